Background: an optimization exercise with open tools, aiming at a short achievable clock period and few clock cycles. Do not read the settings as production practice. At most, simulation tests tie the RTL to the original design; equivalence was not proved. The runs stand in the order in which they began. Some may have run side by side, so a run need not build on the results above it, and the first need not be the original design. Some runs may be left out. An edit can pass the tests and still lose a function that they never use. Only the layout flow was run in run 3; the RTL was not checked for function there. No activity file was given, so power comes from the tool's default toggle rates.

[flow/run.sh]
#!/bin/bash
# synth_recipe.tcl (not shown) runs the flow's synth.tcl, then flattens the netlist and writes it again
# the make line also repeats each setting of config.mk as NAME=value (left out here)
make -C /OpenROAD-flow-scripts/flow DESIGN_CONFIG=/design/flow/config.mk WORK_HOME=/design/flow/orfs CLKGATE_MAP_FILE= SYNTH_SCRIPT=/design/flow/synth_recipe.tcl finish
[flow/config.mk]
export PLATFORM = sky130hd
export DESIGN_NAME = RISC_V_Processor
export DESIGN_NICKNAME = RISC_V_Processor
export VERILOG_FILES = /design/flow/design.v
export SDC_FILE = /design/flow/constraint.sdc
export NUM_CORES = 4
export LEC_CHECK = 0
export CAP_MARGIN = 20
export CORE_MARGIN = 2
export CORE_UTILIZATION = 45
export PLACE_DENSITY = 0.6
export SETUP_SLACK_MARGIN = 1.5
export SLEW_MARGIN = 20
[flow/constraint.sdc]
create_clock -name core_clock -period 13.0 [get_ports {clk}]
set_input_delay 2.6000 -clock core_clock [delete_from_list [all_inputs] [get_ports {clk}]]
set_output_delay 2.6000 -clock core_clock [all_outputs]
set_load 0.01 [all_outputs]
[flow/design.v]
module adder(
	input [63:0] a,
	input [63:0] b,
	output reg [63:0] out
);
always @(*)
begin
  out = a + b;
end
endmodule
module mux1(
	input [63:0] a,
	input [63:0] b,
	input sel,
	output [63:0] data_out
);
assign data_out = sel ? b : a;
endmodule
module instruction_parser(
	input [31:0] ins,
	output [6:0] opcode,
	output [4:0] rd,
	output [2:0] func3,
	output [4:0] rs1,
	output [4:0] rs2,
	output [6:0] func7
);
assign opcode = ins[6:0];
assign rd = ins[11:7];
assign func3 = ins[14:12];
assign rs1 = ins[19:15];
assign rs2 = ins[24:20];
assign func7 = ins[31:25];
endmodule
module Control_Unit
(
    input [6:0] Opcode,
    output reg [1:0] ALUOp,
    output reg Branch,MemRead,MemtoReg,MemWrite,ALUSrc,Regwrite
);
always @(*)
begin
    case (Opcode)
    7'b0110011:
        begin
        ALUSrc = 1'b0;
        MemtoReg = 1'b0;
        Regwrite = 1'b1;
        MemRead = 1'b0;
        MemWrite = 1'b0;
        Branch = 1'b0;
        ALUOp = 2'b10;
        end
    7'b0000011:
        begin
        ALUSrc = 1'b1;
        MemtoReg = 1'b1;
        Regwrite = 1'b1;
        MemRead = 1'b1;
        MemWrite = 1'b0;
        Branch = 1'b0;
        ALUOp = 2'b00;
        end
    7'b0100011:
        begin
        ALUSrc = 1'b1;
        MemtoReg = 1'b0;
        Regwrite = 1'b0;
        MemRead = 1'b0;
        MemWrite = 1'b1;
        Branch = 1'b0;
        ALUOp = 2'b00;
        end
    7'b1100011:
        begin
        ALUSrc = 1'b0;
        MemtoReg = 1'b0;
        Regwrite = 1'b0;
        MemRead = 1'b0;
        MemWrite = 1'b0;
        Branch = 1'b1;
        ALUOp = 2'b01;
        end
	7'b0_01_00_11 : 
		begin
		ALUSrc = 1;
		MemtoReg = 0;
		Regwrite = 1;
		MemRead = 0;
		MemWrite = 0;
		Branch = 0;
		ALUOp = 2'b00;
		end
	default :
		begin
		ALUSrc = 1'b0;
		MemtoReg = 1'b0;
		Regwrite = 1'b0;
		MemRead = 1'b0;
		MemWrite = 1'b0;
		Branch = 1'b0;
		ALUOp = 2'b00;
		end
    endcase
end
endmodule
module ALU_Control
(
    input [1:0] ALUOp,
    input [3:0] Funct,
    output reg [3:0] Operation
);
always@(*)
begin
    Operation = 4'b0010;
    case(ALUOp)
        2'b00:
            begin
		Operation = 4'b0010;  
            end
        2'b01:
            begin
            Operation = 4'b0110;
            end
        2'b10:
            begin
            case(Funct)
            4'b0000:  
                begin
                Operation = 4'b0010;
                end
            4'b1000:  
                begin
                Operation = 4'b0110;
                end
            4'b0111:  
                begin
                Operation = 4'b0000;
                end
            4'b0110:  
                begin
                Operation = 4'b0001;
                end
            default: Operation = 4'b0010;
            endcase
            end
        default: Operation = 4'b0010;
    endcase
end
endmodule
module ImmGen(
	input [31:0] ins,
	output reg [63:0] data
);
always @(*)
begin
case (ins[6:5])
	2'b00 : data = {{52{ins[31]}},ins[31:20]};
	2'b01 : data = {{52{ins[31]}},{ins[31:25],ins[11:7]}};
	default : data = {{52{ins[31]}},{ins[31],ins[7],ins[30:25],ins[11:8]}};
endcase	
end
endmodule
module alu_64(
	input [63:0] a, 
    input [63:0] b,
    input [3:0] ALUOp,
	output reg [63:0] Result,
	output reg ZERO
);
always @ (*)
begin
    case(ALUOp)
    4'b0000 :
        begin
        Result = a&b;
        end
    4'b0001 :
        begin
        Result = a|b;
        end
    4'b0010 :
        begin
        Result = a+b;
        end
    4'b0110:
        begin
        Result = a-b;
        end
    4'b1100:
        begin
        Result = ~(a|b);
        end
    default : Result = 0;
endcase
  	if (Result == 64'd0)
		ZERO = 1'b1;
	else
		ZERO = 1'b0;
	end
endmodule
module registerFile(
	input [63:0] WriteData,
	input [4:0] RS1,
	input [4:0] RS2,
	input [4:0] RD,
	input RegWrite, clk, reset,
	output reg [63:0] ReadData1,
	output reg [63:0] ReadData2
);
reg [63:0] Registers [31:1];
always @(posedge clk)
    if(RegWrite && !reset && RD != 5'd0)
        begin
        Registers[RD] <= WriteData;
        end
always @(*)
    if(reset)
        begin
        ReadData1 = 64'b0;
        ReadData2 = 64'b0;
        end
    else
        begin
        ReadData1 = (RS1 == 5'd0) ? 64'b0 : Registers[RS1];
        ReadData2 = (RS2 == 5'd0) ? 64'b0 : Registers[RS2];
        end
endmodule
module pc_counter(
	input [63:0] PC_In,
	input reset,clk,
	output reg [63:0] PC_Out
);
always @(posedge reset or posedge clk)
begin
  if (reset)
      PC_Out <= 0;
 else
      PC_Out <= PC_In;
end
endmodule
module RISC_V_Processor(
	input clk,
	input reset,
	output [63:0] imem_addr,
	input  [31:0] imem_data,
	output [63:0] dmem_addr,
	output [63:0] dmem_wdata,
	output        dmem_we,
	output        dmem_re,
	input  [63:0] dmem_rdata
);
wire [63:0] out;   
wire [63:0] b1;   
wire [63:0] out1;   
wire [3:0] Operation;
wire [3:0] functx;
wire [1:0] ALUOp;   
wire Branch,MemRead,MemtoReg,MemWrite,ALUSrc,Regwrite;
wire [63:0] Read_Data;
wire [63:0] data;   
assign b1 = data << 1;
wire [31:0] Instruction;   
wire [6:0] opcode;    
wire [4:0] rd;
wire [2:0] func3;
wire [4:0] rs1;
wire [4:0] rs2;
wire [6:0] func7;
wire sel;
wire [63:0] data_out;   
wire [63:0] data_out1;   
wire [63:0] Result;
wire ZERO;
wire [4:0] RS1;
wire [4:0] RS2;
wire [4:0] RD;
wire [63:0] ReadData1;
wire [63:0] ReadData2;
wire [63:0] data_out2;   
wire [63:0] PC_Out;    
wire [63:0] b;               
assign b = 64'd4;
wire GE = ($signed(ReadData1) >= $signed(ReadData2));
assign sel = Branch & (func3[2] ? GE : ZERO);
assign functx = {Instruction[30] ,Instruction[14:12]};
	adder adder1(
	.a(PC_Out),.b(b),
	.out(out)
	);
	mux1 muxAdder(
	.a(out),
	.b(out1),
	.sel(sel),
	.data_out(data_out)
	);
	adder adder2(
	.a(PC_Out),
	.b(b1),
	.out(out1)
	);
	assign imem_addr = PC_Out;
	assign Instruction = imem_data;
	instruction_parser ins_par(
	.ins(Instruction),
	.opcode(opcode),
	.rd(rd),
	.func3(func3),
	.rs1(rs1),
	.rs2(rs2),
	.func7(func7)
	);
	Control_Unit ctrl_unit(
	.Opcode(opcode),
	.ALUOp(ALUOp),
	.Branch(Branch),
	.MemRead(MemRead),
	.MemtoReg(MemtoReg),
	.MemWrite(MemWrite),
	.ALUSrc(ALUSrc),
	.Regwrite(Regwrite)
	);
	registerFile reg_file(
	.WriteData(data_out2),
	.RS1(rs1),.RS2(rs2),
	.RD(rd),
	.RegWrite(Regwrite),
	.clk(clk),
	.reset(reset),
	.ReadData1(ReadData1),
	.ReadData2(ReadData2)
	);
	mux1 muxRegister(
	.a(ReadData2),
	.b(data),
	.sel(ALUSrc),
	.data_out(data_out1)
	);
	ALU_Control  alu_ctrl(
	.ALUOp(ALUOp),
	.Funct(functx),
	.Operation(Operation)
	);
	assign dmem_addr = Result;
	assign dmem_wdata = ReadData2;
	assign dmem_we = MemWrite & ~reset;
	assign dmem_re = MemRead;
	assign Read_Data = dmem_rdata;
	ImmGen Imm(
	.ins(Instruction),
	.data(data)
	);  
	alu_64 alu64(
	.a(ReadData1),
	.b(data_out1),
	.ALUOp(Operation),
	.Result(Result),
	.ZERO(ZERO)
	);
	mux1 mux3(
	.a(Result),
	.b(Read_Data),
	.sel(MemtoReg),
	.data_out(data_out2)
	);
	pc_counter pc(
	.PC_In(
	data_out),
	.reset(reset),
	.clk(clk),
	.PC_Out(PC_Out)
	);
endmodule
==> results.txt, run 1 <==
- Status: no timing/DRC/antenna violations
- Pwr dens: 142 mW/mm²
- Die ar.: 0.250 mm²
- GPL Wtd Cong: 1.01
- Layout cell share with drive strength beyond 1: 25.2%
- DP Worst Slack: -0.283 ns
- WP data required: 10.40 ns
- CP max-delay cell: a22oi_2
- Fmax: 84.7 MHz
- Clock buffer depth: 3
- Final worst slack: 1.19 ns
- Post-Layout Inst Area: 0.131 mm²
- Slew HR: 15.9%
- Hold WS: 0.542 ns
- Synth warn: 7
- Worst Path Max Fanout: 6
- Fillers: 20.1k
- Initial Utilization: 45.1%
- Post-synth cell types: 112
- Avg WL per Cell: 39.4 µm
- Synth async-reset ratio: 3.08%
- Die X: 500 µm
- Final setup viols: 0
- Period utilisation layout: 90.8%
- Fin util: 53.2%
- WS Path Type: in -> out
- CP Launch Type: input port
- DRC viols: 0
- Worst Tran Pin Value: 1.26 ns
- First-pass GRT wire length: 643 mm
- FF-to-FF setup slack: 3.60 ns
- Area Growth Syn to Fin: 18.0%
- Final Skew: 0.0971 ns
- Routed Antenna Nets: 0
- Clk root buf: clkbuf_16
- GR Layer Usage met2: 53.6%
- Num CTS Buffers: 210
- Top delay family on crit path: compound AO/OA/AOI/OAI gates
- Iteration count of the initial detailed-routing pass: 7
- GR met3 Demand/Resource: 13.4%
- Static Leak: 0.0461 µW
- Clk sinks: 2047
- Site row count: 182
- Post-Synthesis Cells: 7884
- Final Hold Viols: 0
- Reg area: 0.0612 mm²
- Min Tclk post-route: 11.81 ns
- Die Height: 500 µm
- Initial antenna violation count: 37
- Primary FF master, synth: edfxtp_1
- DR vias/cell: 7.04
- Post-Route Setup TNS: 0 ns
- Initial DRC Count: 14.2k
- CTS clock-pin slew for the worst setup and hold paths: 0.06 ns
- Arr. time, crit path: 9.21 ns
- Global-route layer with the greatest usage: met2
- Largest net degree at the start of global routing: 96
- DP Area: 0.121 mm²
- Area of the core: 0.245 mm²
- CTS H-tree depth: 4
- CTS tree: built
- Class of the worst hold path: reg -> reg
- Vias in the first global route: 79.8k
- I/O pins: 292
- Final net count: 8907
- Gr ovfl total: 0
- CP bufs+invs: 4
- Clock latency on the worst-skew pair: 0.92 ns
- I/O Buffers: 290
- Slew Limit Fails: 0
- Seq/Total Area, Yosys: 55.3%
- RSZ-0062 raised after global routing: true
- Post-DP HPWL: 310 mm
- Critical path endpoint category: output port
- Routing usage on met1: 49.2%
- Critical Path Max Stage Delay: 0.60 ns
- All-Layer GR Usage: 37.0%
- Multi-input gate area: 0.0478 mm²
- Average size of a mapped cell: 14.0 µm²
- Via Count: 84.7k
- EDFF count, synth: 1984
- Area of the mapped netlist: 0.111 mm²
- WL final: 474 mm
- Max-Cap Viols: 0
- Flops & latches, synth: 2047
- Peak supply drop: 0.000149 V
power by group:
part	internal, µW	leakage [µW]	total (µW)	switching, µW
clock	3570	0.00346	6300	2740
sequential	7820	0.0187	7940	117
combinational	1520	0.0239	4270	2750
total	12900	0.0461	18500	5600
worst reg2reg max path: cells and delay by family (launching register included):
kind	cells	cell delay (ns)
and+or+nand+nor	14	3.82
AOI/OAI and AO/OA	10	2.43
buffers and inverters	9	1.30
muxes	2	0.74
adders and majority gates	2	0.55
DFF	1	0.39
xor gates and xnor gates	1	0.09
Yosys cell counts, drive strengths merged, types with 58 or more instances:
cell	count	area (µm²)
xor2	98	858
nor2b	58	363
mux2i	700	7010
ha	195	2440
inv	163	612
edfxtp	1984	59600
a21o	94	706
nor3	99	495
a221oi	75	657
mux2	78	878
nand4	62	388
a211oi	118	906
nand2	478	1790
a22oi	97	728
nor2	515	1940
mux4	642	14500
dfrtp	63	1580
o221ai	67	587
a21oi	371	1870
o22ai	150	938
buf	302	2110
o21ai	232	1180
clkbuf	239	900
nand3	116	586
xnor2	115	1010
path summary, 6_finish.rpt:
check,cells past startpoint,start,to
worst min-delay path,1,pc.PC_Out[1],pc.PC_Out[1]
worst max-delay path,31,imem_data[20],dmem_addr[63]
worst min register to register,1,pc.PC_Out[1],pc.PC_Out[1]
max in group asynchronous,7,reset,pc.PC_Out[8]
min in group asynchronous,6,reset,pc.PC_Out[53]
worst max register to register,38,reg_file.Registers[26][0],pc.PC_Out[52]
cells by family after synthesis:
family / count (synthesis) / synth area share, %
fa+ha+maj: 235 / 2.59
compound gates: 1626 / 9.98
flops: 2047 / 55.3
buf+inv: 707 / 3.29
simple gates: 1635 / 6.95
mux: 1420 / 20.2
other cells: 1 / 0.00339
xor+xnor: 213 / 1.69
through the flow:
stage | total power [µW] | cells
after floorplan | 10200 | 7884
after global placement | 12000 | 11512
after detailed placement | 12000 | 11513
after CTS | 18300 | 11972
after global routing | 19000 | 12013
final | 18500 | 12035
state kept, by name, summed over array words and instances, names as in the netlist:
name,cells
reg_file.Registers,1984
pc.PC_Out,63
layout by cell type (no fill, tap or decap), drive strengths merged, types with 172 or more instances in the layout:
master	n
o21ai	232
mux4	642
clkbuf	253
nor2	515
inv	172
buf	779
nand2	478
ha	195
clkdlybuf4s50	253
edfxtp	1984
mux2i	700
a21oi	371
what timing repair did:
item,in CTS,in global routing
pin swaps,79,68
setup buffers,56,39
gates cloned,11,1
resized for setup,223,168
endpoints found under the setup margin,103,40
hold buffers,0,0
per-layer routing:
metal	share of wire, %	routed length, µm	vias to the layer above
li1	-	-	33243
met4	5.6	26700	24
met3	16	73800	1254
met1	36	171000	43200
met2	43	202000	7016
met5	0.050	235	-
final cells by class:
class	instances	share of cell area, %
Clock buffer	252	4.17
Inverter	166	0.478
Multi-Input combinational cell	5131	36.6
Antenna cell	23	0.0441
Tap cell	3220	3.09
Clock inverter	140	1.29
Timing Repair Buffer	1056	7.48
Sequential cell	2047	46.8
Testbench counts, summed over its fixed seeds: cycles 61,358.
==> run 2: changes to the inputs <==
--- a/flow/design.v
+++ b/flow/design.v
@@ -250,124 +250,145 @@
 	output        dmem_re,
 	input  [63:0] dmem_rdata
 );
-wire [63:0] out;   
-wire [63:0] b1;   
-wire [63:0] out1;   
-wire [3:0] Operation;
-wire [3:0] functx;
-wire [1:0] ALUOp;   
-wire Branch,MemRead,MemtoReg,MemWrite,ALUSrc,Regwrite;
-wire [63:0] Read_Data;
-wire [63:0] data;   
-assign b1 = data << 1;
-wire [31:0] Instruction;   
-wire [6:0] opcode;    
-wire [4:0] rd;
-wire [2:0] func3;
-wire [4:0] rs1;
-wire [4:0] rs2;
-wire [6:0] func7;
-wire sel;
-wire [63:0] data_out;   
-wire [63:0] data_out1;   
-wire [63:0] Result;
-wire ZERO;
-wire [4:0] RS1;
-wire [4:0] RS2;
-wire [4:0] RD;
-wire [63:0] ReadData1;
-wire [63:0] ReadData2;
-wire [63:0] data_out2;   
-wire [63:0] PC_Out;    
-wire [63:0] b;               
-assign b = 64'd4;
-wire GE = ($signed(ReadData1) >= $signed(ReadData2));
-assign sel = Branch & (func3[2] ? GE : ZERO);
-assign functx = {Instruction[30] ,Instruction[14:12]};
-	adder adder1(
-	.a(PC_Out),.b(b),
-	.out(out)
-	);
-	mux1 muxAdder(
-	.a(out),
-	.b(out1),
-	.sel(sel),
-	.data_out(data_out)
-	);
-	adder adder2(
-	.a(PC_Out),
-	.b(b1),
-	.out(out1)
-	);
-	assign imem_addr = PC_Out;
-	assign Instruction = imem_data;
-	instruction_parser ins_par(
-	.ins(Instruction),
-	.opcode(opcode),
-	.rd(rd),
-	.func3(func3),
-	.rs1(rs1),
-	.rs2(rs2),
-	.func7(func7)
-	);
-	Control_Unit ctrl_unit(
-	.Opcode(opcode),
-	.ALUOp(ALUOp),
-	.Branch(Branch),
-	.MemRead(MemRead),
-	.MemtoReg(MemtoReg),
-	.MemWrite(MemWrite),
-	.ALUSrc(ALUSrc),
-	.Regwrite(Regwrite)
-	);
-	registerFile reg_file(
-	.WriteData(data_out2),
-	.RS1(rs1),.RS2(rs2),
-	.RD(rd),
-	.RegWrite(Regwrite),
-	.clk(clk),
-	.reset(reset),
-	.ReadData1(ReadData1),
-	.ReadData2(ReadData2)
-	);
-	mux1 muxRegister(
-	.a(ReadData2),
-	.b(data),
-	.sel(ALUSrc),
-	.data_out(data_out1)
-	);
-	ALU_Control  alu_ctrl(
-	.ALUOp(ALUOp),
-	.Funct(functx),
-	.Operation(Operation)
-	);
-	assign dmem_addr = Result;
-	assign dmem_wdata = ReadData2;
-	assign dmem_we = MemWrite & ~reset;
-	assign dmem_re = MemRead;
-	assign Read_Data = dmem_rdata;
-	ImmGen Imm(
-	.ins(Instruction),
-	.data(data)
-	);  
-	alu_64 alu64(
-	.a(ReadData1),
-	.b(data_out1),
-	.ALUOp(Operation),
-	.Result(Result),
-	.ZERO(ZERO)
-	);
-	mux1 mux3(
-	.a(Result),
-	.b(Read_Data),
-	.sel(MemtoReg),
-	.data_out(data_out2)
-	);
-	pc_counter pc(
-	.PC_In(
-	data_out),
-	.reset(reset),
-	.clk(clk),
-	.PC_Out(PC_Out)
-	);
+reg  [63:0] pc_f;
+reg  [31:0] ir_d;
+reg  [63:0] pc_d;
+reg         v_d, pred_d;
+reg  [63:0] a_e, b_e, imm_e, alt_e;
+reg  [4:0]  rd_e;
+reg         wr_e, ld_e, st_e, br_e, pred_e, ge_e;
+reg         useimm_e, sub_e, and_e, or_e;
+reg         f1m_e, f1w_e, f2m_e, f2w_e;
+reg  [63:0] res_m, wd_m;
+reg  [4:0]  rd_m;
+reg         wr_m, we_m, re_m;
+reg  [63:0] wb_w;
+reg  [4:0]  rd_w;
+reg         wr_w;
+reg  [63:0] rf [31:1];
+wire redirect;
+wire loaduse;
+assign imem_addr = pc_f;
+wire [31:0] ins_f = imem_data;
+wire br_f   = ins_f[6:0] == 7'b1100011;
+wire pred_f = br_f & (ins_f[31] | (ins_f[19:15] == ins_f[24:20]));
+wire [12:0] off_f = {ins_f[31], ins_f[7], ins_f[30:25], ins_f[11:8], 1'b0};
+wire [13:0] lo_f  = {1'b0, pc_f[12:0]} + {1'b0, off_f};
+wire [50:0] hi_f  = pc_f[63:13];
+wire [50:0] hip_f = hi_f + 51'd1;
+wire [50:0] him_f = hi_f - 51'd1;
+wire [50:0] hit_f = ins_f[31] ? (lo_f[13] ? hi_f : him_f) : (lo_f[13] ? hip_f : hi_f);
+wire [63:0] tgt_f = {hit_f, lo_f[12:0]};
+wire [63:0] seq_f = pc_f + 64'd4;
+always @(posedge clk or posedge reset)
+	if (reset)
+		pc_f <= 64'd0;
+	else if (redirect)
+		pc_f <= alt_e;
+	else if (!loaduse)
+		pc_f <= pred_f ? tgt_f : seq_f;
+always @(posedge clk or posedge reset)
+	if (reset) begin
+		v_d <= 1'b0;
+		pred_d <= 1'b0;
+	end else if (redirect) begin
+		v_d <= 1'b0;
+		pred_d <= 1'b0;
+	end else if (!loaduse) begin
+		v_d <= 1'b1;
+		pred_d <= pred_f;
+	end
+always @(posedge clk)
+	if (!loaduse) begin
+		ir_d <= ins_f;
+		pc_d <= pc_f;
+	end
+wire [6:0] op_d  = ir_d[6:0];
+wire [4:0] rd_d  = ir_d[11:7];
+wire [2:0] f3_d  = ir_d[14:12];
+wire [4:0] rs1_d = ir_d[19:15];
+wire [4:0] rs2_d = ir_d[24:20];
+wire r_d  = op_d == 7'b0110011;
+wire i_d  = op_d == 7'b0010011;
+wire ld_d = op_d == 7'b0000011;
+wire st_d = op_d == 7'b0100011;
+wire br_d = op_d == 7'b1100011;
+wire wr_d = (r_d | i_d | ld_d) & (rd_d != 5'd0);
+wire u1_d = r_d | i_d | ld_d | st_d | br_d;
+wire u2_d = r_d | st_d | br_d;
+wire [63:0] immi_d = {{52{ir_d[31]}}, ir_d[31:20]};
+wire [63:0] imms_d = {{52{ir_d[31]}}, ir_d[31:25], ir_d[11:7]};
+wire [63:0] immb_d = {{51{ir_d[31]}}, ir_d[31], ir_d[7], ir_d[30:25], ir_d[11:8], 1'b0};
+wire [63:0] tgt_d = pc_d + immb_d;
+wire [63:0] seq_d = pc_d + 64'd4;
+wire byp1_d = wr_w & (rd_w == rs1_d);
+wire byp2_d = wr_w & (rd_w == rs2_d);
+wire [63:0] rf1_d = (rs1_d == 5'd0) ? 64'd0 : byp1_d ? wb_w : rf[rs1_d];
+wire [63:0] rf2_d = (rs2_d == 5'd0) ? 64'd0 : byp2_d ? wb_w : rf[rs2_d];
+assign loaduse = v_d & ld_e & ((u1_d & (rs1_d == rd_e)) | (u2_d & (rs2_d == rd_e)));
+wire go_d = v_d & ~redirect & ~loaduse;
+always @(posedge clk or posedge reset)
+	if (reset) begin
+		wr_e <= 1'b0; ld_e <= 1'b0; st_e <= 1'b0; br_e <= 1'b0;
+	end else begin
+		wr_e <= go_d & wr_d;
+		ld_e <= go_d & ld_d & wr_d;
+		st_e <= go_d & st_d;
+		br_e <= go_d & br_d;
+	end
+always @(posedge clk) begin
+	a_e      <= rf1_d;
+	b_e      <= rf2_d;
+	imm_e    <= st_d ? imms_d : immi_d;
+	alt_e    <= pred_d ? seq_d : tgt_d;
+	rd_e     <= rd_d;
+	pred_e   <= pred_d;
+	ge_e     <= f3_d[2];
+	useimm_e <= i_d | ld_d | st_d;
+	sub_e    <= r_d & ( ir_d[30] & (f3_d == 3'b000));
+	and_e    <= r_d & (~ir_d[30] & (f3_d == 3'b111));
+	or_e     <= r_d & (~ir_d[30] & (f3_d == 3'b110));
+	f1m_e    <= wr_e & (rd_e == rs1_d);
+	f1w_e    <= wr_m & (rd_m == rs1_d);
+	f2m_e    <= wr_e & (rd_e == rs2_d);
+	f2w_e    <= wr_m & (rd_m == rs2_d);
+end
+wire [63:0] a_x  = f1m_e ? res_m : f1w_e ? wb_w : a_e;
+wire [63:0] b_x  = f2m_e ? res_m : f2w_e ? wb_w : b_e;
+wire [63:0] o2_x = useimm_e ? imm_e : b_x;
+wire [64:0] as_x = {a_x, 1'b1} + {o2_x ^ {64{sub_e}}, sub_e};
+wire [63:0] res_x = and_e ? (a_x & o2_x) : or_e ? (a_x | o2_x) : as_x[64:1];
+wire eq_x    = a_x == b_x;
+wire ge_x    = $signed(a_x) >= $signed(b_x);
+wire taken_x = ge_e ? ge_x : eq_x;
+assign redirect = br_e & (taken_x ^ pred_e);
+always @(posedge clk or posedge reset)
+	if (reset) begin
+		wr_m <= 1'b0; we_m <= 1'b0; re_m <= 1'b0;
+	end else begin
+		wr_m <= wr_e;
+		we_m <= st_e;
+		re_m <= ld_e;
+	end
+always @(posedge clk) begin
+	res_m <= res_x;
+	wd_m  <= b_x;
+	rd_m  <= rd_e;
+end
+assign dmem_addr  = res_m;
+assign dmem_wdata = wd_m;
+assign dmem_we    = we_m;
+assign dmem_re    = re_m;
+always @(posedge clk or posedge reset)
+	if (reset)
+		wr_w <= 1'b0;
+	else
+		wr_w <= wr_m;
+always @(posedge clk) begin
+	wb_w <= re_m ? dmem_rdata : res_m;
+	rd_w <= rd_m;
+end
+always @(posedge clk)
+	if (wr_w)
+		rf[rd_w] <= wb_w;
 endmodule
==> results.txt, run 2 <==
- WP data required: 13.79 ns
- Fin util: 51.1%
- CTS H-tree depth: 5
- DR vias/cell: 6.62
- Layout cell share with drive strength beyond 1: 21.2%
- Fmax: 149 MHz
- Gr ovfl total: 0
- CTS tree: built
- Clock Power Share: 32.7%
- CP Launch Type: register
- Largest area contributor in the netlist: edfxtp_1
- Worst reg2reg path endpoint: pc_f[56]
- Slew HR: 17.4%
- Clock buffer depth: 4
- Worst r2r path cells: 17
- Initial DRC Count: 9864
- Initial antenna violation count: 9
- Postcts setup bufs: 0
- Total internal power: 17000 µW
- Top delay family on crit path: compound AO/OA/AOI/OAI gates
- Die ar.: 0.290 mm²
- GPL Wtd Cong: 0.933
- Final Hold Viols: 0
- RSZ-0062 raised after global routing: false
- Synth async-reset ratio: 2.87%
- Static Leak: 0.0494 µW
- Average size of a mapped cell: 14.6 µm²
- Worst hold start: pc_d[0]
- Max FFs per register: 1984
- Commonest non-fill, non-tap cell in the layout: edfxtp_1
- CTS clock-pin slew for the worst setup and hold paths: 0.06 ns
- Largest net degree at the start of global routing: 125
- Final Skew: 0.0556 ns
- WL final: 444 mm
- Combinational power share: 21.4%
- Routed Antenna Nets: 0
- I/O Buffers: 291
- First-pass GRT wire length: 629 mm
- Peak supply drop: 0.000113 V
- Class of the worst hold path: reg -> reg
- Vias in the first global route: 86.4k
- Pwr dens: 169 mW/mm²
- Worst Tran Pin Value: 1.24 ns
- I/O pins: 292
- Clock latency on the worst-skew pair: 0.95 ns
- Post-Synthesis Cells: 8775
- Crit path cell chain: buf_4, buf_4, nor2_1, a21oi_1, inv_1, ha_1, a21oi_1, a21oi_1, a2111oi_0, o21ai_1, a21o_1, a311oi_2, mux2i_4, buf_4, inv_2, and3_1, a221o_1
- EDFF count, synth: 2080
- Critical Path Max Stage Delay: 0.65 ns
- Arr. time, crit path: 7.48 ns
- Via Count: 85.9k
- Fillers: 23.5k
- Top reg by flops: rf
- Min Tclk post-route: 6.69 ns
- Commonest non-fill, non-tap cells in the layout: 2080 x edfxtp_1, 998 x mux4_2, 620 x a21oi_1, 501 x nor2_1, 424 x mux2i_1
- Sw frac: 30.8%
- Clk root buf: clkbuf_16
- CP bufs+invs: 5
- Iteration count of the initial detailed-routing pass: 6
- Final setup viols: 0
- Top post-synthesis cells by area: edfxtp_1 49%, mux4_2 17%, dfxtp_1 6.6%
- FF-to-FF setup slack: 6.31 ns
- CP max-delay cell: buf_4
- Critical path endpoint category: register
- DRC viols: 0
- Period utilisation layout: 51.5%
- Worst hold stages: 0
- Worst hold path endpoint: alt_e[0]
- Area of the core: 0.285 mm²
- Site row count: 196
- Flops & latches, synth: 2575
- Hold WS: 0.342 ns
- Post-Route Setup TNS: 0 ns
- Synth warn: 1
- Area Growth Syn to Fin: 13.2%
- Post-synth cell types: 92
- Post-cts repair resize count: 0
- Die X: 538 µm
- Primary FF master, synth: edfxtp_1
- Seq/Total Area, Yosys: 56.6%
- Cts hold-fix bufs: 0
- R2r startpoint: f1m_e
- Count leader, synth: edfxtp_1
- Worst Path Max Fanout: 68
- Max-Cap Viols: 0
- Die Height: 538 µm
- Area of the mapped netlist: 0.129 mm²
- Overall Power: 24600 µW
- Sequential power share: 45.9%
- Status: no timing/DRC/antenna violations
- All-Layer GR Usage: 30.1%
- Slew Limit Fails: 0
- Post-DP HPWL: 273 mm
- Num CTS Buffers: 298
- WS Path Type: reg -> reg
- Clk sinks: 2575
- Final net count: 9360
- Most common library cells after synthesis: 2080 x edfxtp_1, 998 x mux4_2, 622 x a21oi_1
- P_sw: 7580 µW
- Initial Utilization: 45.1%
- Yosys top cell area share: 48.6%
- Avg WL per Cell: 34.2 µm
## run 2: logic make-up after synthesis
logic type | after synthesis | share of synthesized area, %
AO/OA/AOI/OAI | 1733 | 8.49
XOR/XNOR | 322 | 2.19
adder cells (fa/ha/maj) | 255 | 2.50
buffers and inverters | 783 | 2.33
flip-flops | 2575 | 56.6
multiplexers | 1617 | 22.5
AND/OR/NAND/NOR | 1490 | 5.36
## run 2: worst max-delay path by stage
stage,start,endpoint,cells after the start
floorplan,imem_data[31],pc_f[61],14
global placement,imem_data[31],pc_f[61],15
detailed placement,imem_data[31],pc_f[61],15
CTS,f1m_e,pc_f[56],17
global route,f1m_e,pc_f[56],17
finish,f1m_e,pc_f[56],17
## run 2: metrics by stage
| stage | instances | setup slack (ns) | instance area (µm²) |
|---|---|---|---|
| global route | 12986 | 5.71 | 145000 |
| floorplan | 8775 | 7.19 | 129000 |
| CTS | 12982 | 6.19 | 145000 |
| finish | 12989 | 6.31 | 145000 |
| detailed placement | 12467 | 5.66 | 136000 |
| global placement | 12461 | 5.64 | 136000 |
## run 2: final cells by class
type                    instances  area [µm²]  share of cell area (%)
well taps                    3762        4710                    3.24
repair buffers                524        4990                    3.43
flip-flops and latches       2575       72800                    50.0
clock inverters               141        1150                   0.789
multi-input cells            5417       53100                    36.5
diodes                          5        12.5                 0.00860
inverters                     191         721                   0.495
clock buffers                 374        8000                    5.50
## run 2: power groups by stage
stage          sequential (µW)  clock, µW  combinational [µW]
4_1_cts                  11300       8120                5200
3_3_place_gp             11500          0                5110
3_5_place_dp             11500          0                5170
2_1_floorplan            11500          0                2660
5_1_grt                  11400       8430                5620
6_report                 11300       8050                5260
## run 2: per-layer routing
layer  up-vias  global-route usage, %  wire length [µm]
met1     44703                   38.3            166000
met5         -                      0                27
li1      35661                      -                 -
met4         4                   17.6             29800
met3      1045                   4.14             34100
met2      4525                   49.3            214000
## run 2: worst reg2reg max path, cell delays in order, from the launching register on
cell and delay (ns):
dfxtp_4 0.48, buf_4 0.65, buf_4 0.57, nor2_1 0.12, a21oi_1 0.28, inv_1 0.13
ha_1 0.33, a21oi_1 0.18, a21oi_1 0.09, a2111oi_0 0.59, o21ai_1 0.38, a21o_1 0.25
a311oi_2 0.59, mux2i_4 0.32, buf_4 0.55, inv_2 0.49, and3_1 0.31, a221o_1 0.25
Testbench counts for the RTL of run 2, summed over its fixed seeds: cycles 69,827.
==> run 3: changes to the inputs <==
--- a/flow/design.v
+++ b/flow/design.v
@@ -251,144 +251,108 @@
 	input  [63:0] dmem_rdata
 );
 reg  [63:0] pc_f;
-reg  [31:0] ir_d;
-reg  [63:0] pc_d;
-reg         v_d, pred_d;
-reg  [63:0] a_e, b_e, imm_e, alt_e;
-reg  [4:0]  rd_e;
-reg         wr_e, ld_e, st_e, br_e, pred_e, ge_e;
-reg         useimm_e, sub_e, and_e, or_e;
-reg         f1m_e, f1w_e, f2m_e, f2w_e;
+reg  [63:0] a_x, b_x, imm_x, alt_x;
+reg  [4:0]  rd_x;
+reg         wr_x, ld_x, st_x, br_x, pred_x, ge_x;
+reg         useimm_x, sub_x, and_x, or_x;
+reg         f1m_x, f2m_x;
 reg  [63:0] res_m, wd_m;
 reg  [4:0]  rd_m;
 reg         wr_m, we_m, re_m;
-reg  [63:0] wb_w;
-reg  [4:0]  rd_w;
-reg         wr_w;
 reg  [63:0] rf [31:1];
 wire redirect;
 wire loaduse;
 assign imem_addr = pc_f;
-wire [31:0] ins_f = imem_data;
-wire br_f   = ins_f[6:0] == 7'b1100011;
-wire pred_f = br_f & (ins_f[31] | (ins_f[19:15] == ins_f[24:20]));
-wire [12:0] off_f = {ins_f[31], ins_f[7], ins_f[30:25], ins_f[11:8], 1'b0};
+wire [31:0] ir = imem_data;
+wire [6:0] op  = ir[6:0];
+wire [4:0] rd  = ir[11:7];
+wire [2:0] f3  = ir[14:12];
+wire [4:0] rs1 = ir[19:15];
+wire [4:0] rs2 = ir[24:20];
+wire is_r  = op == 7'b0110011;
+wire is_i  = op == 7'b0010011;
+wire is_ld = op == 7'b0000011;
+wire is_st = op == 7'b0100011;
+wire is_br = op == 7'b1100011;
+wire wr_f  = (is_r | is_i | is_ld) & (rd != 5'd0);
+wire u1_f  = is_r | is_i | is_ld | is_st | is_br;
+wire u2_f  = is_r | is_st | is_br;
+wire pred_f = is_br & (ir[31] | (rs1 == rs2));
+wire [12:0] off_f = {ir[31], ir[7], ir[30:25], ir[11:8], 1'b0};
 wire [13:0] lo_f  = {1'b0, pc_f[12:0]} + {1'b0, off_f};
 wire [50:0] hi_f  = pc_f[63:13];
 wire [50:0] hip_f = hi_f + 51'd1;
 wire [50:0] him_f = hi_f - 51'd1;
-wire [50:0] hit_f = ins_f[31] ? (lo_f[13] ? hi_f : him_f) : (lo_f[13] ? hip_f : hi_f);
+wire [50:0] hit_f = ir[31] ? (lo_f[13] ? hi_f : him_f) : (lo_f[13] ? hip_f : hi_f);
 wire [63:0] tgt_f = {hit_f, lo_f[12:0]};
 wire [63:0] seq_f = pc_f + 64'd4;
+wire [63:0] val_m = re_m ? dmem_rdata : res_m;
+wire byp1 = wr_m & (rd_m == rs1);
+wire byp2 = wr_m & (rd_m == rs2);
+wire [63:0] rf1 = (rs1 == 5'd0) ? 64'd0 : byp1 ? val_m : rf[rs1];
+wire [63:0] rf2 = (rs2 == 5'd0) ? 64'd0 : byp2 ? val_m : rf[rs2];
+wire [63:0] imm_i = {{52{ir[31]}}, ir[31:20]};
+wire [63:0] imm_s = {{52{ir[31]}}, ir[31:25], ir[11:7]};
+assign loaduse = ld_x & ((u1_f & (rs1 == rd_x)) | (u2_f & (rs2 == rd_x)));
+wire go = ~redirect & ~loaduse;
 always @(posedge clk or posedge reset)
 	if (reset)
 		pc_f <= 64'd0;
 	else if (redirect)
-		pc_f <= alt_e;
+		pc_f <= alt_x;
 	else if (!loaduse)
 		pc_f <= pred_f ? tgt_f : seq_f;
 always @(posedge clk or posedge reset)
 	if (reset) begin
-		v_d <= 1'b0;
-		pred_d <= 1'b0;
-	end else if (redirect) begin
-		v_d <= 1'b0;
-		pred_d <= 1'b0;
-	end else if (!loaduse) begin
-		v_d <= 1'b1;
-		pred_d <= pred_f;
-	end
-always @(posedge clk)
-	if (!loaduse) begin
-		ir_d <= ins_f;
-		pc_d <= pc_f;
-	end
-wire [6:0] op_d  = ir_d[6:0];
-wire [4:0] rd_d  = ir_d[11:7];
-wire [2:0] f3_d  = ir_d[14:12];
-wire [4:0] rs1_d = ir_d[19:15];
-wire [4:0] rs2_d = ir_d[24:20];
-wire r_d  = op_d == 7'b0110011;
-wire i_d  = op_d == 7'b0010011;
-wire ld_d = op_d == 7'b0000011;
-wire st_d = op_d == 7'b0100011;
-wire br_d = op_d == 7'b1100011;
-wire wr_d = (r_d | i_d | ld_d) & (rd_d != 5'd0);
-wire u1_d = r_d | i_d | ld_d | st_d | br_d;
-wire u2_d = r_d | st_d | br_d;
-wire [63:0] immi_d = {{52{ir_d[31]}}, ir_d[31:20]};
-wire [63:0] imms_d = {{52{ir_d[31]}}, ir_d[31:25], ir_d[11:7]};
-wire [63:0] immb_d = {{51{ir_d[31]}}, ir_d[31], ir_d[7], ir_d[30:25], ir_d[11:8], 1'b0};
-wire [63:0] tgt_d = pc_d + immb_d;
-wire [63:0] seq_d = pc_d + 64'd4;
-wire byp1_d = wr_w & (rd_w == rs1_d);
-wire byp2_d = wr_w & (rd_w == rs2_d);
-wire [63:0] rf1_d = (rs1_d == 5'd0) ? 64'd0 : byp1_d ? wb_w : rf[rs1_d];
-wire [63:0] rf2_d = (rs2_d == 5'd0) ? 64'd0 : byp2_d ? wb_w : rf[rs2_d];
-assign loaduse = v_d & ld_e & ((u1_d & (rs1_d == rd_e)) | (u2_d & (rs2_d == rd_e)));
-wire go_d = v_d & ~redirect & ~loaduse;
-always @(posedge clk or posedge reset)
-	if (reset) begin
-		wr_e <= 1'b0; ld_e <= 1'b0; st_e <= 1'b0; br_e <= 1'b0;
+		wr_x <= 1'b0; ld_x <= 1'b0; st_x <= 1'b0; br_x <= 1'b0;
 	end else begin
-		wr_e <= go_d & wr_d;
-		ld_e <= go_d & ld_d & wr_d;
-		st_e <= go_d & st_d;
-		br_e <= go_d & br_d;
+		wr_x <= go & wr_f;
+		ld_x <= go & is_ld & wr_f;
+		st_x <= go & is_st;
+		br_x <= go & is_br;
 	end
 always @(posedge clk) begin
-	a_e      <= rf1_d;
-	b_e      <= rf2_d;
-	imm_e    <= st_d ? imms_d : immi_d;
-	alt_e    <= pred_d ? seq_d : tgt_d;
-	rd_e     <= rd_d;
-	pred_e   <= pred_d;
-	ge_e     <= f3_d[2];
-	useimm_e <= i_d | ld_d | st_d;
-	sub_e    <= r_d & ( ir_d[30] & (f3_d == 3'b000));
-	and_e    <= r_d & (~ir_d[30] & (f3_d == 3'b111));
-	or_e     <= r_d & (~ir_d[30] & (f3_d == 3'b110));
-	f1m_e    <= wr_e & (rd_e == rs1_d);
-	f1w_e    <= wr_m & (rd_m == rs1_d);
-	f2m_e    <= wr_e & (rd_e == rs2_d);
-	f2w_e    <= wr_m & (rd_m == rs2_d);
+	a_x      <= rf1;
+	b_x      <= rf2;
+	imm_x    <= is_st ? imm_s : imm_i;
+	alt_x    <= pred_f ? seq_f : tgt_f;
+	rd_x     <= rd;
+	pred_x   <= pred_f;
+	ge_x     <= f3[2];
+	useimm_x <= is_i | is_ld | is_st;
+	sub_x    <= is_r & ( ir[30] & (f3 == 3'b000));
+	and_x    <= is_r & (~ir[30] & (f3 == 3'b111));
+	or_x     <= is_r & (~ir[30] & (f3 == 3'b110));
+	f1m_x    <= wr_x & (rd_x == rs1);
+	f2m_x    <= wr_x & (rd_x == rs2);
 end
-wire [63:0] a_x  = f1m_e ? res_m : f1w_e ? wb_w : a_e;
-wire [63:0] b_x  = f2m_e ? res_m : f2w_e ? wb_w : b_e;
-wire [63:0] o2_x = useimm_e ? imm_e : b_x;
-wire [64:0] as_x = {a_x, 1'b1} + {o2_x ^ {64{sub_e}}, sub_e};
-wire [63:0] res_x = and_e ? (a_x & o2_x) : or_e ? (a_x | o2_x) : as_x[64:1];
-wire eq_x    = a_x == b_x;
-wire ge_x    = $signed(a_x) >= $signed(b_x);
-wire taken_x = ge_e ? ge_x : eq_x;
-assign redirect = br_e & (taken_x ^ pred_e);
+wire [63:0] a   = f1m_x ? res_m : a_x;
+wire [63:0] b   = f2m_x ? res_m : b_x;
+wire [63:0] o2  = useimm_x ? imm_x : b;
+wire [64:0] as  = {a, 1'b1} + {o2 ^ {64{sub_x}}, sub_x};
+wire [63:0] res = and_x ? (a & o2) : or_x ? (a | o2) : as[64:1];
+wire eq    = a == b;
+wire ge    = $signed(a) >= $signed(b);
+wire taken = ge_x ? ge : eq;
+assign redirect = br_x & (taken ^ pred_x);
 always @(posedge clk or posedge reset)
 	if (reset) begin
 		wr_m <= 1'b0; we_m <= 1'b0; re_m <= 1'b0;
 	end else begin
-		wr_m <= wr_e;
-		we_m <= st_e;
-		re_m <= ld_e;
+		wr_m <= wr_x;
+		we_m <= st_x;
+		re_m <= ld_x;
 	end
 always @(posedge clk) begin
-	res_m <= res_x;
-	wd_m  <= b_x;
-	rd_m  <= rd_e;
+	res_m <= res;
+	wd_m  <= b;
+	rd_m  <= rd_x;
 end
 assign dmem_addr  = res_m;
 assign dmem_wdata = wd_m;
 assign dmem_we    = we_m;
 assign dmem_re    = re_m;
-always @(posedge clk or posedge reset)
-	if (reset)
-		wr_w <= 1'b0;
-	else
-		wr_w <= wr_m;
-always @(posedge clk) begin
-	wb_w <= re_m ? dmem_rdata : res_m;
-	rd_w <= rd_m;
-end
 always @(posedge clk)
-	if (wr_w)
-		rf[rd_w] <= wb_w;
+	if (wr_m)
+		rf[rd_m] <= val_m;
 endmodule
==> flow/flow/run.sh (new file) <==
#!/bin/bash
# Standard layout, with repair_timing asked to aim well below the clock period
# (a larger setup margin); the clock, SDC and everything else are the standard flow's.
set -euo pipefail
bash standard.sh SETUP_SLACK_MARGIN=9 finish > standard_flow.log 2>&1
==> flow/standard.sh (new file) <==
#!/bin/bash
# synth_recipe.tcl (not shown) runs the flow's synth.tcl, then flattens the netlist and writes it again
# the make line also repeats each setting of config.mk as NAME=value (left out here)
make -C /OpenROAD-flow-scripts/flow DESIGN_CONFIG=/design/flow/config.mk WORK_HOME=/design/flow/orfs CLKGATE_MAP_FILE= SYNTH_SCRIPT=/design/flow/synth_recipe.tcl "${@:-finish}"
removed: flow/run.sh
==> results.txt, run 3 <==
- Commonest non-fill, non-tap cell in the layout: edfxtp_1
- DP Area: 0.126 mm²
- CTS tree: built
- Count leader, synth: edfxtp_1
- Avg WL per Cell: 39.7 µm
- CTS H-tree depth: 4
- GPL Wtd Cong: 0.944
- WP data required: 13.79 ns
- Clk sinks: 2405
- Die ar.: 0.264 mm²
- I/O pins: 292
- DRC viols: 0
- Class of the worst hold path: reg -> reg
- Clk root buf: clkbuf_16
- Clock buffer depth: 4
- Primary FF master, synth: edfxtp_1
- Post-Synthesis Cells: 7684
- Post-Synth XOR/XNOR Area: 2.01%
- Synth Area in Adders: 1.54%
- Max-Cap Viols: 0
- Most common library cells after synthesis: 1984 x edfxtp_1, 878 x mux4_2, 476 x a21oi_1
- Cts hold-fix bufs: 0
- Fmax: 209 MHz
- Gr ovfl total: 0
- Period utilisation layout: 36.9%
- Commonest non-fill, non-tap cells in the layout: 1984 x edfxtp_1, 878 x mux4_2, 519 x buf_4, 379 x a21oi_1, 332 x mux2i_1
- Post-Route Setup TNS: 0 ns
- Min Tclk post-route: 4.79 ns
- Area Growth Syn to Fin: 28.7%
- Site row count: 187
- Initial Utilization: 45.2%
- Top post-synthesis cells by area: edfxtp_1 51%, mux4_2 17%, dfxtp_1 6.0%
- CP Launch Type: input port
- Pwr dens: 150 mW/mm²
- Num CTS Buffers: 249
- Seq/Total Area, Yosys: 58.4%
- GR Layer Usage met2: 52.4%
- Max FFs per register: 1984
- Slew Limit Fails: 0
- Largest area contributor in the netlist: edfxtp_1
- Final Hold Viols: 0
- Static Leak: 0.0525 µW
- Routed Antenna Nets: 0
- Die X: 514 µm
- Post-DP HPWL: 246 mm
- Flops & latches, synth: 2405
- Final net count: 8873
- Status: no timing/DRC/antenna violations
- Initial DRC Count: 14.8k
- I/O Buffers: 291
- All-Layer GR Usage: 34.6%
- Post-Layout Inst Area: 0.151 mm²
- Compound-Gate Fraction of Synth Area: 7.12%
- Iteration count of the initial detailed-routing pass: 8
- Die Height: 514 µm
- EDFF count, synth: 1984
- Synth warn: 1
- Top reg by flops: rf
- WS Path Type: in -> reg
- Worst Tran Pin Value: 1.16 ns
- Post-synth cell types: 82
- Slew HR: 22.3%
- Initial antenna violation count: 31
- Vias in the first global route: 81.0k
- GR met3 Demand/Resource: 9.83%
- Worst Path Max Fanout: 6
- Layout cell share with drive strength beyond 1: 43.0%
- Peak supply drop: 0.000148 V
- Fillers: 19.4k
- Average size of a mapped cell: 15.2 µm²
- Post-synthesis mux area share: 23.7%
- Final setup viols: 0
- Post-synthesis simple-gate area fraction: 4.74%
- Area of the core: 0.259 mm²
- Synth async-reset ratio: 2.95%
- Via Count: 85.5k
- Final Skew: 0.0716 ns
- Clock latency on the worst-skew pair: 0.95 ns
- First-pass GRT wire length: 639 mm
- Area of the mapped netlist: 0.117 mm²
- Global-route layer with the greatest usage: met2
- Routing usage on met1: 45.8%
- Critical path endpoint category: register
- Yosys top cell area share: 50.9%
- DR vias/cell: 6.97
- Arr. time, crit path: 5.58 ns
- Main combinational cell family by area after synthesis: multiplexers
- CTS clock-pin slew for the worst setup and hold paths: 0.06 ns
- WL final: 486 mm
- Largest net degree at the start of global routing: 64
- RSZ-0062 raised after global routing: true
[run 3: cell type report]
type                       instances  area [µm²]  area share, %
sequential                      2405       68700           45.6
antenna                           21        52.6         0.0349
inverter                         182         711          0.472
clock inverter                   123        1210          0.802
multi-input combinational       4523       52200           34.7
timing repair buffer            1268       16500           10.9
clock buffer                     335        6930           4.61
tap                             3402        4260           2.83
timing repair inverter             3        15.0        0.00997
[run 3: critical path, cell delays in order]
cell	delay, ns
buf_4	0.14
inv_1	0.07
fa_2	0.37
nor2b_1	0.13
o21a_1	0.18
o21ai_4	0.10
a211o_4	0.41
buf_6	0.14
a211oi_4	0.40
nand2_4	0.19
o22ai_4	0.23
nand2_2	0.08
a21oi_2	0.16
xor2_1	0.10
mux2_2	0.26
[run 3: routing by layer]
layer	wire length [µm]	vias to the layer above
li1	-	33017
met1	173000	43980
met2	215000	6996
met3	68400	1505
met4	30000	12
met5	79	-
[run 3: repair_timing]
action                      CTS  global route
hold endpoints to repair      0             0
setup endpoints to repair   699           478
pin swaps                   174           292
gates resized for setup    1944           635
gates cloned                106            73
buffers inserted            377           255
[run 3: metrics by stage]
| step | total power [µW] | std cells | worst slack, ns | hold slack (ns) | utilization [%] |
|---|---|---|---|---|---|
| 2_1_floorplan | 12200 | 7684 | 7.72 | 0.331 | - |
| 3_3_place_gp | 13900 | 10972 | 5.93 | 0.334 | 48.6 |
| 3_5_place_dp | 14000 | 10972 | 5.96 | 0.339 | 48.6 |
| 4_1_cts | 21900 | 11913 | 8.41 | 0.354 | 55.5 |
| 5_1_grt | 23100 | 12248 | 8.16 | 0.357 | 58.1 |
| 6_report | 22600 | 12262 | 8.21 | 0.351 | 58.1 |
[run 3: cells by family (layout without fill, tap and decap cells)]
kind of cell / after synthesis / after routing
flops: 2405 / 2405
mux: 1625 / 1625
compound gates: 1337 / 1338
simple gates: 1142 / 1148
buf+inv: 763 / 1911
xor+xnor: 269 / 269
fa+ha+maj: 143 / 143
other cells: 0 / 21
[run 3: where the power goes]
group	internal [µW]	leakage [µW]	switching (µW)
clock network	4140	0.00401	3150
registers	9620	0.0215	341
logic	2050	0.0270	3290
[run 3: worst paths after layout]
path | from | to | slack [ns] | cells past startpoint
worst max-delay path | imem_data[9] | pc_f[48] | 8.21 | 15
worst min-delay path | st_x | we_m | 0.35 | 0
worst min register to register | st_x | we_m | 0.35 | 0
max in group asynchronous | reset | pc_f[48] | 9.66 | 3
worst max register to register | f2m_x | pc_f[56] | 8.36 | 18
min in group asynchronous | reset | wr_m | 1.98 | 2
==> run 4: changes to the inputs <==
--- a/flow/design.v
+++ b/flow/design.v
@@ -331,8 +331,14 @@
 wire [63:0] o2  = useimm_x ? imm_x : b;
 wire [64:0] as  = {a, 1'b1} + {o2 ^ {64{sub_x}}, sub_x};
 wire [63:0] res = and_x ? (a & o2) : or_x ? (a | o2) : as[64:1];
-wire eq    = a == b;
-wire ge    = $signed(a) >= $signed(b);
+wire eq_nn = a_x == b_x;
+wire eq_mn = res_m == b_x;
+wire eq_nm = a_x == res_m;
+wire ge_nn = $signed(a_x) >= $signed(b_x);
+wire ge_mn = $signed(res_m) >= $signed(b_x);
+wire ge_nm = $signed(a_x) >= $signed(res_m);
+wire eq    = f1m_x ? (f2m_x ? 1'b1 : eq_mn) : (f2m_x ? eq_nm : eq_nn);
+wire ge    = f1m_x ? (f2m_x ? 1'b1 : ge_mn) : (f2m_x ? ge_nm : ge_nn);
 wire taken = ge_x ? ge : eq;
 assign redirect = br_x & (taken ^ pred_x);
 always @(posedge clk or posedge reset)
==> results.txt, run 4 <==
- Initial antenna violation count: 17
- Area of the mapped netlist: 0.120 mm²
- All-Layer GR Usage: 35.3%
- Post-DP HPWL: 252 mm
- Largest area contributor in the netlist: edfxtp_1
- Yosys top cell area share: 49.6%
- Initial Utilization: 45.2%
- I/O pins: 292
- Routed Antenna Nets: 0
- CTS H-tree depth: 5
- Primary FF master, synth: edfxtp_1
- Commonest non-fill, non-tap cells in the layout: 1984 x edfxtp_1, 1008 x mux4_2, 524 x buf_4, 382 x a21oi_1, 330 x nand2_1
- DRC viols: 0
- Synth async-reset ratio: 2.95%
- Status: no timing/DRC/antenna violations
- Top delay family on crit path: compound AO/OA/AOI/OAI gates
- Initial DRC Count: 14.2k
- Gr ovfl total: 0
- Clk root buf: clkbuf_16
- Post-Route Setup TNS: 0 ns
- Static Leak: 0.0550 µW
- Final Hold Viols: 0
- Placed cell count: 11.4k
- DP Area: 0.129 mm²
- Average size of a mapped cell: 15.0 µm²
- Final setup viols: 0
- Clock latency on the worst-skew pair: 0.87 ns
- Arr. time, crit path: 5.55 ns
- RSZ-0062 raised after global routing: true
- Top reg by flops: rf
- Layout cell share with drive strength beyond 1: 41.3%
- Clock buffer depth: 4
- WS Path Type: in -> reg
- EDFF count, synth: 1984
- Clk sinks: 2405
- First-pass GRT wire length: 669 mm
- Worst Path Max Fanout: 7
- Avg WL per Cell: 39.5 µm
- I/O Buffers: 291
- WP data required: 13.74 ns
- Fmax: 208 MHz
- Iteration count of the initial detailed-routing pass: 8
- Vias in the first global route: 83.6k
- Via Count: 88.7k
- Flops & latches, synth: 2405
- Largest net degree at the start of global routing: 86
- CP bufs+invs: 2
- Site row count: 189
- Seq/Total Area, Yosys: 57.0%
- Critical path endpoint category: register
- Cts hold-fix bufs: 0
- CP max-delay cell: o32a_1
- WL final: 504 mm
- Setup crit start: imem_data[28]
- Most common library cells after synthesis: 1984 x edfxtp_1, 1008 x mux4_2, 459 x o21ai_0
- Fin cells: 12.8k
- CP Launch Type: input port
- Pwr dens: 156 mW/mm²
- Final net count: 9385
- DR vias/cell: 6.95
- Fillers: 19.8k
- Post-synth cell types: 82
- Final Skew: 0.0508 ns
- Min Tclk post-route: 4.81 ns
- Slew HR: 16.2%
- Slew Limit Fails: 0
- Max-Cap Viols: 0
- Count leader, synth: edfxtp_1
- Max FFs per register: 1984
- Crit path cell chain: clkdlybuf4s15_2, ha_2, a21oi_4, nor3b_2, nand3_2, a311oi_2, buf_6, and2_4, nand3_4, or2_4, o32a_1, o22ai_1, a21oi_1, mux2_4
- CTS clock-pin slew for the worst setup and hold paths: 0.06 ns
- GPL Wtd Cong: 0.976
- Num CTS Buffers: 272
- Worst hold start: st_x
- Worst Tran Pin Value: 1.26 ns
- Die Height: 520 µm
- Commonest non-fill, non-tap cell in the layout: edfxtp_1
- R2r startpoint: f2m_x
- CTS tree: built
- Critical Path Max Stage Delay: 0.39 ns
- Period utilisation layout: 37.0%
- Top post-synthesis cells by area: edfxtp_1 50%, mux4_2 19%, dfxtp_1 5.8%
- Area of the core: 0.265 mm²
- Die ar.: 0.271 mm²
- Post-Layout Inst Area: 0.155 mm²
- Post-Synthesis Cells: 8004
- Class of the worst hold path: reg -> reg
- Synth warn: 1
- Peak supply drop: 0.000104 V
- Die X: 520 µm
- Area Growth Syn to Fin: 29.0%
==> run 4: cell count changes in the layout (fill, tap and decap cells not counted), sizes merged, moves of 24 or more <==
cell / before / now
a21o: 56 / 110
o21ai: 364 / 462
nand2: 225 / 375
buf: 1076 / 1140
mux4: 878 / 1008
a221oi: 206 / 109
o221ai: 74 / 45
nor2b: 71 / 47
inv: 183 / 231
nor3: 194 / 117
nor2: 313 / 387
ha: 142 / 270
a211oi: 23 / 84
mux2: 375 / 179
==> run 4: kinds of logic after synthesis <==
kind of cell	after synthesis	synth area share, %
AO/OA/AOI/OAI	1417	7.17
adder cells (fa/ha/maj)	271	2.83
flip-flops	2405	57.0
XOR/XNOR	265	1.93
multiplexers	1539	23.5
buffers and inverters	810	2.55
AND/OR/NAND/NOR	1297	5.04
==> run 4: path summary, 6_finish.rpt <==
check	slack, ns	endpoint	cells after the start
max reg2reg	8.39	res_m[61]	21
max in group asynchronous	10.09	pc_f[55]	4
min	0.36	we_m	0
max	8.19	pc_f[60]	14
min in group asynchronous	2.23	we_m	3
min reg2reg	0.36	we_m	0
==> run 4: stage by stage <==
step | util [%] | setup WS, ns | hold slack, ns | power [µW]
final | 58.4 | 8.19 | 0.363 | 24100
after global routing | 58.4 | 8.15 | 0.369 | 24700
after CTS | 56.2 | 8.28 | 0.361 | 23400
after detailed placement | 48.5 | 5.79 | 0.346 | 14900
after global placement | 48.5 | 5.77 | 0.334 | 14800
after floorplan | - | 7.53 | 0.331 | 12900
==> run 4: layout make-up <==
type / instances / area (µm²) / share of cell area (%)
Inverter: 228 / 936 / 0.604
Clock buffer: 360 / 7480 / 4.83
Timing Repair Buffer: 1303 / 17200 / 11.1
Clock inverter: 120 / 1220 / 0.785
Sequential cell: 2405 / 68700 / 44.4
Antenna cell: 9 / 22.5 / 0.0145
Tap cell: 3533 / 4420 / 2.85
Timing Repair inverter: 2 / 22.5 / 0.0145
Multi-Input combinational cell: 4804 / 54800 / 35.4
==> run 4: repair_timing <==
action / 4_1_cts / 5_1_grt
resized for setup: 2043 / 598
endpoints found under the setup margin: 534 / 759
gates cloned: 150 / 51
buffers inserted: 410 / 218
pin swaps: 171 / 289
==> run 4: metal layers <==
layer | GRT usage, % | share of wire (%) | vias to the layer above
met2 | 52.8 | 44 | 7120
met4 | 17.7 | 6.5 | 14
li1 | - | - | 34268
met1 | 46.9 | 36 | 45827
met5 | 0 | 0.063 | -
met3 | 10.7 | 14 | 1500
==> run 4: report_power, final <==
group | internal, µW | total (µW) | switching [µW]
combinational | 2510 | 6330 | 3820
clock | 4460 | 7740 | 3280
sequential | 9650 | 10100 | 402
Testbench counts for the RTL of run 4, summed over its fixed seeds: cycles 65,665.
==> run 5: changes to the inputs <==
==> flow/design.v (replaced) <==
module adder(
	input [63:0] a,
	input [63:0] b,
	output reg [63:0] out
);
always @(*)
begin
  out = a + b;
end
endmodule
module branch_unit(
	input  [63:0] a,
	input  [63:0] b,
	input         ge_sel,
	input         br,
	input         pred,
	input         far,
	output        taken,
	output        redirect
);
wire eq = a == b;
wire ge = $signed(a) >= $signed(b);
assign taken    = ge_sel ? ge : eq;
assign redirect = br & ((taken ^ pred) | far);
endmodule
module instruction_parser(
	input [31:0] ins,
	output [6:0] opcode,
	output [4:0] rd,
	output [2:0] func3,
	output [4:0] rs1,
	output [4:0] rs2,
	output [6:0] func7
);
assign opcode = ins[6:0];
assign rd = ins[11:7];
assign func3 = ins[14:12];
assign rs1 = ins[19:15];
assign rs2 = ins[24:20];
assign func7 = ins[31:25];
endmodule
module Control_Unit
(
    input [6:0] Opcode,
    output reg [1:0] ALUOp,
    output reg Branch,MemRead,MemtoReg,MemWrite,ALUSrc,Regwrite
);
always @(*)
begin
    case (Opcode)
    7'b0110011:
        begin
        ALUSrc = 1'b0;
        MemtoReg = 1'b0;
        Regwrite = 1'b1;
        MemRead = 1'b0;
        MemWrite = 1'b0;
        Branch = 1'b0;
        ALUOp = 2'b10;
        end
    7'b0000011:
        begin
        ALUSrc = 1'b1;
        MemtoReg = 1'b1;
        Regwrite = 1'b1;
        MemRead = 1'b1;
        MemWrite = 1'b0;
        Branch = 1'b0;
        ALUOp = 2'b00;
        end
    7'b0100011:
        begin
        ALUSrc = 1'b1;
        MemtoReg = 1'b0;
        Regwrite = 1'b0;
        MemRead = 1'b0;
        MemWrite = 1'b1;
        Branch = 1'b0;
        ALUOp = 2'b00;
        end
    7'b1100011:
        begin
        ALUSrc = 1'b0;
        MemtoReg = 1'b0;
        Regwrite = 1'b0;
        MemRead = 1'b0;
        MemWrite = 1'b0;
        Branch = 1'b1;
        ALUOp = 2'b01;
        end
	7'b0_01_00_11 : 
		begin
		ALUSrc = 1;
		MemtoReg = 0;
		Regwrite = 1;
		MemRead = 0;
		MemWrite = 0;
		Branch = 0;
		ALUOp = 2'b00;
		end
	default :
		begin
		ALUSrc = 1'b0;
		MemtoReg = 1'b0;
		Regwrite = 1'b0;
		MemRead = 1'b0;
		MemWrite = 1'b0;
		Branch = 1'b0;
		ALUOp = 2'b00;
		end
    endcase
end
endmodule
module sign_x(
	input  [63:0] a,
	input  [63:0] b,
	input         cin,
	input         and_op,
	input         or_op,
	output        s
);
wire [63:0] sum = a + b + {63'd0, cin};
assign s = and_op ? (a[63] & b[63]) : or_op ? (a[63] | b[63]) : sum[63];
endmodule
module inc64(
	input  [63:0] a,
	output [63:0] y,
	output [50:0] hp,
	output [50:0] hm
);
assign y  = a + 64'd4;
assign hp = a[63:13] + 51'd1;
assign hm = a[63:13] - 51'd1;
endmodule
module alu_64(
	input  [63:0] a,
	input  [63:0] b,
	input         sub,
	input         and_op,
	input         or_op,
	output [63:0] res
);
wire [64:0] s = {a, 1'b1} + {b, sub};
assign res = and_op ? (a & b) : or_op ? (a | b) : s[64:1];
endmodule
module rf_read(
	input  [4:0]   rs,
	input  [247:0] rf,       
	output [7:0]   rd
);
wire [3:0] lo = 4'b1 << rs[1:0];
wire [7:0] hi = 8'b1 << rs[4:2];
reg  [7:0] grp [0:7];
reg  [7:0] v;
integer i, j;
always @(*) begin
	for (i = 0; i < 8; i = i + 1) begin
		grp[i] = 8'd0;
		for (j = 0; j < 4; j = j + 1)
			if (i*4+j > 0)
				grp[i] = grp[i] | ({8{lo[j]}} & rf[8*(i*4+j-1) +: 8]);
	end
	v = 8'd0;
	for (i = 0; i < 8; i = i + 1)
		v = v | ({8{hi[i]}} & grp[i]);
end
assign rd = v;
endmodule
module fetch_next(
	input  [63:0] pc,
	input  [31:0] ir,
	input  [50:0] hip,        
	input  [50:0] him,        
	output [12:0] lo,
	output [50:0] hi,
	output        far
);
wire [12:0] off = {ir[31], ir[7], ir[30:25], ir[11:8], 1'b0};
reg  [12:0] kg, kp;
integer d, j;
always @(*) begin
	kg = pc[12:0] & off;
	kp = pc[12:0] ^ off;
	for (d = 1; d < 13; d = d * 2)
		for (j = 12; j >= d; j = j - 1) begin
			kg[j] = kg[j] | (kp[j] & kg[j-d]);
			kp[j] = kp[j] & kp[j-d];
		end
end
assign lo  = (pc[12:0] ^ off) ^ {kg[11:0], 1'b0};
assign far = kg[12] != ir[31];
assign hi  = far ? (ir[31] ? him : hip) : pc[63:13];
endmodule
module RISC_V_Processor(
	input clk,
	input reset,
	output [63:0] imem_addr,
	input  [31:0] imem_data,
	output [63:0] dmem_addr,
	output [63:0] dmem_wdata,
	output        dmem_we,
	output        dmem_re,
	input  [63:0] dmem_rdata
);
reg  [63:0] pc_f;    
reg  [63:0] pc_i;    
reg  [63:0] a_x, b_x, o2_x, tgt_x, seq_x;
reg  [4:0]  rd_x;
reg         wr_x, ld_x, st_x, br_x, pred_x, far_x, ge_x;
reg         sub_x, and_x, or_x;
reg  [63:0] res_m, ad_m, wd_m;
reg  [4:0]  rd_m;
reg         wr_m, we_m, re_m;
reg  [63:0] rf [31:1];
wire redirect;
wire sgn_x;
wire loaduse;
wire [63:0] res;
wire [63:0] alt;
assign imem_addr = pc_f;
wire [31:0] ir = imem_data;
wire [6:0] op  = ir[6:0];
wire [4:0] rd  = ir[11:7];
wire [2:0] f3  = ir[14:12];
wire [4:0] rs1 = ir[19:15];
wire [4:0] rs2 = ir[24:20];
wire is_r  = op == 7'b0110011;
wire is_i  = op == 7'b0010011;
wire is_ld = op == 7'b0000011;
wire is_st = op == 7'b0100011;
wire is_br = op == 7'b1100011;
wire wr_f  = (is_r | is_i | is_ld) & (rd != 5'd0);
wire u1_f  = is_r | is_i | is_ld | is_st | is_br;
wire u2_f  = is_r | is_st | is_br;
wire sub_f = is_r & ( ir[30] & (f3 == 3'b000));
wire imm_sel = is_i | is_ld | is_st;
wire pred_f, far_f;
wire [63:0] seq_f, pc_next;
wire [63:0] val_m = re_m ? dmem_rdata : res_m;
wire fw1 = wr_x & (rd_x == rs1);
wire fw2 = wr_x & (rd_x == rs2);
wire by1 = wr_m & (rd_m == rs1);
wire by2 = wr_m & (rd_m == rs2);
wire bgez_f = is_br & f3[2] & (rs2 == 5'd0);
wire known_f = bgez_f & ((fw1 & ~ld_x) | (~fw1 & by1));
wire sign_f  = fw1 ? sgn_x : val_m[63];
wire [63:0] tgt_f, nt_f;
wire [50:0] hip_f, him_f, hi_f;
wire [12:0] lo_f;
wire spred_f;
inc64 inc(.a(pc_i), .y(seq_f), .hp(hip_f), .hm(him_f));
fetch_next nxt(
	.pc(pc_i), .ir(ir), .hip(hip_f), .him(him_f), .lo(lo_f), .hi(hi_f), .far(far_f)
);
assign tgt_f   = {pc_i[63:13], lo_f};
assign spred_f = is_br & (ir[31] | (rs1 == rs2));
assign nt_f    = loaduse ? pc_i : spred_f ? tgt_f : seq_f;
assign pred_f = known_f ? ~sign_f : spred_f;
assign pc_next = redirect ? alt : known_f ? (sign_f ? seq_f : tgt_f) : nt_f;
wire [247:0] rf_sl [0:7];
genvar gi, gs;
generate
	for (gs = 0; gs < 8; gs = gs + 1) begin : g_sl
		for (gi = 1; gi < 32; gi = gi + 1) begin : g_rf
			assign rf_sl[gs][8*(gi-1) +: 8] = rf[gi][8*gs +: 8];
		end
	end
endgenerate
wire [63:0] src1, src2, o2_f;
wire [63:0] imm_i = {{52{ir[31]}}, ir[31:20]};
wire [63:0] imm_s = {{52{ir[31]}}, ir[31:25], ir[11:7]};
wire [63:0] imm_f = is_st ? imm_s : imm_i;
wire [63:0] rd1, rd2;
generate
	for (gs = 0; gs < 8; gs = gs + 1) begin : g_rd
		rf_read rp1(.rs(rs1), .rf(rf_sl[gs]), .rd(rd1[8*gs +: 8]));
		rf_read rp2(.rs(rs2), .rf(rf_sl[gs]), .rd(rd2[8*gs +: 8]));
	end
endgenerate
wire [63:0] oth1 = by1 ? val_m : rd1;
wire [63:0] oth2 = by2 ? val_m : rd2;
assign src1 = fw1 ? res : oth1;
assign src2 = fw2 ? res : oth2;
wire fwo2 = fw2 & ~imm_sel;
assign o2_f = fwo2 ? (res ^ {64{sub_f}}) : imm_sel ? imm_f : (oth2 ^ {64{sub_f}});
assign loaduse = ld_x & ((u1_f & (rs1 == rd_x)) | (u2_f & (rs2 == rd_x)));
wire go = ~redirect & ~loaduse;
always @(posedge clk)
	if (reset)
		pc_f <= 64'd0;
	else
		pc_f <= pc_next;
always @(posedge clk or posedge reset)
	if (reset)
		pc_i <= 64'd0;
	else
		pc_i <= pc_next;
always @(posedge clk or posedge reset)
	if (reset) begin
		wr_x <= 1'b0; ld_x <= 1'b0; st_x <= 1'b0; br_x <= 1'b0;
	end else begin
		wr_x <= go & wr_f;
		ld_x <= go & is_ld & wr_f;
		st_x <= go & is_st;
		br_x <= go & is_br;
	end
always @(posedge clk) begin
	a_x    <= src1;
	b_x    <= src2;
	o2_x   <= o2_f;
	tgt_x  <= {hi_f, lo_f};
	seq_x  <= seq_f;
	rd_x   <= rd;
	pred_x <= pred_f;
	far_x  <= pred_f & far_f;
	ge_x   <= f3[2];
	sub_x  <= sub_f;
	and_x  <= is_r & (~ir[30] & (f3 == 3'b111));
	or_x   <= is_r & (~ir[30] & (f3 == 3'b110));
end
alu_64 alu(
	.a(a_x), .b(o2_x), .sub(sub_x), .and_op(and_x), .or_op(or_x), .res(res)
);
sign_x sgn(
	.a(a_x), .b(o2_x), .cin(sub_x), .and_op(and_x), .or_op(or_x), .s(sgn_x)
);
wire taken;
branch_unit bru(
	.a(a_x), .b(b_x), .ge_sel(ge_x), .br(br_x), .pred(pred_x), .far(far_x),
	.taken(taken), .redirect(redirect)
);
assign alt = taken ? tgt_x : seq_x;
always @(posedge clk or posedge reset)
	if (reset) begin
		wr_m <= 1'b0;
	end else begin
		wr_m <= wr_x;
	end
always @(posedge clk)
	if (reset) begin
		we_m <= 1'b0; re_m <= 1'b0; ad_m <= 64'd0;
	end else begin
		we_m <= st_x; re_m <= ld_x; ad_m <= res;
	end
always @(posedge clk) begin
	res_m <= res;
	wd_m  <= b_x;
	rd_m  <= rd_x;
end
assign dmem_addr  = ad_m;
assign dmem_wdata = wd_m;
assign dmem_we    = we_m;
assign dmem_re    = re_m;
always @(posedge clk)
	if (wr_m)
		rf[rd_m] <= val_m;
endmodule
==> flow/flow/run.sh (replaced) <==
#!/bin/bash
# The standard layout, with these changes to how hard it optimises:
#  - ABC maps with its delay-oriented 'map' (flow/abc_speed.script) in place
#    of ORFS's default speed script; the rest of ORFS's scripts are copied as
#    they are
#  - no full-adder extraction (ADDER_MAP_FILE empty), so ABC maps the adders
#  - repair_timing aims well below the clock period (a larger setup margin)
#  - the port buffers are plain buffers (buf_4) rather than the default pick
# The clock, the SDC and the rest of the flow are the standard flow's.
set -euo pipefail
rm -rf scripts_abc
cp -r "$FLOW_HOME/scripts" scripts_abc
cp flow/abc_speed.script scripts_abc/abc_speed.script
bash standard.sh "SCRIPTS_DIR=$PWD/scripts_abc" ADDER_MAP_FILE= SETUP_SLACK_MARGIN=9 \
	"BUFFER_PORTS_ARGS=-buffer_cell sky130_fd_sc_hd__buf_4" finish > standard_flow.log 2>&1
==> flow/flow/abc_speed.script (new file) <==
&get -n
&st
&dch
&put
map -D 300
buffer -c
topo
stime -c
upsize -c -D 300
dnsize -c -D 300
--- a/flow/config.mk
+++ b/flow/config.mk
@@ -7,7 +7,10 @@
 export LEC_CHECK = 0
 export CAP_MARGIN = 20
 export CORE_MARGIN = 2
-export CORE_UTILIZATION = 45
-export PLACE_DENSITY = 0.6
+export CORE_UTILIZATION = 50
+export CTS_CLUSTER_DIAMETER = 100
+export CTS_CLUSTER_SIZE = 20
+export PLACE_DENSITY = 0.62
 export SETUP_SLACK_MARGIN = 1.5
 export SLEW_MARGIN = 20
+export SYNTH_HIERARCHICAL = 1
==> results.txt, run 5 <==
- Final setup viols: 0
- WP data required: 13.77 ns
- Post-synthesis simple-gate area fraction: 31.0%
- Status: no timing/DRC/antenna violations
- Worst setup path endpoint: o2_x[0]
- Post-synthesis mux area share: 0%
- Min Tclk post-route: 4.30 ns
- Final Skew: 0.0476 ns
- CTS tree: built
- Avg WL per Cell: 35.0 µm
- WL final: 661 mm
- Die Height: 526 µm
- Synth warn: 10
- Pwr dens: 133 mW/mm²
- Routed Antenna Nets: 0
- Top reg by flops: rf
- Fillers: 22.5k
- Worst r2r path cells: 18
- Max FFs per register: 1984
- Critical path endpoint category: register
- Max-Cap Viols: 0
- Primary FF master, synth: edfxtp_1
- Setup crit start: imem_data[23]
- Clock latency on the worst-skew pair: 0.93 ns
- Initial antenna violation count: 44
- Static Leak: 0.0577 µW
- Synth Area in Adders: 0%
- Flops & latches, synth: 2647
- Commonest non-fill, non-tap cells in the layout: 2750 x nand3_1, 2289 x nand2_1, 1984 x edfxtp_1, 1293 x nand4_1, 775 x nor2_1
- Initial Utilization: 50.3%
- Area of the mapped netlist: 0.136 mm²
- Clk root buf: clkbuf_16
- Yosys top cell area share: 43.7%
- R2r startpoint: a_x[35]
- I/O pins: 292
- Num CTS Buffers: 160
- WS Path Type: in -> reg
- Seq/Total Area, Yosys: 53.7%
- Average size of a mapped cell: 9.15 µm²
- Post-Synthesis Cells: 14.9k
- Overall Power: 21500 µW
- Slew HR: 16.8%
- DRC viols: 0
- RSZ-0062 raised after global routing: true
- Iteration count of the initial detailed-routing pass: 15
- Commonest non-fill, non-tap cell in the layout: nand3_1
- Die ar.: 0.277 mm²
- Main combinational cell family by area after synthesis: simple AND/OR/NAND/NOR gates
- Post-Route Setup TNS: 0 ns
- Clock buffer depth: 4
- Period utilisation layout: 33.1%
- CTS H-tree depth: 4
- I/O Buffers: 291
- Arr. time, crit path: 5.06 ns
- First-pass GRT wire length: 889 mm
- Die X: 526 µm
- Slew Limit Fails: 0
- Final net count: 15.3k
- Peak supply drop: 0.000127 V
- Compound-Gate Fraction of Synth Area: 8.80%
- Worst Tran Pin Value: 1.25 ns
- Area Growth Syn to Fin: 18.5%
- Most common library cells after synthesis: 2838 x nand3_1, 2359 x nand2_1, 1984 x edfxtp_1
- Clk sinks: 2647
- Post-Synth XOR/XNOR Area: 1.03%
- Site row count: 191
- GPL Wtd Cong: 1.01
- FF-to-FF setup slack: 8.80 ns
- DR vias/cell: 7.19
- Count leader, synth: nand3_1
- Synth async-reset ratio: 2.61%
- Vias in the first global route: 122k
- EDFF count, synth: 1984
- Area of the core: 0.271 mm²
- CTS clock-pin slew for the worst setup and hold paths: 0.09 ns
- Worst reg2reg path endpoint: pc_f[35]
- Initial DRC Count: 26.5k
- CP Launch Type: input port
- Top post-synthesis cells by area: edfxtp_1 44%, nand3_1 10%, dfxtp_1 8.7%
- Post-DP HPWL: 369 mm
- All-Layer GR Usage: 44.1%
- Layout cell share with drive strength beyond 1: 15.7%
- Post-synth cell types: 81
- Via Count: 136k
- Class of the worst hold path: reg -> reg
- Gr ovfl total: 0
- Worst Path Max Fanout: 17
- Largest area contributor in the netlist: edfxtp_1
- Fmax: 233 MHz
- Final Hold Viols: 0
- Largest net degree at the start of global routing: 161
==> run 5: cell count changes after synthesis, moves of 454 or more <==
cell      previous run  this run
nor2_1             385       839
mux4_2            1008         0
nand2_1            374      2359
nand4_1             78      1293
a22oi_1              1       495
nand3b_1             7       706
nand3_1            121      2838
buf_2                5       533
==> run 5: logic make-up (layout without fill, tap and decap cells) <==
logic type | count (synthesis) | after routing
compound gates | 1926 | 1928
buf+inv | 1767 | 2159
xor+xnor | 157 | 157
simple gates | 8388 | 8406
flops | 2647 | 2647
other cells | 0 | 29
==> run 5: worst min path at each step <==
stage / endpoint / startpoint / slack [ns] / cells past startpoint
after floorplan: wd_m[12] / b_x[12] / 0.33 / 0
after global placement: wd_m[24] / b_x[24] / 0.36 / 0
after detailed placement: wd_m[26] / b_x[26] / 0.36 / 0
after CTS: wd_m[26] / b_x[26] / 0.36 / 0
after global routing: wd_m[26] / b_x[26] / 0.38 / 0
final: wd_m[9] / b_x[9] / 0.36 / 0
==> run 5: critical path, stage by stage <==
cell and delay, ns:
buf_8 0.25, buf_16 0.31, inv_2 0.16, nor3_4 0.50, a22oi_1 0.25, nand4_1 0.20
inv_1 0.07, o21ai_2 0.23, a21oi_1 0.12, a21oi_1 0.18, o21ai_0 0.09
==> run 5: final cells by class <==
| type | count | area (µm²) | share of cell area, % |
|---|---|---|---|
| multi-input combinational | 10491 | 59700 | 36.9 |
| antenna | 29 | 72.6 | 0.0449 |
| inverter | 705 | 2920 | 1.81 |
| clock inverter | 21 | 294 | 0.182 |
| timing repair buffer | 1170 | 16100 | 9.97 |
| timing repair inverter | 5 | 50.0 | 0.0310 |
| clock buffer | 258 | 4450 | 2.75 |
| sequential | 2647 | 73500 | 45.5 |
| tap | 3570 | 4470 | 2.77 |
==> run 5: modules after synthesis (local to each module, per instance) <==
module	cells	cell area, µm²	copies in the design
branch_unit	373	1750	1
alu_64	1448	7070	1
sign_x	255	1400	1
rf_read	415	2240	16
inc64	849	4440	1
RISC_V_Processor	4846	83600	1
fetch_next	474	2140	1
==> run 5: per-stage QoR <==
stage	hold WS, ns	worst slack [ns]	utilization [%]	cells	cell area, µm²
6_report	0.357	8.70	59.6	18896	162000
5_1_grt	0.376	8.68	59.6	18872	161000
4_1_cts	0.365	8.87	57.4	18624	156000
3_3_place_gp	0.361	6.30	52.2	18002	141000
3_5_place_dp	0.362	6.18	52.2	18003	141000
2_1_floorplan	0.331	8.87	-	14885	137000
==> run 5: repair_timing <==
action | in CTS | in global routing
buffers inserted | 230 | 160
setup endpoints to repair | 506 | 396
hold buffers | 0 | 0
resized for setup | 1005 | 618
pin swaps | 131 | 319
cloned | 112 | 81
==> run 5: where the power goes <==
part	total, µW	internal, µW	switching [µW]
clock network	5480	2420	3060
registers	10700	10200	553
logic	5270	1540	3730
total	21500	14100	7340
==> run 5: layer usage <==
layer	track usage, %	up-vias	wire (µm)
met5	0	-	530
met3	14.1	2908	104000
li1	-	55397	-
met4	27.0	28	53400
met1	57.8	65263	230000
met2	63.5	12205	272000
Testbench counts for the RTL of run 5, summed over its fixed seeds: cycles 62,850.
==> run 6: changes to the inputs <==
--- a/flow/design.v
+++ b/flow/design.v
@@ -23,6 +23,13 @@
 assign taken    = ge_sel ? ge : eq;
 assign redirect = br & ((taken ^ pred) | far);
 endmodule
+module mux4oh(
+	input  [3:0]  s,
+	input  [63:0] d0, d1, d2, d3,
+	output [63:0] y
+);
+assign y = ({64{s[0]}} & d0) | ({64{s[1]}} & d1) | ({64{s[2]}} & d2) | ({64{s[3]}} & d3);
+endmodule
 module instruction_parser(
 	input [31:0] ins,
 	output [6:0] opcode,
@@ -114,13 +121,15 @@
 module sign_x(
 	input  [63:0] a,
 	input  [63:0] b,
-	input         cin,
+	input         sub_op,
 	input         and_op,
 	input         or_op,
 	output        s
 );
-wire [63:0] sum = a + b + {63'd0, cin};
-assign s = and_op ? (a[63] & b[63]) : or_op ? (a[63] | b[63]) : sum[63];
+wire [63:0] sum = a + b;
+wire [63:0] dif = a - b;
+assign s = and_op ? (a[63] & b[63]) : or_op ? (a[63] | b[63]) :
+           sub_op ? dif[63] : sum[63];
 endmodule
 module inc64(
 	input  [63:0] a,
@@ -135,13 +144,16 @@
 module alu_64(
 	input  [63:0] a,
 	input  [63:0] b,
-	input         sub,
+	input         add_op,
+	input         sub_op,
 	input         and_op,
 	input         or_op,
 	output [63:0] res
 );
-wire [64:0] s = {a, 1'b1} + {b, sub};
-assign res = and_op ? (a & b) : or_op ? (a | b) : s[64:1];
+wire [63:0] s = a + b;
+wire [63:0] d = a - b;
+assign res = ({64{add_op}} & s) | ({64{sub_op}} & d) |
+             ({64{and_op}} & (a & b)) | ({64{or_op}} & (a | b));
 endmodule
 module rf_read(
 	input  [4:0]   rs,
@@ -207,7 +219,7 @@
 reg  [63:0] a_x, b_x, o2_x, tgt_x, seq_x;
 reg  [4:0]  rd_x;
 reg         wr_x, ld_x, st_x, br_x, pred_x, far_x, ge_x;
-reg         sub_x, and_x, or_x;
+reg         add_x, sub_x, and_x, or_x;
 reg  [63:0] res_m, ad_m, wd_m;
 reg  [4:0]  rd_m;
 reg         wr_m, we_m, re_m;
@@ -234,6 +246,8 @@
 wire u2_f  = is_r | is_st | is_br;
 wire sub_f = is_r & ( ir[30] & (f3 == 3'b000));
 wire imm_sel = is_i | is_ld | is_st;
+wire and_f = is_r & (~ir[30] & (f3 == 3'b111));
+wire or_f  = is_r & (~ir[30] & (f3 == 3'b110));
 wire pred_f, far_f;
 wire [63:0] seq_f, pc_next;
 wire [63:0] val_m = re_m ? dmem_rdata : res_m;
@@ -277,12 +291,18 @@
 		rf_read rp2(.rs(rs2), .rf(rf_sl[gs]), .rd(rd2[8*gs +: 8]));
 	end
 endgenerate
-wire [63:0] oth1 = by1 ? val_m : rd1;
-wire [63:0] oth2 = by2 ? val_m : rd2;
-assign src1 = fw1 ? res : oth1;
-assign src2 = fw2 ? res : oth2;
-wire fwo2 = fw2 & ~imm_sel;
-assign o2_f = fwo2 ? (res ^ {64{sub_f}}) : imm_sel ? imm_f : (oth2 ^ {64{sub_f}});
+mux4oh m1(
+	.s({1'b0, ~fw1 & ~by1, ~fw1 & by1, fw1}),
+	.d0(res), .d1(val_m), .d2(rd1), .d3(64'd0), .y(src1)
+);
+mux4oh m2(
+	.s({1'b0, ~fw2 & ~by2, ~fw2 & by2, fw2}),
+	.d0(res), .d1(val_m), .d2(rd2), .d3(64'd0), .y(src2)
+);
+mux4oh mo(
+	.s({~imm_sel & ~fw2 & ~by2, ~imm_sel & ~fw2 & by2, imm_sel, ~imm_sel & fw2}),
+	.d0(res), .d1(imm_f), .d2(val_m), .d3(rd2), .y(o2_f)
+);
 assign loaduse = ld_x & ((u1_f & (rs1 == rd_x)) | (u2_f & (rs2 == rd_x)));
 wire go = ~redirect & ~loaduse;
 always @(posedge clk)
@@ -315,14 +335,16 @@
 	far_x  <= pred_f & far_f;
 	ge_x   <= f3[2];
 	sub_x  <= sub_f;
-	and_x  <= is_r & (~ir[30] & (f3 == 3'b111));
-	or_x   <= is_r & (~ir[30] & (f3 == 3'b110));
+	and_x  <= and_f;
+	or_x   <= or_f;
+	add_x  <= ~sub_f & ~and_f & ~or_f;
 end
 alu_64 alu(
-	.a(a_x), .b(o2_x), .sub(sub_x), .and_op(and_x), .or_op(or_x), .res(res)
+	.a(a_x), .b(o2_x), .add_op(add_x), .sub_op(sub_x), .and_op(and_x), .or_op(or_x),
+	.res(res)
 );
 sign_x sgn(
-	.a(a_x), .b(o2_x), .cin(sub_x), .and_op(and_x), .or_op(or_x), .s(sgn_x)
+	.a(a_x), .b(o2_x), .sub_op(sub_x), .and_op(and_x), .or_op(or_x), .s(sgn_x)
 );
 wire taken;
 branch_unit bru(
==> results.txt, run 6 <==
- Status: no timing/DRC/antenna violations
- Largest area contributor in the netlist: edfxtp_1
- DRC viols: 0
- Fin cells: 20.4k
- Multi-input gate area: 0.0681 mm²
- EDFF count, synth: 1984
- Gr ovfl total: 0
- Layout cell share with drive strength beyond 1: 14.0%
- Die Height: 544 µm
- Peak supply drop: 0.000140 V
- Critical path endpoint category: register
- Initial DRC Count: 26.3k
- Primary FF master, synth: edfxtp_1
- Reg area: 0.0735 mm²
- Final Hold Viols: 0
- Area of the core: 0.291 mm²
- WS Path Type: reg -> reg
- WP data required: 13.83 ns
- FF-to-FF setup slack: 8.42 ns
- Combinational power share: 28.9%
- Seq/Total Area, Yosys: 50.2%
- Count leader, synth: nand3_1
- Synth async-reset ratio: 2.61%
- Critical Path Max Stage Delay: 0.39 ns
- Top delay family on crit path: simple AND/OR/NAND/NOR gates
- Worst hold stages: 0
- Hold WS: 0.365 ns
- Commonest non-fill, non-tap cells in the layout: 2966 x nand3_1, 2577 x nand2_1, 1984 x edfxtp_1, 1434 x nand4_1, 772 x nor2_1
- Vias in the first global route: 129k
- CP max-delay cell: dfxtp_4
- Initial antenna violation count: 45
- Min Tclk post-route: 4.58 ns
- Class of the worst hold path: reg -> reg
- P_sw: 8420 µW
- Period utilisation layout: 35.2%
- Sequential power share: 47.4%
- Pwr dens: 137 mW/mm²
- Clk root buf: clkbuf_16
- GPL Wtd Cong: 1.08
- Final net count: 16.4k
- Area of the mapped netlist: 0.146 mm²
- Static Leak: 0.0592 µW
- Num CTS Buffers: 158
- WL final: 722 mm
- Synth warn: 10
- Placed cell count: 19.7k
- I/O Buffers: 291
- Final worst slack: 8.42 ns
- Worst hold start: b_x[39]
- Top post-synthesis cells by area: edfxtp_1 41%, nand3_1 10%, dfxtp_1 8.2%
- Sw frac: 36.9%
- Initial Utilization: 50.2%
- Most common library cells after synthesis: 2992 x nand3_1, 2604 x nand2_1, 1984 x edfxtp_1
- Fillers: 25.5k
- Yosys top cell area share: 40.9%
- Overall Power: 22800 µW
- Commonest non-fill, non-tap cell in the layout: nand3_1
- Iteration count of the initial detailed-routing pass: 9
- DR vias/cell: 7.07
- Max-Cap Viols: 0
- Arr. time, crit path: 5.41 ns
- Worst hold path endpoint: wd_m[39]
- CP bufs+invs: 5
- Worst Path Max Fanout: 7
- Clock latency on the worst-skew pair: 0.96 ns
- Clock Power Share: 23.8%
- Slew HR: 12.0%
- Post-synth cell types: 96
- Worst reg2reg path endpoint: pc_f[42]
- Via Count: 144k
- Fmax: 218 MHz
- Post-Route Setup TNS: 0 ns
- Post-DP HPWL: 443 mm
- CTS tree: built
- First-pass GRT wire length: 975 mm
- Max FFs per register: 1984
- CTS clock-pin slew for the worst setup and hold paths: 0.09 ns
- Final Skew: 0.0735 ns
- Total internal power: 14400 µW
- Die ar.: 0.296 mm²
- Slew Limit Fails: 0
- Site row count: 198
- Worst r2r path cells: 26
- Clock buffer depth: 4
- Area Growth Syn to Fin: 14.3%
- CP Launch Type: register
- Top reg by flops: rf
- Post-Synthesis Cells: 16.1k
- Cts hold-fix bufs: 0
- RSZ-0062 raised after global routing: true
- All-Layer GR Usage: 46.3%
- Worst Tran Pin Value: 1.32 ns
- Avg WL per Cell: 35.5 µm
- I/O pins: 292
- Flops & latches, synth: 2648
- Final setup viols: 0
- Routed Antenna Nets: 0
- Clk sinks: 2648
- Average size of a mapped cell: 9.05 µm²
- CTS H-tree depth: 4
- R2r startpoint: o2_x[2]
- DP Worst Slack: 6.46 ns
- Die X: 544 µm
- Largest net degree at the start of global routing: 91
- Most frequent CP cell: nand3_1
==> run 6: cell types whose count changed after synthesis, sizes merged, moves of 58 or more <==
cell / change
nand4: +164
nand3: +164
a31oi: +102
buf: +65
nor2: +58
a22oi: +323
mux2: +63
nand2: +291
==> run 6: how the worst max path moves through the flow <==
stage                        from  endpoint  slack (ns)  cells after the start
detailed placement  imem_data[15]   a_x[29]        6.46                     12
finish                    o2_x[2]  pc_f[42]        8.42                     26
floorplan           imem_data[20]  pc_f[20]        8.81                     11
global placement    imem_data[15]   a_x[29]        6.53                     12
CTS                       o2_x[5]  pc_f[45]        8.77                     22
global route              o2_x[6]  pc_f[20]        8.30                     24
==> run 6: area by class of cell <==
type                    instances  area share [%]
multi-input cells           11829            40.9
diodes                         17          0.0255
clock inverters                17           0.152
well taps                    3900            2.93
inverters                     685            1.61
repair buffers               1000            7.59
repair inverters                2          0.0105
flip-flops and latches       2648            44.1
clock buffers                 272            2.69
==> run 6: power groups by stage <==
stage	Sequential [µW]	Combinational [µW]	Clock (µW)
floorplan	10600	3450	0
global placement	10900	5740	0
detailed placement	10900	5740	0
CTS	10700	6070	5400
global route	10800	6830	5690
finish	10800	6570	5420
==> run 6: cells by family after synthesis <==
| kind of cell | Yosys count | share of synthesized area, % |
|---|---|---|
| muxes | 63 | 0.487 |
| DFF | 2648 | 50.2 |
| other | 1 | 0.00257 |
| xor gates and xnor gates | 126 | 1.13 |
| buffers and inverters | 1758 | 5.48 |
| AOI/OAI and AO/OA | 2445 | 11.2 |
| and+or+nand+nor | 9054 | 31.5 |
==> run 6: Yosys stat by module, one instance, submodules excluded <==
module	flip-flops and latches	cell area (µm²)	cells
inc64	0	4440	849
alu_64	0	13300	2614
RISC_V_Processor	2648	78800	3710
mux4oh	0	1520	220
fetch_next	0	2140	474
branch_unit	0	1750	373
sign_x	0	4840	775
rf_read	0	2240	415
==> run 6: worst register-to-register path: stages, from the launching register on <==
cell and delay (ns):
dfxtp_4 0.39, buf_12 0.14, nor2_4 0.22, buf_4 0.16, nand3_1 0.20, nand3b_1 0.19
a21oi_1 0.08, nand3b_1 0.18, o21ai_2 0.37, nand4_1 0.15, nand3_1 0.18, nand3_1 0.12
nand3_2 0.16, nand3_1 0.12, nand4_1 0.13, nand2_1 0.07, o21bai_1 0.16, nand2_2 0.20
inv_2 0.13, nand4_4 0.17, nand2_8 0.15, nor2_4 0.05, a21oi_4 0.15, buf_12 0.21
clkbuf_16 0.24, o21ai_2 0.07, a21oi_1 0.13
==> run 6: routing by layer <==
layer / track usage [%] / up-vias / share of wire [%]
met3: 14.1 / 2677 / 15
met1: 61.0 / 68963 / 36
met5: 0 / - / 0.064
li1: - / 60342 / -
met2: 66.2 / 12082 / 41
met4: 29.2 / 34 / 7.8
==> run 6: repair_timing <==
action / 4_1_cts / 5_1_grt
setup buffers: 156 / 105
gates cloned: 75 / 37
resized for setup: 814 / 343
endpoints found under the setup margin: 495 / 437
hold endpoints to repair: 0 / 0
pin swaps: 90 / 111
==> run 6: through the flow <==
stage	utilization, %	area [µm²]
final	57.3	167000
after global placement	52.1	151000
after floorplan	-	146000
after CTS	56.1	163000
after detailed placement	52.1	151000
after global routing	57.3	167000
Testbench counts for the RTL of run 6, summed over its fixed seeds: cycles 62,850.
==> run 7: changes to the inputs <==
--- a/flow/design.v
+++ b/flow/design.v
@@ -121,15 +121,10 @@
 module sign_x(
 	input  [63:0] a,
 	input  [63:0] b,
-	input         sub_op,
-	input         and_op,
-	input         or_op,
 	output        s
 );
 wire [63:0] sum = a + b;
-wire [63:0] dif = a - b;
-assign s = and_op ? (a[63] & b[63]) : or_op ? (a[63] | b[63]) :
-           sub_op ? dif[63] : sum[63];
+assign s = sum[63];
 endmodule
 module inc64(
 	input  [63:0] a,
@@ -256,7 +251,7 @@
 wire by1 = wr_m & (rd_m == rs1);
 wire by2 = wr_m & (rd_m == rs2);
 wire bgez_f = is_br & f3[2] & (rs2 == 5'd0);
-wire known_f = bgez_f & ((fw1 & ~ld_x) | (~fw1 & by1));
+wire known_f = bgez_f & ((fw1 & add_x & ~ld_x) | (~fw1 & by1));
 wire sign_f  = fw1 ? sgn_x : val_m[63];
 wire [63:0] tgt_f, nt_f;
 wire [50:0] hip_f, him_f, hi_f;
@@ -344,7 +339,7 @@
 	.res(res)
 );
 sign_x sgn(
-	.a(a_x), .b(o2_x), .sub_op(sub_x), .and_op(and_x), .or_op(or_x), .s(sgn_x)
+	.a(a_x), .b(o2_x), .s(sgn_x)
 );
 wire taken;
 branch_unit bru(
==> results.txt, run 7 <==
- Final Skew: 0.0547 ns
- DR vias/cell: 7.07
- R2r startpoint: a_x[48]
- Largest area contributor in the netlist: edfxtp_1
- Peak supply drop: 0.000144 V
- Critical Path Max Stage Delay: 0.36 ns
- P_sw: 8010 µW
- Largest net degree at the start of global routing: 165
- Clock buffer depth: 4
- Max FFs per register: 1984
- Total internal power: 14200 µW
- CTS H-tree depth: 4
- Final worst slack: 8.78 ns
- Area Growth Syn to Fin: 13.1%
- Worst Tran Pin Value: 1.29 ns
- Synth async-reset ratio: 2.61%
- Clock latency on the worst-skew pair: 0.93 ns
- Commonest non-fill, non-tap cells in the layout: 2931 x nand3_1, 2511 x nand2_1, 1984 x edfxtp_1, 1326 x nand4_1, 797 x nor2_1
- Final Hold Viols: 0
- Worst reg2reg path endpoint: b_x[57]
- WP data required: 13.80 ns
- Min Tclk post-route: 4.22 ns
- Die ar.: 0.289 mm²
- Fin cells: 19.6k
- Placed cell count: 19.0k
- Routed Antenna Nets: 0
- Class of the worst hold path: reg -> reg
- Primary FF master, synth: edfxtp_1
- Post-DP HPWL: 402 mm
- Initial antenna violation count: 38
- Seq/Total Area, Yosys: 51.4%
- Crit path cell chain: buf_16, buf_8, buf_16, nor2_4, buf_8, nand2_1, nand4_1, a22oi_1, nand4_1, a22oi_1, nand2_1
- I/O pins: 292
- Arr. time, crit path: 5.03 ns
- Clk root buf: clkbuf_16
- Via Count: 139k
- Count leader, synth: nand3_1
- Average size of a mapped cell: 9.11 µm²
- FF-to-FF setup slack: 8.89 ns
- EDFF count, synth: 1984
- CTS tree: built
- Post-Synthesis Cells: 15.6k
- Site row count: 195
- Slew Limit Fails: 0
- Initial DRC Count: 24.8k
- Die X: 538 µm
- Iteration count of the initial detailed-routing pass: 9
- RSZ-0062 raised after global routing: true
- Yosys top cell area share: 41.8%
- Top reg by flops: rf
- Final setup viols: 0
- Clock Power Share: 24.1%
- Combinational power share: 27.6%
- Die Height: 538 µm
- Post-synth cell types: 90
- Top post-synthesis cells by area: edfxtp_1 42%, nand3_1 11%, dfxtp_1 8.4%
- Setup crit start: imem_data[21]
- Worst setup path endpoint: b_x[46]
- Synth warn: 10
- Post-Route Setup TNS: 0 ns
- Sw frac: 36.1%
- Avg WL per Cell: 34.3 µm
- CP Launch Type: input port
- Fin util: 57.0%
- Clk sinks: 2648
- Cts hold-fix bufs: 0
- Slew HR: 13.7%
- Max-Cap Viols: 0
- CP max-delay cell: buf_16
- GPL Wtd Cong: 1.09
- Fmax: 237 MHz
- First-pass GRT wire length: 909 mm
- Flops & latches, synth: 2648
- Layout cell share with drive strength beyond 1: 12.7%
- Num CTS Buffers: 156
- WL final: 671 mm
- Worst Path Max Fanout: 102
- Sequential power share: 48.3%
- I/O Buffers: 291
- Pwr dens: 138 mW/mm²
- Commonest non-fill, non-tap cell in the layout: nand3_1
- All-Layer GR Usage: 43.5%
- WS Path Type: in -> reg
- Status: no timing/DRC/antenna violations
- Period utilisation layout: 32.5%
- Static Leak: 0.0567 µW
- DRC viols: 0
- CTS clock-pin slew for the worst setup and hold paths: 0.09 ns
- DP Worst Slack: 6.60 ns
- Worst r2r path cells: 11
- Gr ovfl total: 0
- Final net count: 15.8k
- Initial Utilization: 50.4%
- Vias in the first global route: 122k
- Critical path endpoint category: register
- Area of the core: 0.283 mm²
- Area of the mapped netlist: 0.142 mm²
- Most common library cells after synthesis: 2999 x nand3_1, 2531 x nand2_1, 1984 x edfxtp_1
## run 7: cell count changes in the layout (fill, tap and decap cells not counted), sizes merged, moves of 40 or more
cell | before | now
a21oi | 527 | 487
a31oi | 285 | 230
buf | 911 | 745
inv | 685 | 608
nand2 | 2659 | 2583
nand4 | 1473 | 1356
o21ai | 484 | 394
o21bai | 44 | 86
## run 7: how the worst min path moves through the flow
| stage | start | to | slack [ns] | cells past startpoint |
|---|---|---|---|---|
| finish | b_x[15] | wd_m[15] | 0.37 | 0 |
| global route | b_x[22] | wd_m[22] | 0.38 | 0 |
| CTS | b_x[15] | wd_m[15] | 0.37 | 0 |
| detailed placement | b_x[15] | wd_m[15] | 0.37 | 0 |
| global placement | b_x[22] | wd_m[22] | 0.37 | 0 |
| floorplan | b_x[12] | wd_m[12] | 0.33 | 0 |
## run 7: through the flow
step / instance area (µm²) / hold slack, ns / power, µW
after floorplan: 143000 / 0.331 / 13900
after global placement: 148000 / 0.366 / 16200
after detailed placement: 148000 / 0.367 / 16200
after CTS: 157000 / 0.374 / 21600
after global routing: 161000 / 0.382 / 22700
final: 161000 / 0.373 / 22200
## run 7: power groups by stage
stage | Sequential (µW) | Clock, µW | Combinational, µW
after floorplan | 10600 | 0 | 3320
after global placement | 10800 | 0 | 5370
after detailed placement | 10800 | 0 | 5380
after CTS | 10700 | 5310 | 5640
after global routing | 10700 | 5600 | 6380
final | 10700 | 5340 | 6120
## run 7: layout make-up
class,instances,area (µm²)
Tap cell,3743,4680
Multi-Input combinational cell,11443,65000
Fill cell,24931,122000
Clock inverter,14,179
Inverter,615,2430
Timing Repair inverter,2,17.5
Timing Repair Buffer,835,11000
Clock buffer,270,4400
Antenna cell,25,62.6
Sequential cell,2648,73400
## run 7: cell families (layout without fill, tap and decap cells)
| group | after synthesis | count (layout) | synth area share, % |
|---|---|---|---|
| muxes | 64 | 64 | 0.506 |
| xor gates and xnor gates | 84 | 84 | 0.516 |
| other | 1 | 155 | 0.00263 |
| buffers and inverters | 1679 | 1736 | 5.41 |
| DFF | 2648 | 2648 | 51.4 |
| and+or+nand+nor | 8834 | 8840 | 31.3 |
| AOI/OAI and AO/OA | 2321 | 2325 | 10.9 |
## run 7: per-module statistics from Yosys, one instance, submodules excluded
module            area [µm²]  times used
RISC_V_Processor       79100           1
alu_64                 13300           1
branch_unit             1750           1
fetch_next              2140           1
inc64                   4440           1
mux4oh                  1520           3
rf_read                 2240          16
sign_x                  1340           1
## run 7: timing repair
action                                  in CTS  in global routing
cloned                                      60                 51
resized for setup                          602                393
endpoints found under the hold margin        0                  0
endpoints found under the setup margin     429                417
buffers inserted                            54                104
pin swaps                                   40                158
## run 7: critical path: cells and delay by family
family / cells / cell delay [ns]
simple gates: 5 / 0.74
buf+inv: 4 / 0.94
compound gates: 2 / 0.56
## run 7: layer usage
layer	GRT usage (%)	share of wire, %	vias up
li1	-	-	58241
met4	27.0	7.5	8
met1	59.1	37	66660
met3	9.79	14	2261
met2	63.2	42	11362
met5	0	0.0097	-
Testbench counts for the RTL of run 7, summed over its fixed seeds: cycles 62,850.
==> run 8: changes to the inputs <==
--- a/flow/design.v
+++ b/flow/design.v
@@ -155,20 +155,20 @@
 	input  [247:0] rf,       
 	output [7:0]   rd
 );
-wire [3:0] lo = 4'b1 << rs[1:0];
-wire [7:0] hi = 8'b1 << rs[4:2];
-reg  [7:0] grp [0:7];
+wire [7:0] lo = 8'b1 << rs[2:0];
+wire [3:0] hi = 4'b1 << rs[4:3];
+reg  [7:0] grp [0:3];
 reg  [7:0] v;
 integer i, j;
 always @(*) begin
-	for (i = 0; i < 8; i = i + 1) begin
+	for (i = 0; i < 4; i = i + 1) begin
 		grp[i] = 8'd0;
-		for (j = 0; j < 4; j = j + 1)
-			if (i*4+j > 0)
-				grp[i] = grp[i] | ({8{lo[j]}} & rf[8*(i*4+j-1) +: 8]);
+		for (j = 0; j < 8; j = j + 1)
+			if (i*8+j > 0)
+				grp[i] = grp[i] | ({8{lo[j]}} & rf[8*(i*8+j-1) +: 8]);
 	end
 	v = 8'd0;
-	for (i = 0; i < 8; i = i + 1)
+	for (i = 0; i < 4; i = i + 1)
 		v = v | ({8{hi[i]}} & grp[i]);
 end
 assign rd = v;
==> results.txt, run 8 <==
- Average size of a mapped cell: 9.15 µm²
- Gr ovfl total: 0
- Fillers: 25.6k
- Crit path cell chain: buf_12, buf_4, nor2_1, o21ai_0, nand4_1, buf_4, a22oi_1, nand2_1
- Clock latency on the worst-skew pair: 0.95 ns
- Placed cell count: 19.2k
- Area of the core: 0.291 mm²
- Initial DRC Count: 30.1k
- Die ar.: 0.296 mm²
- Layout cell share with drive strength beyond 1: 13.2%
- Routed Antenna Nets: 0
- Clk sinks: 2648
- First-pass GRT wire length: 992 mm
- Commonest non-fill, non-tap cells in the layout: 4398 x nand4_1, 1984 x edfxtp_1, 1743 x nand2_1, 1314 x nand3_1, 844 x nor2_1
- FF-to-FF setup slack: 8.91 ns
- Final Hold Viols: 0
- R2r startpoint: a_x[28]
- Max-Cap Viols: 0
- Primary FF master, synth: edfxtp_1
- Initial Utilization: 50.2%
- I/O Buffers: 291
- Post-synth cell types: 90
- Critical path endpoint category: register
- All-Layer GR Usage: 46.0%
- CP Launch Type: input port
- Worst r2r path cells: 12
- Peak supply drop: 0.000143 V
- DRC viols: 0
- Count leader, synth: nand4_1
- Final setup viols: 0
- WP data required: 13.87 ns
- Slew Limit Fails: 0
- Commonest non-fill, non-tap cell in the layout: nand4_1
- Worst reg2reg path endpoint: a_x[58]
- Reg area: 0.0734 mm²
- Vias in the first global route: 133k
- Top reg by flops: rf
- Avg WL per Cell: 36.7 µm
- Post-Synthesis Cells: 16.0k
- EDFF count, synth: 1984
- Status: no timing/DRC/antenna violations
- DP Worst Slack: 5.94 ns
- WL final: 727 mm
- CTS H-tree depth: 4
- Hold WS: 0.335 ns
- Slew HR: 10.3%
- Clk root buf: clkbuf_16
- CP max-delay cell: nor2_1
- Clock buffer depth: 4
- Yosys top cell area share: 40.8%
- Multi-input gate area: 0.0660 mm²
- Pwr dens: 136 mW/mm²
- Max FFs per register: 1984
- Via Count: 150k
- Post-DP HPWL: 419 mm
- Arr. time, crit path: 5.04 ns
- Min Tclk post-route: 4.17 ns
- WS Path Type: in -> reg
- Die Height: 544 µm
- Critical Path Max Stage Delay: 1.02 ns
- Num CTS Buffers: 157
- Flops & latches, synth: 2648
- RSZ-0062 raised after global routing: true
- Most common library cells after synthesis: 4398 x nand4_1, 1984 x edfxtp_1, 1763 x nand2_1
- Static Leak: 0.0574 µW
- Final worst slack: 8.83 ns
- Setup crit start: imem_data[24]
- Final Skew: 0.0662 ns
- Final net count: 15.9k
- I/O pins: 292
- Largest net degree at the start of global routing: 96
- Largest area contributor in the netlist: edfxtp_1
- CTS clock-pin slew for the worst setup and hold paths: 0.09 ns
- Seq/Total Area, Yosys: 50.2%
- Synth async-reset ratio: 2.61%
- Worst setup path endpoint: o2_x[46]
- DR vias/cell: 7.56
- Fmax: 240 MHz
- Area Growth Syn to Fin: 13.2%
- Post-Route Setup TNS: 0 ns
- Period utilisation layout: 32.1%
- Synth warn: 10
- Worst Tran Pin Value: 1.34 ns
- Area of the mapped netlist: 0.146 mm²
- Iteration count of the initial detailed-routing pass: 12
- GPL Wtd Cong: 1.08
- Most frequent CP cell: buf_4
- Top post-synthesis cells by area: edfxtp_1 41%, nand4_1 19%, dfxtp_1 8.2%
- Worst Path Max Fanout: 17
- CTS tree: built
- Site row count: 198
- Fin cells: 19.8k
- Die X: 544 µm
- Initial antenna violation count: 37
- Class of the worst hold path: reg -> reg
[run 8: changes by cell type after synthesis, moves of 48 or more]
cell | previous run | this run
o21ai_0 | 299 | 779
nand3b_1 | 655 | 31
nand2_1 | 2531 | 1763
nand4_1 | 1326 | 4398
nand3_1 | 2999 | 1415
nor3_1 | 108 | 44
a21oi_1 | 479 | 367
a31oi_1 | 223 | 111
nor3_2 | 79 | 31
a22oi_1 | 812 | 412
buf_2 | 510 | 846
nor2_1 | 866 | 930
buf_4 | 55 | 103
[run 8: cells by family after synthesis]
kind of cell | Yosys count | share of synthesized area [%]
multiplexers | 64 | 0.494
AND/OR/NAND/NOR | 8882 | 32.7
other | 1 | 0.00257
flip-flops | 2648 | 50.2
XOR/XNOR | 84 | 0.504
buffers and inverters | 2063 | 6.69
AO/OA/AOI/OAI | 2209 | 9.45
[run 8: routing by layer]
metal | track usage (%) | share of wire, %
met1 | 61.5 | 36
met2 | 65.1 | 41
met3 | 14.5 | 16
met4 | 27.3 | 7.7
met5 | 0 | 0.015
[run 8: modules after synthesis (local to each module, per instance)]
| module | times used | cells | flops+latches | cell area (µm²) |
|---|---|---|---|---|
| rf_read | 16 | 435 | 0 | 2460 |
| sign_x | 1 | 252 | 0 | 1340 |
| mux4oh | 3 | 220 | 0 | 1520 |
| inc64 | 1 | 849 | 0 | 4440 |
| alu_64 | 1 | 2614 | 0 | 13300 |
| branch_unit | 1 | 373 | 0 | 1750 |
| fetch_next | 1 | 474 | 0 | 2140 |
| RISC_V_Processor | 1 | 3769 | 2648 | 79100 |
[run 8: what timing repair did]
item,4_1_cts,5_1_grt
resized for setup,745,530
gates cloned,95,63
endpoints found under the setup margin,481,455
buffers inserted,97,97
pin swaps,66,123
hold buffers,0,0
hold endpoints to repair,0,0
[run 8: cell type report]
cell class	count	area share [%]
clock inverter	16	0.130
sequential	2648	44.4
clock buffer	270	2.68
tap	3900	2.95
multi-input combinational	11378	40.0
inverter	615	1.57
timing repair buffer	982	8.25
antenna	19	0.0288
timing repair inverter	3	0.0174
[run 8: per-stage QoR]
step	instance area (µm²)	power [µW]	utilization, %
3_3_place_gp	150000	16300	51.4
4_1_cts	161000	21800	55.3
3_5_place_dp	150000	16300	51.5
2_1_floorplan	147000	13900	-
5_1_grt	165000	23000	56.8
6_report	165000	22400	56.8
[run 8: critical path: cells and delay by family]
kind | cells | cell delay, ns
compound gates | 2 | 0.44
buf+inv | 3 | 0.63
simple gates | 3 | 1.30
[run 8: power by group]
part           leakage (µW)  internal [µW]  total, µW  switching [µW]
combinational        0.0316           1640       6370            4720
sequential           0.0236          10200      10700             514
clock               0.00221           2370       5400            3030
total                0.0574          14200      22400            8270
[run 8: worst min path at each step]
stage	start	end	cells past startpoint
finish	b_x[9]	wd_m[9]	0
global route	b_x[9]	wd_m[9]	0
CTS	b_x[9]	wd_m[9]	0
detailed placement	b_x[14]	wd_m[14]	0
global placement	b_x[23]	wd_m[23]	0
floorplan	b_x[12]	wd_m[12]	0
Testbench counts for the RTL of run 8, summed over its fixed seeds: cycles 62,850.
==> run 9: changes to the inputs <==
--- a/flow/design.v
+++ b/flow/design.v
@@ -30,6 +30,13 @@
 );
 assign y = ({64{s[0]}} & d0) | ({64{s[1]}} & d1) | ({64{s[2]}} & d2) | ({64{s[3]}} & d3);
 endmodule
+module mux2_64(
+	input         s,
+	input  [63:0] d0, d1,
+	output [63:0] y
+);
+assign y = s ? d1 : d0;
+endmodule
 module instruction_parser(
 	input [31:0] ins,
 	output [6:0] opcode,
@@ -155,20 +162,20 @@
 	input  [247:0] rf,       
 	output [7:0]   rd
 );
-wire [7:0] lo = 8'b1 << rs[2:0];
-wire [3:0] hi = 4'b1 << rs[4:3];
-reg  [7:0] grp [0:3];
+wire [3:0] lo = 4'b1 << rs[1:0];
+wire [7:0] hi = 8'b1 << rs[4:2];
+reg  [7:0] grp [0:7];
 reg  [7:0] v;
 integer i, j;
 always @(*) begin
-	for (i = 0; i < 4; i = i + 1) begin
+	for (i = 0; i < 8; i = i + 1) begin
 		grp[i] = 8'd0;
-		for (j = 0; j < 8; j = j + 1)
-			if (i*8+j > 0)
-				grp[i] = grp[i] | ({8{lo[j]}} & rf[8*(i*8+j-1) +: 8]);
+		for (j = 0; j < 4; j = j + 1)
+			if (i*4+j > 0)
+				grp[i] = grp[i] | ({8{lo[j]}} & rf[8*(i*4+j-1) +: 8]);
 	end
 	v = 8'd0;
-	for (i = 0; i < 4; i = i + 1)
+	for (i = 0; i < 8; i = i + 1)
 		v = v | ({8{hi[i]}} & grp[i]);
 end
 assign rd = v;
@@ -253,7 +260,7 @@
 wire bgez_f = is_br & f3[2] & (rs2 == 5'd0);
 wire known_f = bgez_f & ((fw1 & add_x & ~ld_x) | (~fw1 & by1));
 wire sign_f  = fw1 ? sgn_x : val_m[63];
-wire [63:0] tgt_f, nt_f;
+wire [63:0] tgt_f;
 wire [50:0] hip_f, him_f, hi_f;
 wire [12:0] lo_f;
 wire spred_f;
@@ -263,9 +270,17 @@
 );
 assign tgt_f   = {pc_i[63:13], lo_f};
 assign spred_f = is_br & (ir[31] | (rs1 == rs2));
-assign nt_f    = loaduse ? pc_i : spred_f ? tgt_f : seq_f;
-assign pred_f = known_f ? ~sign_f : spred_f;
-assign pc_next = redirect ? alt : known_f ? (sign_f ? seq_f : tgt_f) : nt_f;
+assign pred_f  = known_f ? ~sign_f : spred_f;
+wire nrr    = ~reset & ~redirect;
+wire s_hold = nrr & loaduse;
+wire s_tgt  = nrr & ~loaduse & (known_f ? ~sign_f : spred_f);
+wire s_seq  = nrr & ~loaduse & (known_f ?  sign_f : ~spred_f);
+wire [63:0] pc_in;
+mux4oh pcm(
+	.s({1'b0, s_seq, s_tgt, s_hold}),
+	.d0(pc_i), .d1(tgt_f), .d2(seq_f), .d3(64'd0), .y(pc_in)
+);
+mux2_64 pcr(.s(redirect & ~reset), .d0(pc_in), .d1(alt), .y(pc_next));
 wire [247:0] rf_sl [0:7];
 genvar gi, gs;
 generate
@@ -301,10 +316,7 @@
 assign loaduse = ld_x & ((u1_f & (rs1 == rd_x)) | (u2_f & (rs2 == rd_x)));
 wire go = ~redirect & ~loaduse;
 always @(posedge clk)
-	if (reset)
-		pc_f <= 64'd0;
-	else
-		pc_f <= pc_next;
+	pc_f <= pc_next;
 always @(posedge clk or posedge reset)
 	if (reset)
 		pc_i <= 64'd0;
==> results.txt, run 9 <==
- Final setup viols: 0
- Seq/Total Area, Yosys: 51.4%
- Fillers: 24.6k
- Global-route layer with the greatest usage: met2
- Commonest non-fill, non-tap cell in the layout: nand3_1
- Top reg by flops: rf
- Final Skew: 0.0695 ns
- Routed Antenna Nets: 0
- EDFF count, synth: 1984
- Initial antenna violation count: 39
- Num CTS Buffers: 157
- Clk sinks: 2648
- Flops & latches, synth: 2648
- Area of the core: 0.283 mm²
- Die ar.: 0.289 mm²
- Die Height: 537 µm
- CTS tree: built
- Commonest non-fill, non-tap cells in the layout: 2856 x nand3_1, 2483 x nand2_1, 1984 x edfxtp_1, 1330 x nand4_1, 788 x a22oi_1
- Post-Synthesis Cells: 15.3k
- Fmax: 238 MHz
- GR Layer Usage met2: 63.1%
- Post-Route Setup TNS: 0 ns
- Gr ovfl total: 0
- I/O pins: 292
- Total internal power: 13900 µW
- DRC viols: 0
- Reg area: 0.0734 mm²
- Sw frac: 35.2%
- Die X: 537 µm
- All-Layer GR Usage: 44.2%
- Clock Power Share: 24.8%
- Post-DP HPWL: 409 mm
- WP data required: 13.77 ns
- Initial Utilization: 50.3%
- Max-Cap Viols: 0
- Via Count: 137k
- Sequential power share: 48.9%
- Count leader, synth: nand3_1
- Worst Tran Pin Value: 1.28 ns
- Static Leak: 0.0566 µW
- Synth warn: 10
- Most common library cells after synthesis: 2871 x nand3_1, 2492 x nand2_1, 1984 x edfxtp_1
- GR met3 Demand/Resource: 13.2%
- RSZ-0062 raised after global routing: true
- Final net count: 15.6k
- WL final: 674 mm
- Fin cells: 19.4k
- GPL Wtd Cong: 1.13
- Slew HR: 14.1%
- Multi-input gate area: 0.0648 mm²
- Vias in the first global route: 122k
- Avg WL per Cell: 34.7 µm
- Largest net degree at the start of global routing: 122
- Worst Path Max Fanout: 8
- Combinational power share: 26.4%
- Synth async-reset ratio: 2.61%
- Top post-synthesis cells by area: edfxtp_1 42%, nand3_1 10%, dfxtp_1 8.4%
- Overall Power: 21500 µW
- Final worst slack: 8.80 ns
- DP Worst Slack: 6.58 ns
- Site row count: 195
- Area Growth Syn to Fin: 13.3%
- WS Path Type: in -> reg
- CP Launch Type: input port
- Yosys top cell area share: 41.9%
- Clock buffer depth: 4
- Average size of a mapped cell: 9.31 µm²
- Arr. time, crit path: 4.97 ns
- Critical path endpoint category: register
- Period utilisation layout: 32.3%
- I/O Buffers: 291
- Layout cell share with drive strength beyond 1: 14.0%
- Placed cell count: 18.8k
- Slew Limit Fails: 0
- Post-synth cell types: 90
- DR vias/cell: 7.06
- Largest area contributor in the netlist: edfxtp_1
- Status: no timing/DRC/antenna violations
- Pwr dens: 133 mW/mm²
- CTS H-tree depth: 4
- Peak supply drop: 0.000159 V
- Max FFs per register: 1984
- Clock latency on the worst-skew pair: 0.93 ns
- Min Tclk post-route: 4.20 ns
- Primary FF master, synth: edfxtp_1
- Initial DRC Count: 25.7k
- Class of the worst hold path: reg -> reg
- Clk root buf: clkbuf_16
- CTS clock-pin slew for the worst setup and hold paths: 0.08 ns
- Final Hold Viols: 0
- First-pass GRT wire length: 917 mm
- Routing usage on met1: 60.1%
- P_sw: 7580 µW
- Iteration count of the initial detailed-routing pass: 12
- Area of the mapped netlist: 0.142 mm²
==> run 9: changes by cell type after synthesis, sizes merged, moves of 127 or more <==
cell	delta
nor2	-192
mux2	+127
nand3b	+623
nand2	+729
nand3	+1457
o21ai	-578
nand4	-3068
a22oi	+526
buf	-392
==> run 9: layer usage <==
layer  part of all wire (%)  routed length [µm]
met1                     37              249000
met2                     41              277000
met3                     15              103000
met4                    6.6               44600
met5                  0.029                 198
==> run 9: stage by stage <==
stage	utilization, %	hold WS (ns)	instance area, µm²
after global routing	57.0	0.380	161000
after detailed placement	52.3	0.364	148000
final	57.0	0.372	161000
after global placement	52.2	0.363	148000
after floorplan	-	0.331	143000
after CTS	56.0	0.371	158000
==> run 9: cell type report <==
cell class                      instances  share of cell area, %
Multi-Input combinational cell      11255                   40.2
Antenna cell                           19                 0.0295
Clock buffer                          269                   2.72
Timing Repair Buffer                  899                   7.14
Inverter                              550                   1.35
Tap cell                             3743                   2.90
Clock inverter                         16                  0.123
Sequential cell                      2648                   45.5
Timing Repair inverter                  2                0.00854
==> run 9: kinds of logic (layout without fill, tap and decap cells) <==
group | after synthesis | after routing | share of synthesized area (%)
xor gates and xnor gates | 81 | 81 | 0.499
muxes | 191 | 191 | 1.67
and+or+nand+nor | 8541 | 8547 | 30.4
DFF | 2648 | 2648 | 51.4
buffers and inverters | 1588 | 1736 | 5.28
other | 1 | 214 | 0.00264
AOI/OAI and AO/OA | 2241 | 2241 | 10.7
==> run 9: final timing paths <==
path                          startpoint  endpoint  slack, ns  cells past startpoint
setup / recovery           imem_data[15]   pc_i[8]       8.80                     15
hold / removal                   b_x[16]  wd_m[16]       0.37                      0
setup reg to reg                o2_x[30]   a_x[63]       8.87                     13
hold reg to reg                  b_x[16]  wd_m[16]       0.37                      0
max in group asynchronous          reset  pc_i[26]       9.80                      4
min in group asynchronous          reset  pc_i[49]       2.23                      3
==> run 9: power groups by stage <==
stage	sequential, µW	clock (µW)	combinational, µW
finish	10500	5330	5670
global route	10500	5610	5880
CTS	10500	5320	5260
detailed placement	10700	0	4950
global placement	10700	0	4940
floorplan	10500	0	2930
==> run 9: worst max-delay path, stage by stage <==
cell	delay (ns)
buf_16	0.14
buf_8	0.15
buf_16	0.13
nand2_4	0.06
o221a_4	0.16
nand4_1	0.21
nand2_4	0.14
buf_6	0.11
nand3_4	0.06
o211a_4	0.34
buf_12	0.18
buf_16	0.16
a22oi_2	0.12
nand2_1	0.08
mux2_4	0.28
==> run 9: per-module statistics from Yosys, one instance, submodules excluded, a selection <==
module	flops+latches	times used
rf_read	0	16
mux2_64	0	1
inc64	0	1
sign_x	0	1
RISC_V_Processor	2648	1
branch_unit	0	1
==> run 9: what timing repair did <==
item / CTS / global route
hold endpoints to repair: 0 / 0
setup buffers: 111 / 84
hold buffers: 0 / 0
pin swaps: 72 / 64
endpoints found under the setup margin: 461 / 409
cloned: 78 / 41
gates resized for setup: 629 / 291
Testbench counts for the RTL of run 9, summed over its fixed seeds: cycles 62,850.
==> run 10: changes to the inputs <==
--- a/flow/design.v
+++ b/flow/design.v
@@ -162,20 +162,20 @@
 	input  [247:0] rf,       
 	output [7:0]   rd
 );
-wire [3:0] lo = 4'b1 << rs[1:0];
-wire [7:0] hi = 8'b1 << rs[4:2];
-reg  [7:0] grp [0:7];
+wire [7:0] lo = 8'b1 << rs[2:0];
+wire [3:0] hi = 4'b1 << rs[4:3];
+reg  [7:0] grp [0:3];
 reg  [7:0] v;
 integer i, j;
 always @(*) begin
-	for (i = 0; i < 8; i = i + 1) begin
+	for (i = 0; i < 4; i = i + 1) begin
 		grp[i] = 8'd0;
-		for (j = 0; j < 4; j = j + 1)
-			if (i*4+j > 0)
-				grp[i] = grp[i] | ({8{lo[j]}} & rf[8*(i*4+j-1) +: 8]);
+		for (j = 0; j < 8; j = j + 1)
+			if (i*8+j > 0)
+				grp[i] = grp[i] | ({8{lo[j]}} & rf[8*(i*8+j-1) +: 8]);
 	end
 	v = 8'd0;
-	for (i = 0; i < 8; i = i + 1)
+	for (i = 0; i < 4; i = i + 1)
 		v = v | ({8{hi[i]}} & grp[i]);
 end
 assign rd = v;
==> results.txt, run 10 <==
- Status: no timing/DRC/antenna violations
- Worst Tran Pin Value: 1.32 ns
- Clock buffer depth: 4
- GR met3 Demand/Resource: 14.5%
- Routed Antenna Nets: 0
- Layout cell share with drive strength beyond 1: 13.3%
- Die X: 544 µm
- First-pass GRT wire length: 979 mm
- Sequential power share: 48.7%
- Sw frac: 35.6%
- Initial antenna violation count: 41
- Pwr dens: 132 mW/mm²
- CTS tree: built
- Area of the core: 0.291 mm²
- Clock Power Share: 24.6%
- Final Hold Viols: 0
- Post-synth cell types: 90
- Worst hold stages: 0
- Max-Cap Viols: 0
- Global-route layer with the greatest usage: met2
- Clk sinks: 2648
- Commonest non-fill, non-tap cells in the layout: 4402 x nand4_1, 1984 x edfxtp_1, 1710 x nand2_1, 1278 x nand3_1, 713 x nor2_1
- Post-Layout Inst Area: 0.164 mm²
- Initial DRC Count: 28.8k
- Routing usage on met1: 60.4%
- Num CTS Buffers: 157
- Die Height: 544 µm
- I/O Buffers: 291
- CTS H-tree depth: 4
- Count leader, synth: nand4_1
- Avg WL per Cell: 36.8 µm
- Initial Utilization: 50.2%
- Gr ovfl total: 0
- Cts hold-fix bufs: 0
- Average size of a mapped cell: 9.34 µm²
- WL final: 718 mm
- Final setup viols: 0
- Post-DP HPWL: 415 mm
- Worst Path Max Fanout: 34
- Via Count: 148k
- CTS clock-pin slew for the worst setup and hold paths: 0.09 ns
- Worst r2r path cells: 13
- Final Skew: 0.0659 ns
- Synth warn: 10
- P_sw: 7680 µW
- Iteration count of the initial detailed-routing pass: 10
- Static Leak: 0.0564 µW
- Most common library cells after synthesis: 4402 x nand4_1, 1984 x edfxtp_1, 1724 x nand2_1
- I/O pins: 292
- WS Path Type: in -> reg
- CP Launch Type: input port
- DR vias/cell: 7.56
- Flops & latches, synth: 2648
- RSZ-0062 raised after global routing: true
- Area of the mapped netlist: 0.146 mm²
- DRC viols: 0
- Die ar.: 0.296 mm²
- Clock latency on the worst-skew pair: 0.93 ns
- Vias in the first global route: 131k
- Yosys top cell area share: 40.9%
- Site row count: 198
- Fmax: 237 MHz
- Post-Route Setup TNS: 0 ns
- Max FFs per register: 1984
- Class of the worst hold path: reg -> reg
- Total internal power: 13900 µW
- Clk root buf: clkbuf_16
- Arr. time, crit path: 5.03 ns
- Slew HR: 11.4%
- WP data required: 13.81 ns
- Top reg by flops: rf
- Primary FF master, synth: edfxtp_1
- Synth async-reset ratio: 2.61%
- Post-Synthesis Cells: 15.6k
- Area Growth Syn to Fin: 12.3%
- All-Layer GR Usage: 45.5%
- GR Layer Usage met2: 65.5%
- EDFF count, synth: 1984
- Final net count: 15.6k
- Min Tclk post-route: 4.22 ns
- Slew Limit Fails: 0
- DP Area: 0.150 mm²
- Peak supply drop: 0.000173 V
- Combinational power share: 26.7%
- Period utilisation layout: 32.4%
- Seq/Total Area, Yosys: 50.2%
- Largest net degree at the start of global routing: 139
- GPL Wtd Cong: 1.10
- Commonest non-fill, non-tap cell in the layout: nand4_1
- Critical path endpoint category: register
- Largest area contributor in the netlist: edfxtp_1
- Top post-synthesis cells by area: edfxtp_1 41%, nand4_1 19%, dfxtp_1 8.2%
==> run 10: cell types whose count changed after synthesis, moves of 400 or more <==
cell	previous run	this run
a22oi_1	928	528
o21ai_0	233	713
nand3_1	2871	1287
nand2_1	2492	1724
nand4_1	1330	4402
nand3b_1	654	30
==> run 10: area by class of cell <==
cell class | count | area (µm²)
clock inverter | 15 | 188
multi-input combinational | 11192 | 65600
tap | 3900 | 4880
sequential | 2648 | 73400
timing repair inverter | 1 | 8.76
antenna | 19 | 47.5
fill | 25569 | 127000
timing repair buffer | 934 | 13000
inverter | 550 | 2390
clock buffer | 266 | 4360
==> run 10: logic make-up after synthesis <==
kind of cell,share of synthesized area (%)
compound gates,9.23
other cells,0.00257
buf+inv,6.56
flops,50.2
simple gates,31.9
xor+xnor,0.486
mux,1.63
==> run 10: path summary, 6_finish.rpt <==
check / to / startpoint / slack (ns)
worst max-delay path: a_x[56] / imem_data[16] / 8.78
worst min-delay path: wd_m[22] / b_x[22] / 0.37
worst max register to register: a_x[56] / o2_x[51] / 8.83
worst min register to register: wd_m[22] / b_x[22] / 0.37
max in group asynchronous: pc_i[63] / reset / 10.29
min in group asynchronous: wr_m / reset / 1.80
==> run 10: worst max-delay path, cell delays in order <==
cell and delay [ns]:
buf_16 0.16, buf_16 0.19, buf_12 0.12, o221a_2 0.23, nand4_1 0.14, nand2_4 0.11, buf_4 0.16, buf_12 0.12
inv_8 0.26, buf_12 0.31, a22oi_1 0.16, nand2_1 0.30
==> run 10: layer usage <==
metal | routed length (µm) | vias to the layer above
li1 | - | 60729
met1 | 257000 | 70698
met2 | 295000 | 13350
met3 | 112000 | 2854
met4 | 54600 | 32
met5 | 214 | -
==> run 10: through the flow <==
| stage | total power (µW) | worst slack [ns] | instances | hold slack, ns | utilization [%] |
|---|---|---|---|---|---|
| after detailed placement | 15600 | 6.20 | 18914 | 0.365 | 51.5 |
| after CTS | 21100 | 8.83 | 19385 | 0.368 | 55.3 |
| final | 21600 | 8.78 | 19525 | 0.366 | 56.4 |
| after floorplan | 13400 | 8.21 | 15805 | 0.331 | - |
| after global routing | 22000 | 8.72 | 19510 | 0.382 | 56.3 |
| after global placement | 15600 | 6.26 | 18906 | 0.362 | 51.4 |
==> run 10: power groups by stage <==
stage | clock network (µW) | registers (µW) | logic, µW
after floorplan | 0 | 10500 | 2960
after global placement | 0 | 10600 | 4990
after detailed placement | 0 | 10600 | 5000
after CTS | 5300 | 10500 | 5310
after global routing | 5570 | 10500 | 5940
final | 5310 | 10500 | 5760
==> run 10: repair_timing <==
| action | 4_1_cts | 5_1_grt |
|---|---|---|
| cloned | 84 | 54 |
| setup endpoints to repair | 506 | 396 |
| resized for setup | 773 | 385 |
| pin swaps | 68 | 68 |
| setup buffers | 106 | 63 |
==> run 10: Yosys stat by module (local to each module, per instance), a selection <==
module            flip-flops and latches  area (µm²)  copies in the design  cells inside
alu_64                                 0       13300                     1          2614
RISC_V_Processor                    2648       76300                     1          3138
rf_read                                0        2460                    16           435
mux2_64                                0        1080                     1            71
fetch_next                             0        2140                     1           474
mux4oh                                 0        1520                     4           220
Testbench counts for the RTL of run 10, summed over its fixed seeds: cycles 62,850.
==> run 11: changes to the inputs <==
--- a/flow/design.v
+++ b/flow/design.v
@@ -15,13 +15,14 @@
 	input         br,
 	input         pred,
 	input         far,
+	input         replay,
 	output        taken,
 	output        redirect
 );
 wire eq = a == b;
 wire ge = $signed(a) >= $signed(b);
 assign taken    = ge_sel ? ge : eq;
-assign redirect = br & ((taken ^ pred) | far);
+assign redirect = (br & ((taken ^ pred) | far)) | replay;
 endmodule
 module mux4oh(
 	input  [3:0]  s,
@@ -220,7 +221,7 @@
 reg  [63:0] pc_i;    
 reg  [63:0] a_x, b_x, o2_x, tgt_x, seq_x;
 reg  [4:0]  rd_x;
-reg         wr_x, ld_x, st_x, br_x, pred_x, far_x, ge_x;
+reg         wr_x, ld_x, st_x, br_x, pred_x, far_x, ge_x, replay_x;
 reg         add_x, sub_x, and_x, or_x;
 reg  [63:0] res_m, ad_m, wd_m;
 reg  [4:0]  rd_m;
@@ -272,12 +273,11 @@
 assign spred_f = is_br & (ir[31] | (rs1 == rs2));
 assign pred_f  = known_f ? ~sign_f : spred_f;
 wire nrr    = ~reset & ~redirect;
-wire s_hold = nrr & loaduse;
-wire s_tgt  = nrr & ~loaduse & (known_f ? ~sign_f : spred_f);
-wire s_seq  = nrr & ~loaduse & (known_f ?  sign_f : ~spred_f);
+wire s_tgt  = nrr & (known_f ? ~sign_f : spred_f);
+wire s_seq  = nrr & (known_f ?  sign_f : ~spred_f);
 wire [63:0] pc_in;
 mux4oh pcm(
-	.s({1'b0, s_seq, s_tgt, s_hold}),
+	.s({1'b0, s_seq, s_tgt, 1'b0}),
 	.d0(pc_i), .d1(tgt_f), .d2(seq_f), .d3(64'd0), .y(pc_in)
 );
 mux2_64 pcr(.s(redirect & ~reset), .d0(pc_in), .d1(alt), .y(pc_next));
@@ -325,7 +325,9 @@
 always @(posedge clk or posedge reset)
 	if (reset) begin
 		wr_x <= 1'b0; ld_x <= 1'b0; st_x <= 1'b0; br_x <= 1'b0;
+		replay_x <= 1'b0;
 	end else begin
+		replay_x <= ~redirect & loaduse;
 		wr_x <= go & wr_f;
 		ld_x <= go & is_ld & wr_f;
 		st_x <= go & is_st;
@@ -335,8 +337,8 @@
 	a_x    <= src1;
 	b_x    <= src2;
 	o2_x   <= o2_f;
-	tgt_x  <= {hi_f, lo_f};
-	seq_x  <= seq_f;
+	tgt_x  <= loaduse ? pc_i : {hi_f, lo_f};
+	seq_x  <= loaduse ? pc_i : seq_f;
 	rd_x   <= rd;
 	pred_x <= pred_f;
 	far_x  <= pred_f & far_f;
@@ -356,7 +358,7 @@
 wire taken;
 branch_unit bru(
 	.a(a_x), .b(b_x), .ge_sel(ge_x), .br(br_x), .pred(pred_x), .far(far_x),
-	.taken(taken), .redirect(redirect)
+	.replay(replay_x), .taken(taken), .redirect(redirect)
 );
 assign alt = taken ? tgt_x : seq_x;
 always @(posedge clk or posedge reset)
==> results.txt, run 11 <==
- Status: no timing/DRC/antenna violations
- Area Growth Syn to Fin: 12.3%
- DP Worst Slack: 6.05 ns
- FF-to-FF setup slack: 8.72 ns
- Commonest non-fill, non-tap cell in the layout: nand4_1
- CTS tree: built
- First-pass GRT wire length: 997 mm
- Via Count: 150k
- Top reg by flops: rf
- Class of the worst hold path: reg -> reg
- Final Hold Viols: 0
- Iteration count of the initial detailed-routing pass: 10
- Largest area contributor in the netlist: edfxtp_1
- Peak supply drop: 0.000140 V
- Clock buffer depth: 4
- Worst setup path endpoint: pc_f[21]
- All-Layer GR Usage: 45.7%
- Critical Path Max Stage Delay: 0.38 ns
- Worst Tran Pin Value: 1.24 ns
- Most frequent CP cell: buf_16
- Yosys top cell area share: 40.5%
- Final worst slack: 8.69 ns
- Largest net degree at the start of global routing: 122
- Seq/Total Area, Yosys: 49.7%
- CTS clock-pin slew for the worst setup and hold paths: 0.09 ns
- Clk root buf: clkbuf_16
- Cts hold-fix bufs: 0
- Fillers: 25.9k
- Die ar.: 0.299 mm²
- WL final: 736 mm
- Fmax: 232 MHz
- Routing usage on met1: 59.8%
- Clock latency on the worst-skew pair: 0.95 ns
- Max-Cap Viols: 0
- Site row count: 199
- Final setup viols: 0
- Setup crit start: imem_data[17]
- R2r startpoint: b_x[16]
- Average size of a mapped cell: 9.24 µm²
- Avg WL per Cell: 37.0 µm
- Vias in the first global route: 134k
- Reg area: 0.0735 mm²
- GR Layer Usage met2: 66.1%
- DRC viols: 0
- Num CTS Buffers: 157
- Initial DRC Count: 28.3k
- CP max-delay cell: o211a_4
- GR met3 Demand/Resource: 14.0%
- Area of the core: 0.294 mm²
- CP Launch Type: input port
- Multi-input gate area: 0.0667 mm²
- Gr ovfl total: 0
- Post-synth cell types: 89
- Initial antenna violation count: 54
- Max FFs per register: 1984
- Area of the mapped netlist: 0.147 mm²
- I/O pins: 292
- Global-route layer with the greatest usage: met2
- Post-Synthesis Cells: 15.9k
- Static Leak: 0.0571 µW
- Count leader, synth: nand4_1
- Die Height: 547 µm
- Primary FF master, synth: edfxtp_1
- Top post-synthesis cells by area: edfxtp_1 40%, nand4_1 19%, dfxtp_1 8.1%
- Synth async-reset ratio: 2.64%
- DR vias/cell: 7.56
- Post-Route Setup TNS: 0 ns
- Slew HR: 17.3%
- Critical path endpoint category: register
- Period utilisation layout: 33.2%
- Min Tclk post-route: 4.31 ns
- Crit path cell chain: buf_16, buf_16, buf_16, inv_6, nand2_4, o2111a_1, nand4_1, nand2_2, nand3_4, o211a_4, buf_12, buf_16, a22oi_2, nand2_1, mux2_4
- EDFF count, synth: 1984
- Clk sinks: 2649
- WS Path Type: in -> reg
- Final net count: 15.9k
- Worst r2r path cells: 19
- GPL Wtd Cong: 1.06
- Routed Antenna Nets: 0
- I/O Buffers: 291
- Pwr dens: 133 mW/mm²
- Flops & latches, synth: 2649
- CTS H-tree depth: 4
- Most common library cells after synthesis: 4400 x nand4_1, 1984 x edfxtp_1, 1754 x nand2_1
- Slew Limit Fails: 0
- Worst reg2reg path endpoint: pc_f[21]
- Worst Path Max Fanout: 8
- Arr. time, crit path: 5.10 ns
- Synth warn: 10
- Layout cell share with drive strength beyond 1: 13.3%
- WP data required: 13.79 ns
- Post-DP HPWL: 421 mm
- RSZ-0062 raised after global routing: true
- Final Skew: 0.0751 ns
- Die X: 547 µm
- Initial Utilization: 50.2%
- Commonest non-fill, non-tap cells in the layout: 4400 x nand4_1, 1984 x edfxtp_1, 1740 x nand2_1, 1278 x nand3_1, 733 x nor2_1
run 11: cell count changes after synthesis, moves of 6 or more:
cell	before	now
xnor2_1	10	19
inv_1	501	628
nor2_1	801	826
nand2_1	1724	1754
a22oi_1	528	521
clkbuf_1	283	300
inv_2	48	40
buf_4	110	116
o21ai_1	122	141
o21ai_0	713	827
run 11: power by group:
group	switching [µW]	internal, µW	leakage [µW]	total [µW]
clock	3010	2360	0.00219	5370
combinational	4480	1570	0.0314	6050
sequential	470	10100	0.0236	10600
run 11: how the worst min path moves through the flow:
| stage | endpoint | cells past startpoint | from | slack (ns) |
|---|---|---|---|---|
| 6_report | wd_m[31] | 0 | b_x[31] | 0.38 |
| 5_1_grt | wd_m[30] | 0 | b_x[30] | 0.39 |
| 4_1_cts | wd_m[31] | 0 | b_x[31] | 0.38 |
| 3_5_place_dp | wd_m[31] | 0 | b_x[31] | 0.37 |
| 3_3_place_gp | wd_m[31] | 0 | b_x[31] | 0.36 |
| 2_1_floorplan | wd_m[12] | 0 | b_x[12] | 0.33 |
run 11: cell families (layout without fill, tap and decap cells):
group	after synthesis	after routing	synth area share, %
other	1	234	0.00255
multiplexers	191	191	1.61
AND/OR/NAND/NOR	8640	8643	31.7
buffers and inverters	2113	1883	6.88
flip-flops	2649	2649	49.7
XOR/XNOR	91	91	0.541
AO/OA/AOI/OAI	2257	2257	9.54
run 11: layout make-up:
cell class                 count  share of cell area [%]
sequential                  2649                    44.4
multi-input combinational  11378                    40.3
timing repair buffer         930                    7.67
tap                         3919                    2.97
clock buffer                 265                    2.65
inverter                     669                    1.70
clock inverter                16                   0.141
antenna                       38                  0.0575
timing repair inverter         3                  0.0416
run 11: worst max-delay path: cells and delay by family:
family	cells	cell delay, ns
buf+inv	6	0.85
compound gates	3	0.68
simple gates	5	0.63
mux	1	0.29
run 11: routing by layer:
layer  part of all wire [%]  wire [µm]  vias up
li1                       -          -    61696
met1                     36     262000    72277
met2                     42     306000    13343
met3                     15     111000     2819
met4                    7.7      56500       32
met5                  0.085        627        -
run 11: what timing repair did:
item / 4_1_cts / 5_1_grt
hold endpoints to repair: 0 / 0
resized for setup: 762 / 517
setup buffers: 86 / 79
pin swaps: 54 / 97
gates cloned: 76 / 63
endpoints found under the setup margin: 561 / 445
run 11: modules after synthesis, one instance, submodules excluded:
module / cells inside / times used / area (µm²)
RISC_V_Processor: 3486 / 1 / 77800
alu_64: 2614 / 1 / 13300
inc64: 849 / 1 / 4440
rf_read: 435 / 16 / 2460
fetch_next: 474 / 1 / 2140
branch_unit: 356 / 1 / 1680
mux4oh: 220 / 4 / 1520
sign_x: 252 / 1 / 1340
mux2_64: 71 / 1 / 1080
run 11: through the flow:
| step | utilization, % | cells | hold slack (ns) | total power, µW | cell area (µm²) |
|---|---|---|---|---|---|
| 6_report | 56.3 | 19867 | 0.377 | 22000 | 165000 |
| 4_1_cts | 55.0 | 19687 | 0.376 | 21400 | 161000 |
| 5_1_grt | 56.3 | 19843 | 0.392 | 22500 | 165000 |
| 3_3_place_gp | 51.4 | 19242 | 0.363 | 16000 | 151000 |
| 2_1_floorplan | - | 16137 | 0.331 | 13700 | 148000 |
| 3_5_place_dp | 51.4 | 19244 | 0.368 | 16000 | 151000 |
Testbench counts for the RTL of run 11, summed over its fixed seeds: cycles 62,955.

==> static timing again, ports no longer ideal <==
Ports are ideal in the flow. The routed layouts listed here were re-timed in OpenROAD.
Step 1 (the two cells are an assumption about what drives the block):
set clk [get_ports {clk}]
set_driving_cell -lib_cell sky130_fd_sc_hd__clkbuf_16 $clk
set_driving_cell -lib_cell sky130_fd_sc_hd__buf_2 [delete_from_list [all_inputs] $clk]
Step 2 also shifts input and output timing later by t, the mid clock arrival at the registers, as if the neighbouring blocks saw the same clock.
a / b / c = no drivers / after step 1 / after step 2; a / b = the first two.
run | t, ns | setup slack, ns | hold slack, ns
run 1 | 0.970 | 1.194 / 1.105 / 0.878 | 0.542 / 0.542 / 0.542
run 2 | 1.009 | 6.306 / 6.306 / 5.504 | 0.342 / 0.342 / 0.342
run 3 | 1.016 | 8.209 / 8.263 / 7.246 | 0.351 / 0.351 / 0.351
run 4 | 0.949 | 8.194 / 8.258 / 7.310 | 0.363 / 0.363 / 0.363
run 5 | 1.016 | 8.703 / 8.469 / 7.453 | 0.357 / 0.357 / 0.357
run 6 | 1.026 | 8.422 / 8.422 / 7.425 | 0.365 / 0.365 / 0.365
run 7 | 1.011 | 8.775 / 8.583 / 7.572 | 0.373 / 0.373 / 0.373
run 8 | 1.016 | 8.828 / 8.571 / 7.556 | 0.335 / 0.335 / 0.335
run 9 | 1.027 | 8.799 / 8.588 / 7.561 | 0.372 / 0.372 / 0.372
run 10 | 1.015 | 8.782 / 8.538 / 7.522 | 0.366 / 0.366 / 0.366
run 11 | 1.022 | 8.690 / 8.413 / 7.391 | 0.377 / 0.377 / 0.377
After both steps every run listed still meets setup and hold. The setup slack of run 11, which loses most, moves by -0.277 ns with the drivers and by -1.299 ns with both steps.
